This design comes from an exercise in tuning for a short achievable clock period and few clock cycles per item on the open sky130 flow, not from production work. Only simulation tests tie the RTL to the original design; equivalence was not proved. Order is by start time. A run may have started before the one above it ended, and the first run may already hold edits. Some runs may be left out. An edit can pass the tests and still lose a function that they never use. No activity file was given, so power comes from the tool's default toggle rates.

### config.mk
export PLATFORM = sky130hd
export DESIGN_NAME = processor_arm
export DESIGN_NICKNAME = processor_arm
export VERILOG_FILES = /design/flow/design.v
export SDC_FILE = /design/flow/constraint.sdc
export NUM_CORES = 4
export LEC_CHECK = 0
export CAP_MARGIN = 20
export CORE_MARGIN = 2
export CORE_UTILIZATION = 40
export SLEW_MARGIN = 20
### constraint.sdc
create_clock -name core_clock -period 10.0 [get_ports {CLOCK_50}]
set_input_delay 2.0000 -clock core_clock [delete_from_list [all_inputs] [get_ports {CLOCK_50}]]
set_output_delay 2.0000 -clock core_clock [all_outputs]
set_load 0.01 [all_outputs]
### design.v
module mux2
    #(parameter N = 64) (
    input  logic [N-1:0] d0, d1,
    input  logic         s,
    output logic [N-1:0] y
);
    assign y = s ? d1 : d0;
endmodule
module adder 
    #(parameter N = 64) (
    input  logic [N-1:0] a, b,
    output logic [N-1:0] y
);
    assign y = a + b;
endmodule
module sl2
    #(parameter N = 64) (
    input  logic [N-1:0] a,
    output logic [N-1:0] y
);
    assign y = {a[N-3:0], 2'b00};
endmodule
module flopr
	#(parameter N = 64) (
	input  logic         clk, reset,
	input  logic [N-1:0] d,
	output logic [N-1:0] q
);
	always_ff @(posedge clk, posedge reset)
	begin
		if (reset) q <= '0;  
		else       q <= d;
	end
endmodule
module flopr_e
    #(parameter N = 64) (
    input  logic         clk, reset,
    input  logic [N-1:0] d,
    input  logic         enable,
    output logic [N-1:0] q
);
    always_ff @(posedge clk, posedge reset)
    begin
        if (reset)       q <= '0;
        else if (enable) q <= d;
    end
endmodule
module alu (
	input  logic [63:0] a, b,
	input  logic [3:0]  ALUControl,
	output logic [63:0] result,
	output logic        zero
);
	always_comb
	begin
		case(ALUControl)
			4'b0000     : result = a & b;
			4'b0001      : result = a | b;
			4'b0010    : result = a + b;
			4'b0110   : result = a - b;
			4'b0111: result = b;
			4'b1100     : result = ~(a | b);
			4'b1000    : result = b << (2'b00 * 16);
			4'b1001    : result = b << (2'b01 * 16);
			4'b1010    : result = b << (2'b10 * 16);
			4'b1011    : result = b << (2'b11 * 16);
			default      : result = 64'b0;
		endcase
		zero = result ? 1'b0 : 1'b1;
	end
endmodule
module signext (
	input  logic [31:0] a,
	output logic [63:0] y
);
	always_comb
	begin
		casez(a[31:21])  
			11'b111_1100_0010  : y = {{55{a[20]}}, a[20:12]};  
			11'b111_1100_0000  : y = {{55{a[20]}}, a[20:12]};  
			11'b101_1010_0???   : y = {{45{a[23]}}, a[23:5]};   
			11'b100_1000_100?  : y = {52'b0, a[21:10]};        
			11'b100_1001_000?  : y = {52'b0, a[21:10]};        
			11'b101_1001_000?  : y = {52'b0, a[21:10]};        
			11'b110_1000_100?  : y = {52'b0, a[21:10]};        
			11'b110_1001_01??  : y = {48'b0, a[20:5]};         
			default: y = 64'b0;                    
		endcase
	end
endmodule
module regfile (
    input  logic        clk, we3,
    input  logic [4:0]  ra1, ra2, wa3,
    input  logic [63:0] wd3,
    output logic [63:0] rd1, rd2
);
    logic [63:0] registers [0:30];
    logic [63:0] rf1, rf2;
    assign rf1 = (ra1 == 5'd31) ? 64'd0 : registers[ra1];
    assign rf2 = (ra2 == 5'd31) ? 64'd0 : registers[ra2];
    always_ff @(posedge clk)
    begin
        if (we3 & (wa3 != 5'd31)) registers[wa3] <= wd3;
    end
    mux2 #(64) R_DATA1(
        .d0(rf1),
        .d1(wd3),
        .s(we3 & (wa3 != 5'd31) & (ra1 == wa3)),
        .y(rd1)
    );
    mux2 #(64) R_DATA2(
        .d0(rf2),
        .d1(wd3),
        .s(we3 & (wa3 != 5'd31) & (ra2 == wa3)),
        .y(rd2)
    );
endmodule
module maindec (
    input  logic [10:0] Op,
    output logic        Reg2Loc,
    output logic        ALUSrc,
    output logic        MemtoReg,
    output logic        RegWrite,
    output logic        MemRead,
    output logic        MemWrite,
    output logic        Branch,
    output logic [1:0]  ALUOp
);
    always_comb
    begin
        casez(Op)
            11'b111_1100_0010: begin
                Reg2Loc  = 1'b0;
                ALUSrc   = 1'b1;
                MemtoReg = 1'b1;
                RegWrite = 1'b1;
                MemRead  = 1'b1;
                MemWrite = 1'b0;
                Branch   = 1'b0;
                ALUOp    = 2'b00;
            end
            11'b111_1100_0000: begin
                Reg2Loc  = 1'b1;
                ALUSrc   = 1'b1;
                MemtoReg = 1'b0;
                RegWrite = 1'b0;
                MemRead  = 1'b0;
                MemWrite = 1'b1;
                Branch   = 1'b0;
                ALUOp    = 2'b00;
            end
            11'b101_1010_0???: begin
                Reg2Loc  = 1'b1;
                ALUSrc   = 1'b0;
                MemtoReg = 1'b0;
                RegWrite = 1'b0;
                MemRead  = 1'b0;
                MemWrite = 1'b0;
                Branch   = 1'b1;
                ALUOp    = 2'b01;
            end
            11'b100_0101_1000: begin
                Reg2Loc  = 1'b0;
                ALUSrc   = 1'b0;
                MemtoReg = 1'b0;
                RegWrite = 1'b1;
                MemRead  = 1'b0;
                MemWrite = 1'b0;
                Branch   = 1'b0;
                ALUOp    = 2'b10;
            end
            11'b110_0101_1000: begin
                Reg2Loc  = 1'b0;
                ALUSrc   = 1'b0;
                MemtoReg = 1'b0;
                RegWrite = 1'b1;
                MemRead  = 1'b0;
                MemWrite = 1'b0;
                Branch   = 1'b0;
                ALUOp    = 2'b10;
            end
            11'b100_0101_0000: begin
                Reg2Loc  = 1'b0;
                ALUSrc   = 1'b0;
                MemtoReg = 1'b0;
                RegWrite = 1'b1;
                MemRead  = 1'b0;
                MemWrite = 1'b0;
                Branch   = 1'b0;
                ALUOp    = 2'b10;
            end
            11'b101_0101_0000: begin
                Reg2Loc  = 1'b0;
                ALUSrc   = 1'b0;
                MemtoReg = 1'b0;
                RegWrite = 1'b1;
                MemRead  = 1'b0;
                MemWrite = 1'b0;
                Branch   = 1'b0;
                ALUOp    = 2'b10;
            end
            11'b100_1000_100?: begin
                Reg2Loc  = 1'b0;
                ALUSrc   = 1'b1;
                MemtoReg = 1'b0;
                RegWrite = 1'b1;
                MemRead  = 1'b0;
                MemWrite = 1'b0;
                Branch   = 1'b0;
                ALUOp    = 2'b11;
            end
            11'b100_1001_000?: begin
                Reg2Loc  = 1'b0;
                ALUSrc   = 1'b1;
                MemtoReg = 1'b0;
                RegWrite = 1'b1;
                MemRead  = 1'b0;
                MemWrite = 1'b0;
                Branch   = 1'b0;
                ALUOp    = 2'b11;
            end
            11'b101_1001_000?: begin
                Reg2Loc  = 1'b0;
                ALUSrc   = 1'b1;
                MemtoReg = 1'b0;
                RegWrite = 1'b1;
                MemRead  = 1'b0;
                MemWrite = 1'b0;
                Branch   = 1'b0;
                ALUOp    = 2'b11;
            end
            11'b110_1000_100?: begin
                Reg2Loc  = 1'b0;
                ALUSrc   = 1'b1;
                MemtoReg = 1'b0;
                RegWrite = 1'b1;
                MemRead  = 1'b0;
                MemWrite = 1'b0;
                Branch   = 1'b0;
                ALUOp    = 2'b11;
            end
            11'b110_1001_01??: begin
                Reg2Loc  = 1'b0;
                ALUSrc   = 1'b1;
                MemtoReg = 1'b0;
                RegWrite = 1'b1;
                MemRead  = 1'b0;
                MemWrite = 1'b0;
                Branch   = 1'b0;
                ALUOp    = 2'b11;
            end
            default: begin            
                Reg2Loc  = 1'b0;
                ALUSrc   = 1'b0;
                MemtoReg = 1'b0;
                RegWrite = 1'b0;
                MemRead  = 1'b0;
                MemWrite = 1'b0;
                Branch   = 1'b0;
                ALUOp    = 2'b00;
            end
        endcase
    end
endmodule
module aludec (
    input  logic [10:0] funct,  
    input  logic [1:0]  aluop,  
    output logic [3:0]  alucontrol
);
    always_comb
        case(aluop)
            2'b00: alucontrol = 4'b0010;
            2'b01: alucontrol = 4'b0111;
            2'b10:
                case(funct)
                    11'b100_0101_1000   : alucontrol = 4'b0010;
                    11'b110_0101_1000   : alucontrol = 4'b0110;
                    11'b100_0101_0000   : alucontrol = 4'b0000;
                    11'b101_0101_0000   : alucontrol = 4'b0001;
                    default: alucontrol = 4'b0000;
                endcase
            2'b11:
                casez(funct)
                    11'b100_1000_100?:  alucontrol = 4'b0010;
                    11'b100_1001_000?:  alucontrol = 4'b0000;
                    11'b101_1001_000?:  alucontrol = 4'b0001;
                    11'b110_1000_100?:  alucontrol = 4'b0110;
                    11'b110_1001_01??:  case(funct[1:0])  
                                2'b00  : alucontrol = 4'b1000;
                                2'b01  : alucontrol = 4'b1001;
                                2'b10  : alucontrol = 4'b1010;
                                default: alucontrol = 4'b1011;
                            endcase
                    default: alucontrol = 4'b0000;
                endcase
            default: alucontrol = 4'b0000;
        endcase
endmodule
module controller(
    input  logic [10:0] instr,
    output logic [3:0]  AluControl,						
    output logic        reg2loc, regWrite, AluSrc, Branch, memtoReg, memRead, memWrite
);
    logic [1:0] AluOp_s;
    maindec decPpal(
        .Op(instr), 
        .Reg2Loc(reg2loc), 
        .ALUSrc(AluSrc), 
        .MemtoReg(memtoReg), 
        .RegWrite(regWrite), 
        .MemRead(memRead), 
        .MemWrite(memWrite), 
        .Branch(Branch), 
        .ALUOp(AluOp_s)
    );	
    aludec decAlu (
        .funct(instr), 
        .aluop(AluOp_s), 
        .alucontrol(AluControl)
    );
endmodule
module hazard_du (
    input  logic [4:0] Instr_Ra1, Instr_Ra2,
    input  logic [4:0] ID_EX_Rd, EX_MEM_Rd, MEM_WB_Rd,
    input  logic       MEM_WB_MemRead,
    input  logic       ID_EX_RegWrite,
    input  logic       EX_MEM_RegWrite,
    output logic       PCWrite,
    output logic       IF_ID_Write,
    output logic       stall
);
    always_comb
        if (ID_EX_RegWrite & (ID_EX_Rd !== 5'd31) & (ID_EX_Rd == Instr_Ra1 | ID_EX_Rd == Instr_Ra2)) begin
            IF_ID_Write = 1'b0;
            PCWrite     = 1'b0;
            stall       = 1'b1;
        end
        else if (EX_MEM_RegWrite & (EX_MEM_Rd !== 5'd31) & (EX_MEM_Rd == Instr_Ra1 | EX_MEM_Rd == Instr_Ra2)) begin
            IF_ID_Write = 1'b0;
            PCWrite     = 1'b0;
            stall       = 1'b1;
        end
        else begin
            IF_ID_Write = 1'b1;
            PCWrite     = 1'b1;
            stall       = 1'b0;
        end
endmodule
module fetch
    #(parameter N = 64) (
    input  logic         PCSrc_F,
    input  logic         clk, reset,
    input  logic [N-1:0] PCBranch_F,
    output logic [N-1:0] imem_addr_F,
    input  logic         enable
);
    logic [N-1:0] mux_out;
    logic [N-1:0] add_out;
    mux2 #(64) MUX(
        .d0(add_out),
        .d1(PCBranch_F),
        .s(PCSrc_F),
        .y(mux_out)
    );
    flopr_e #(64) PC(
        .clk(clk),
        .reset(reset),
        .d(mux_out),
        .q(imem_addr_F),
        .enable(enable)
    );
    adder #(64) Add(
        .a(imem_addr_F),
        .b(64'd4),
        .y(add_out)
    );
endmodule
module decode
    #(parameter N = 64) (
    input  logic         regWrite_D, reg2loc_D, clk,
    input  logic [N-1:0] writeData3_D,
    input  logic [31:0]  instr_D,
    output logic [N-1:0] signImm_D, readData1_D, readData2_D, 
    input  logic [4:0]   wa3_D,  
    output logic [4:0]   ra1_D, ra2_D
); 
    assign ra1_D = instr_D[9:5];
    mux2 #(5) ra2mux(
        .d0(instr_D[20:16]),
        .d1(instr_D[4:0]),
        .s(reg2loc_D),
        .y(ra2_D)
    );
    regfile registers(
        .clk(clk),
        .we3(regWrite_D),
        .ra1(ra1_D),
        .ra2(ra2_D),
        .wa3(wa3_D),            
        .wd3(writeData3_D),
        .rd1(readData1_D),
        .rd2(readData2_D)
    );
    signext ext(
        .a(instr_D),
        .y(signImm_D)
    );
endmodule
module execute
    #(parameter N = 64) (
    input  logic         AluSrc,
    input  logic [3:0]   AluControl,
    input  logic [N-1:0] PC_E,
    input  logic [N-1:0] signImm_E,
    input  logic [N-1:0] readData1_E,
    input  logic [N-1:0] readData2_E,
    output logic [N-1:0] PCBranch_E,
    output logic [N-1:0] aluResult_E,
    output logic [N-1:0] writeData_E,
    output logic         zero_E
);
    logic [N-1:0] mux_out;
    logic [N-1:0] shift_left_2_out;
    mux2 #(64) MUX(
        .d0(readData2_E),
        .d1(signImm_E),
        .s(AluSrc),
        .y(mux_out)
    );
    alu ALU(
        .a(readData1_E),
        .b(mux_out),
        .ALUControl(AluControl),
        .result(aluResult_E),
        .zero(zero_E)
    );
    sl2 #(64) Shift_left_2(
        .a(signImm_E),
        .y(shift_left_2_out)
    );
    adder #(64) Add(
        .a(PC_E),
        .b(shift_left_2_out),
        .y(PCBranch_E)
    );
    assign writeData_E = readData2_E;
endmodule
module memory(
    input  logic Branch_M, zero_M,					
    output logic PCSrc_M
);
    assign PCSrc_M = Branch_M & zero_M;
endmodule
module writeback
    #(parameter N = 64) (
    input  logic [N-1:0] aluResult_W, DM_readData_W,
    input  logic         memtoReg,
    output logic [N-1:0] writeData3_W
);
    mux2 #(64) MtoRmux(
        .d0(aluResult_W),
        .d1(DM_readData_W),
        .s(memtoReg),
        .y(writeData3_W)
    );
endmodule
module datapath 
    #(parameter N = 64) (
    input  logic         reset, clk,
    input  logic         reg2loc,									
    input  logic         AluSrc,
    input  logic [3:0]   AluControl,
    input  logic         Branch,
    input  logic         memRead,
    input  logic         memWrite,
    input  logic         regWrite,	
    input  logic         memtoReg,									
    input  logic [31:0]  IM_readData,
    input  logic [N-1:0] DM_readData,
    output logic [N-1:0] IM_addr, DM_addr, DM_writeData,
    output logic         DM_writeEnable, DM_readEnable,
    output logic         IF_ID_Write,  
    output logic         flush         
);					
    logic         PCSrc;
    logic [N-1:0] PCBranch_E, aluResult_E, writeData_E, writeData3; 
    logic [N-1:0] signImm_D, readData1_D, readData2_D;
    logic         zero_E;
    logic [95:0]  qIF_ID;
    logic [270:0] qID_EX;
    logic [202:0] qEX_MEM;
    logic [135:0] qMEM_WB;
    logic [4:0]   Reg_address1, Reg_address2;
    logic         PCWrite, stall;  
    logic [9:0]   Ctrl_signals;
    fetch #(64) FETCH(
        .PCSrc_F(PCSrc),
        .clk(clk),
        .reset(reset),
        .PCBranch_F(qEX_MEM[197:134]),
        .imem_addr_F(IM_addr),
        .enable(PCWrite | PCSrc)
    );
    flopr_e #(96) IF_ID(
        .clk(clk),
        .reset(reset), 
        .d(PCSrc ? 96'b0 : {IM_addr, IM_readData}),
        .q(qIF_ID),
        .enable(IF_ID_Write | PCSrc)
    );
    hazard_du HDU(
        .Instr_Ra1(Reg_address1),
        .Instr_Ra2(Reg_address2),
        .ID_EX_Rd(qID_EX[4:0]),
        .EX_MEM_Rd(qEX_MEM[4:0]),
        .MEM_WB_Rd(qMEM_WB[4:0]),
        .MEM_WB_MemRead(qMEM_WB[135]),
        .ID_EX_RegWrite(qID_EX[262]),
        .EX_MEM_RegWrite(qEX_MEM[199]),
        .PCWrite(PCWrite),
        .IF_ID_Write(IF_ID_Write),
        .stall(stall)
    );
    decode #(64) DECODE(
        .regWrite_D(qMEM_WB[134]),
        .reg2loc_D(reg2loc), 
        .clk(clk),
        .writeData3_D(writeData3),
        .instr_D(qIF_ID[31:0]), 
        .signImm_D(signImm_D), 
        .readData1_D(readData1_D),
        .readData2_D(readData2_D),
        .wa3_D(qMEM_WB[4:0]),
        .ra1_D(Reg_address1),
        .ra2_D(Reg_address2)
    );
    mux2 #(10) ID_CTRL_SIGNALS(
        .d0({AluSrc, AluControl, Branch, memRead, memWrite, regWrite, memtoReg}),
        .d1(10'b0),
        .s(stall | PCSrc),
        .y(Ctrl_signals)
    );
    flopr #(271) ID_EX(
        .clk(clk),
        .reset(reset), 
        .d({Ctrl_signals, qIF_ID[95:32], signImm_D, readData1_D, readData2_D, qIF_ID[4:0]}),
        .q(qID_EX)
    );
    execute #(64) EXECUTE(
        .AluSrc(qID_EX[270]),
        .AluControl(qID_EX[269:266]),
        .PC_E(qID_EX[260:197]), 
        .signImm_E(qID_EX[196:133]), 
        .readData1_E(qID_EX[132:69]), 
        .readData2_E(qID_EX[68:5]), 
        .PCBranch_E(PCBranch_E), 
        .aluResult_E(aluResult_E), 
        .writeData_E(writeData_E), 
        .zero_E(zero_E)
    );
    flopr #(203) EX_MEM(
        .clk(clk),
        .reset(reset), 
        .d({PCSrc ? 5'b0 : qID_EX[265:261], PCBranch_E, zero_E, aluResult_E, writeData_E, qID_EX[4:0]}),
        .q(qEX_MEM)
    );
    memory MEMORY(
        .Branch_M(qEX_MEM[202]), 
        .zero_M(qEX_MEM[133]), 
        .PCSrc_M(PCSrc)
    );
    assign flush = PCSrc;
    assign DM_writeData = qEX_MEM[68:5];
    assign DM_addr = qEX_MEM[132:69];
    assign DM_writeEnable = qEX_MEM[200];
    assign DM_readEnable = qEX_MEM[201];
    flopr #(136) MEM_WB(
        .clk(clk),
        .reset(reset), 
        .d({qEX_MEM[201], qEX_MEM[199:198], qEX_MEM[132:69], DM_readData, qEX_MEM[4:0]}),
        .q(qMEM_WB)
    );
    writeback #(64) WRITEBACK(
        .aluResult_W(qMEM_WB[132:69]), 
        .DM_readData_W(qMEM_WB[68:5]), 
        .memtoReg(qMEM_WB[133]), 
        .writeData3_W(writeData3)
    );		
endmodule
module processor_arm
    #(parameter N = 64) (
    input  logic         CLOCK_50, reset,
    output logic [N-1:0] IM_addr,
    input  logic [31:0]  IM_readData,
    output logic [N-1:0] DM_writeData, DM_addr,
    output logic         DM_writeEnable, DM_readEnable,
    input  logic [N-1:0] DM_readData
);
    logic [31:0]  q;		
    logic [3:0]   AluControl;
    logic         reg2loc, regWrite, AluSrc, Branch, memtoReg, memRead, memWrite;
    logic [10:0]  instr;
    logic         IF_ID_Write;    
    logic         flush;          
    controller c(
        .instr(instr), 
        .AluControl(AluControl), 
        .reg2loc(reg2loc), 
        .regWrite(regWrite), 
        .AluSrc(AluSrc), 
        .Branch(Branch),
        .memtoReg(memtoReg), 
        .memRead(memRead), 
        .memWrite(memWrite)
    );
    datapath #(64) dp(
        .reset(reset), 
        .clk(CLOCK_50), 
        .reg2loc(reg2loc), 
        .AluSrc(AluSrc), 
        .AluControl(AluControl), 
        .Branch(Branch), 
        .memRead(memRead),
        .memWrite(memWrite), 
        .regWrite(regWrite), 
        .memtoReg(memtoReg), 
        .IM_readData(q), 
        .DM_readData(DM_readData), 
        .IM_addr(IM_addr), 
        .DM_addr(DM_addr), 
        .DM_writeData(DM_writeData), 
        .DM_writeEnable(DM_writeEnable), 
        .DM_readEnable(DM_readEnable),
        .IF_ID_Write(IF_ID_Write),
        .flush(flush)
    );
    assign q = IM_readData;
    flopr_e #(11) IF_ID_TOP(
        .clk(CLOCK_50),
        .reset(reset), 
        .d(flush ? 11'b0 : q[31:21]), 
        .q(instr),
        .enable(IF_ID_Write | flush)
    );
endmodule
### run.sh
#!/bin/bash
# synth_recipe.tcl (not shown) runs the flow's synth.tcl, then flattens the netlist and writes it again
# the make line also repeats each setting of config.mk as NAME=value (left out here)
make -C /OpenROAD-flow-scripts/flow DESIGN_CONFIG=/design/flow/config.mk WORK_HOME=/design/flow/orfs CLKGATE_MAP_FILE= SYNTH_SCRIPT=/design/flow/synth_recipe.tcl finish
==> metrics.csv, run 1 <==
stage;metric;value;unit
power;pwr-share-comb;17.9;%
clock_network;cts_tree;yes;
synth;ys_ff_latch;2706;
clock_network;clockBufferDepth;4;
placed_design;gp_congestion;0.940;
floorplanning;core;327000;sq um
synth;syn_area_per_cell;12.1;sq um
critical_path;critPathArrivalTime;9.88;ns
routing;via_per_inst;6.28;
sta;rsz0062_at_grt;no;
routing;met2_length;208000;um
power;intPower;21.4;mW
placed_design;io_buffers;291;
critical_path;crit_path_frequent_cell;nor4_1;
placed_design;placed_area;138000;sq um
critical_path;cp_top_family;simple AND/OR/NAND/NOR gates;
clock_network;cts_setup_buffers;0;
routing;vias;96400;
sta;slew_headroom;15.6;%
clock_network;cts_max_level;5;
clock_network;clock-sinks;2706;
final_layout;final_cell_area;148000;sq um
routing;wl_met1;193000;um
synth;synth.distinct_cells;92;
final_layout;num-fill-cells;29200;
critical_path;cp_slowest_cell;nor4_1;
clock_network;clk_latency;0.90;ns
routing;firstDrtPassIters;9;
global_routing;grt_pass1_wl;673000;um
synth;synthArstFlopShare;26.7;%
sta;setup_viol;0;
global_routing;grt_max_degree;148;
sta;fin_crit_sh;91.0;%
sta;tightest_slew;1.24;ns
clock_network;ctsResizeCount;0;
final_layout;nets;11000;
critical_path;path_buf_inv;2;
final_layout;area_growth;12.4;%
critical_path;cp.required;10.78;ns
critical_path;path_class;flip-flop to flip-flop;
synth;synth.area.top_cells;edfxtp_1, dfrtp_1, mux4_2;
routing;ant_nets;0;
global_routing;grtUsageTotal;27.8;%
placed_design;hpwl;293000;um
placed_design;pre_cts_ws;0.919;ns
floorplanning;rows;210;
sta;period_minus_slack;9.10;ns
floorplanning;start_util;40.2;%
final_layout;final_util;45.1;%
global_routing;antenna_found_initial;30;
synth;syn_area;131000;sq um
critical_path;path_max_fanout;49;
power;pwr-share-clk;35.1;%
global_routing;first_global_vias;92200;
synth;synth_warnings;12;
sta;tns;0;ns
power;power_switching_share;29.6;%
routing;wire_per_inst;30.8;um
routing;highest_layer;met5;
worst_hold_path;hold_class;flip-flop to flip-flop;
routing;finalWirelength;473000;um
power;p_switching;9.00;mW
clock_network;numCtsBuffers;296;
critical_path;reg2reg_slack;0.90;ns
power;power_leakage;53.2;nW
routing;drt_iter0_markers;13000;
power;seq_power_share;46.9;%
synth;ys_seq_area_share;59.1;%
global_routing;grt.overflow.total;0;
power;fin_total_pwr;30.4;mW
synth;yosys_most_used_dff;edfxtp_1;
floorplanning;dieHeight;577;um
floorplanning;io_pins;292;
critical_path;crit_path_end_kind;flip-flop;
sta;hold_violations;0;
clock_network;root_buffer;clkbuf_16;
clock_network;path_clk_slew;0.06;ns
synth;synth-edff-count;1984;
critical_path;max_stage_delay;0.76;ns
sta;timing.final.max_slew_violations;0;
synth;yosys.area.top_type;edfxtp_1;
routing;met3WireLength;54200;um
synth;netlist.area_leader.share;45.4;%
power;power_density;206;nW/um^2
sta;maxClockFrequency;110;MHz
status;outcome;finished clean;
clock_network;ctsHoldBuffers;0;
critical_path;crit_chain;buf_4, mux2_4, or4_4, or4b_1, nor2_1, o21ai_0, nor3_1, a41oi_1, xor2_1, ha_1, nand4_1, nor4_1, or3b_2, a21oi_1, mux2i_1, nand2_1, nor4_1, or4b_2, nor4_1, buf_4, nand4b_1, nor4_2;
final_layout;drive_above_1_share;12.5;%
power;ir_drop;132;uV
final_layout;final_cells;15300;
floorplanning;die_w;577;um
sta;finClkSkew;0.0675;ns
floorplanning;die_area;333000;sq um
sta;fin_hold_ws;0.339;ns
placed_design;dp.cells;14800;
routing;route.detailed.drc;0;
run;drv_cap;0;
synth;synth_cells;10900;
sta;finalWorstSetupSlack;0.904;ns
critical_path;cp-start-kind;flip-flop;
metal layers:
metal / up-vias / track usage (%)
met5: - / 0
met4: 8 / 9.69
met3: 979 / 6.32
met2: 5945 / 41.7
met1: 49000 / 39.6
li1: 40400 / -
worst register-to-register path, delay by kind of cell (launching register included):
kind | cells | cell delay (ns)
flops | 1 | 0.69
xor+xnor | 1 | 0.22
mux | 2 | 0.63
compound gates | 3 | 0.73
simple gates | 13 | 5.26
fa+ha+maj | 1 | 0.57
buf+inv | 2 | 0.86
power by group through the flow:
| stage | logic (mW) | clock network [mW] | registers, mW |
|---|---|---|---|
| 2_1_floorplan | 3.10 | 0 | 14.1 |
| 4_1_cts | 5.33 | 10.8 | 14.3 |
| 5_1_grt | 5.80 | 11.3 | 14.3 |
| 6_report | 5.45 | 10.7 | 14.3 |
| 3_3_place_gp | 5.21 | 0 | 14.5 |
| 3_5_place_dp | 5.31 | 0 | 14.5 |
cells by family (layout without fill, tap and decap cells):
kind of cell | count (synthesis) | in the layout | synth area share, %
multiplexers | 898 | 898 | 12.4
XOR/XNOR | 243 | 243 | 1.63
AO/OA/AOI/OAI | 1640 | 1640 | 8.35
adder cells (fa/ha/maj) | 130 | 130 | 1.25
other | 0 | 12 | 0
flip-flops | 2706 | 2706 | 59.1
AND/OR/NAND/NOR | 4206 | 4206 | 14.0
buffers and inverters | 1034 | 1161 | 3.34
layout make-up:
cell class / count / area [sq um] / area share (%)
timing repair buffer: 523 / 5050 / 3.42
clock buffer: 394 / 8060 / 5.46
tap: 4346 / 5440 / 3.68
antenna: 12 / 30.0 / 0.0203
sequential: 2706 / 77700 / 52.6
clock inverter: 127 / 1180 / 0.796
inverter: 117 / 443 / 0.300
multi-input combinational: 7117 / 49800 / 33.7
Yosys cell counts (all sizes together), types with 11 or more instances:
cell type / number
inv: 117
dfrtp: 722
nand2b: 19
o32a: 17
o2111ai: 12
or3: 17
nand3: 1003
mux4: 576
nand4b: 11
clkbuf: 641
nor3: 65
a211o: 15
and2: 19
ha: 128
nand2: 2272
o31ai: 20
xnor2: 132
nor2b: 52
nor2: 468
a311oi: 326
nor4: 27
xor2: 111
o221ai: 16
edfxtp: 1984
a211oi: 22
a22oi: 37
o22ai: 164
nand4: 56
o21bai: 18
buf: 276
mux2i: 312
a21oi: 307
a31oi: 114
and3: 127
o21ai: 348
o211ai: 30
o21a: 24
a21o: 90
cells in the final DEF (no fill, tap or decap), types with 30 or more instances in the layout:
cell type,instances
nand2_1,2268
edfxtp_1,1984
nand3_1,1001
dfrtp_1,712
mux4_2,576
nor2_1,434
o21ai_0,342
a311oi_1,326
a21oi_1,306
clkbuf_16,303
clkdlybuf4s50_1,291
mux2i_1,280
buf_4,200
o22ai_1,163
xnor2_1,131
ha_1,128
and3_1,127
inv_1,114
a31oi_1,114
xor2_1,111
a21o_1,90
clkbuf_1,77
nor3_1,64
nand4_1,56
nor2b_1,52
clkinv_2,49
a22oi_1,37
nor2_4,33
buf_12,32
clkinv_1,30
registers in the layout, summed over array words and instances, names as in the netlist:
| name | flops |
|---|---|
| dp.MEM_WB.q | 135 |
| dp.EX_MEM.q | 202 |
| dp.ID_EX.q | 225 |
| dp.DECODE.registers.registers | 1984 |
| dp.IF_ID.q | 96 |
| dp.FETCH.PC.q | 64 |
final timing paths:
check	cells after the start	from	to
worst min register to register	0	dp.IF_ID.q[36]	dp.ID_EX.q[201]
min in group asynchronous	2	reset	dp.IF_ID.q[77]
worst min-delay path	0	dp.IF_ID.q[36]	dp.ID_EX.q[201]
worst max-delay path	22	dp.ID_EX.q[270]	dp.EX_MEM.q[133]
max in group asynchronous	4	reset	dp.EX_MEM.q[148]
worst max register to register	22	dp.ID_EX.q[270]	dp.EX_MEM.q[133]
Testbench counts, summed over its fixed seeds: cycles 86,871, instrs 48,617.
==> inputs of run 2 (changes only) <==
==> design.v (replaced) <==
module processor_arm
    #(parameter N = 64) (
    input  logic         CLOCK_50, reset,
    output logic [N-1:0] IM_addr,
    input  logic [31:0]  IM_readData,
    output logic [N-1:0] DM_writeData, DM_addr,
    output logic         DM_writeEnable, DM_readEnable,
    input  logic [N-1:0] DM_readData
);
    logic clk;
    assign clk = CLOCK_50;
    logic [9:0]  pc;             
    logic [31:0] ir_d;
    logic [9:0]  pc_d;
    logic        v_d;
    logic        pred_d;         
    logic [4:0]  r2_d;           
    logic [30:0] oh1, oh2;       
    logic [63:0] a_e, b_e, s_e;
    logic        sub_e, and_e, or_e, ekz_e;    
    logic [4:0]  rd_e;
    logic        we_e, ld_e, st_e;
    logic [63:0] res_m, sd_m;
    logic [4:0]  rd_m;
    logic        we_m, ld_m;
    logic [63:0] dma_q;
    logic        dre_q, dwe_q;
    logic [9:0]  ima_q;
    logic [63:0] regs [0:30];
    logic [30:0] zbit;
    logic [10:0] op;
    assign op = ir_d[31:21];
    logic is_ldur, is_stur, is_cbz, is_add, is_sub, is_and, is_orr;
    logic is_addi, is_subi, is_andi, is_orri, is_movz, is_r, is_i;
    logic [11:0] dec_d, dec_f;
    logic [10:0] fop;
    assign fop = IM_readData[31:21];
    assign dec_f = {(fop == 11'b111_1100_0010),
                    (fop == 11'b111_1100_0000),
                    (fop[10:3] == 8'b1011_0100),
                    (fop == 11'b100_0101_1000),
                    (fop == 11'b110_0101_1000),
                    (fop == 11'b100_0101_0000),
                    (fop == 11'b101_0101_0000),
                    (fop[10:1] == 10'b100_1000_100),
                    (fop[10:1] == 10'b110_1000_100),
                    (fop[10:1] == 10'b100_1001_000),
                    (fop[10:1] == 10'b101_1001_000),
                    (fop[10:2] == 9'b110_1001_01)};
    assign {is_ldur, is_stur, is_cbz, is_add, is_sub, is_and, is_orr,
            is_addi, is_subi, is_andi, is_orri, is_movz} = dec_d;
    assign is_r    = is_add | is_sub | is_and | is_orr;
    assign is_i    = is_addi | is_subi | is_andi | is_orri;
    logic [4:0] rn, r2, rt;
    assign rn = ir_d[9:5];
    assign rt = ir_d[4:0];
    assign r2 = r2_d;
    logic uses1, uses2, writes;
    assign uses1  = is_r | is_i | is_ldur | is_stur;
    assign uses2  = is_r | is_stur | is_cbz;
    assign writes = (is_r | is_i | is_movz | is_ldur) & (rt != 5'd31);
    logic [63:0] sum_e, suma_e, and_v, or_v, alu_e;
    logic        z_e, sub_d;
    ks_add64 ADD(.a(a_e), .b(b_e), .inv1(sub_e), .inv2(sub_e ^ sub_d), .s1(sum_e), .s2(suma_e));
    assign and_v = a_e & b_e;
    assign or_v  = a_e | b_e;
    assign alu_e = and_e ? and_v : or_e ? or_v : sum_e;
    logic zs_and, zs_or, zs_sub;
    zdet64 ZDET(.a(a_e), .b(b_e), .and_op(zs_and), .or_op(zs_or), .sub_op(zs_sub), .z(z_e));
    logic [63:0] rf1, rf2, mval;
    logic [1983:0] regs_flat;
    always_comb
        for (int i = 0; i < 31; i++)
            regs_flat[i*64 +: 64] = regs[i];
    rfread RF1(.oh(oh1), .regs(regs_flat), .y(rf1));
    rfread RF2(.oh(oh2), .regs(regs_flat), .y(rf2));
    logic e1, e2, m1, m2;
    assign e1 = we_e & (rd_e == rn);
    assign e2 = we_e & (rd_e == r2);
    assign m1 = we_m & (rd_m == rn);
    assign m2 = we_m & (rd_m == r2);
    assign mval = ld_m ? DM_readData : res_m;
    logic        e1m, e2r, sum_sel;
    logic [63:0] a_oth, b_oth, s_oth, a_next, b_next, s_next;
    assign sum_sel = ~and_e & ~or_e;
    assign e1m   = e1 & ~is_movz;
    assign e2r   = e2 & is_r;
    assign a_oth = (is_movz ? 64'd0 : m1 ? mval : rf1) ^ {64{sub_d}};
    assign s_oth = m2 ? mval : rf2;
    assign b_oth = is_r ? s_oth : bimm;
    fwd4 FA(.x_sum(suma_e), .x_and(and_v ^ {64{sub_d}}), .x_or(or_v ^ {64{sub_d}}), .x_oth(a_oth),
            .s_sum(e1m & sum_sel), .s_and(e1m & and_e), .s_or(e1m & or_e), .s_oth(~e1m), .y(a_next));
    fwd4 FB(.x_sum(sum_e), .x_and(and_v), .x_or(or_v), .x_oth(b_oth),
            .s_sum(e2r & sum_sel), .s_and(e2r & and_e), .s_or(e2r & or_e), .s_oth(~e2r), .y(b_next));
    fwd4 FS(.x_sum(sum_e), .x_and(and_v), .x_or(or_v), .x_oth(s_oth),
            .s_sum(e2 & sum_sel), .s_and(e2 & and_e), .s_or(e2 & or_e), .s_oth(~e2), .y(s_next));
    logic stall;
    assign stall = v_d & ( (uses1 & e1 & ld_e) | (uses2 & e2 & ld_e) |
                           (is_cbz & ~e2 & m2 & ld_m) );
    logic zc, taken, redirect_d;
    assign zc    = |(oh2 & zbit) | (r2 == 5'd31);
    logic cbz_ok;
    assign cbz_ok     = v_d & is_cbz & ~stall;
    logic rd_ne, rd_e1, rd_e0;
    assign rd_ne      = cbz_ok & ~e2 & (zc ^ pred_d);
    assign rd_e1      = cbz_ok & e2 & ~pred_d;    
    assign rd_e0      = cbz_ok & e2 & pred_d;     
    assign redirect_d = rd_ne | (z_e ? rd_e1 : rd_e0);
    logic [9:0] target, fix_pc;
    assign target = pc_d + ir_d[14:5];
    logic [9:0] pc_d1, pc1;
    always_comb
        for (int i = 0; i < 10; i++) begin
            pc_d1[i] = pc_d[i] ^ (&(pc_d | ~((10'd1 << i) - 10'd1)));
            pc1[i]   = pc[i]   ^ (&(pc   | ~((10'd1 << i) - 10'd1)));
        end
    assign fix_pc = pred_d ? pc_d1 : target;
    logic [31:0] fi;
    logic [4:0]  frt;
    logic        f_cbz, fd, fe, fm, dkz, dknz, fz, pred_f;
    assign fi    = IM_readData;
    assign frt   = fi[4:0];
    assign f_cbz = (fi[31:24] == 8'b1011_0100);
    assign fd    = v_d & writes & (rt == frt);
    assign fe    = we_e & (rd_e == frt);
    assign fm    = we_m & (rd_m == frt);
    assign dkz   = (is_sub & (rn == ir_d[20:16])) |
                   (is_andi & (ir_d[21:10] == 12'd0)) |
                   (is_and & ((rn == 5'd31) | (ir_d[20:16] == 5'd31))) |
                   (is_movz & (ir_d[20:5] == 16'd0));
    assign dknz  = (is_movz & (ir_d[20:5] != 16'd0)) |
                   (is_orri & (ir_d[21:10] != 12'd0));
    logic [31:0] zvo;
    assign zvo = {1'b1, zbit};
    fpred FP(.frt(frt), .zvo(zvo), .d_en(v_d & writes), .d_rd(rt), .dkz(dkz),
             .e_en(we_e), .e_rd(rd_e), .ze(ekz_e), .fz(fz));
    assign pred_f = f_cbz & fz;
    logic [9:0] target_f;
    assign target_f = pc + fi[14:5];
    logic [4:0]  f_r2;
    logic [30:0] f_oh1, f_oh2;
    assign f_r2 = fi[28] ? fi[4:0] : fi[20:16];
    always_comb
        for (int i = 0; i < 31; i++) begin
            f_oh1[i] = (fi[9:5] == i);
            f_oh2[i] = (f_r2 == i);
        end
    logic [63:0] bimm;
    always_comb begin
        if (is_ldur | is_stur)  bimm = {{55{ir_d[20]}}, ir_d[20:12]};
        else if (is_movz)       bimm = {48'd0, ir_d[20:5]} << {ir_d[22:21], 4'd0};
        else                    bimm = {52'd0, ir_d[21:10]};
    end
    logic        go;
    assign sub_d = is_sub | is_subi;
    assign go    = v_d & ~stall;
    logic [9:0] pc_base, pc_next, ima_next;
    logic [9:0] pa, pa_r, pcb_r, fix_r, x1, x0, x1r, x0r;
    logic       red1, red0;
    assign pc_base = stall ? pc : pc1;
    assign pa      = (f_cbz & ~stall) ? target_f : pc_base;
    assign pa_r    = reset ? 10'd0 : pa;
    assign pcb_r   = reset ? 10'd0 : pc_base;
    assign fix_r   = reset ? 10'd0 : fix_pc;
    assign red1    = rd_ne | rd_e1;
    assign red0    = rd_ne | rd_e0;
    pcsel2 P1(.red(red1), .fz(fz), .fix(fix_pc), .pa(pa), .pb(pc_base), .y(x1));
    pcsel2 P0(.red(red0), .fz(fz), .fix(fix_pc), .pa(pa), .pb(pc_base), .y(x0));
    pcsel2 R1(.red(red1), .fz(fz), .fix(fix_r), .pa(pa_r), .pb(pcb_r), .y(x1r));
    pcsel2 R0(.red(red0), .fz(fz), .fix(fix_r), .pa(pa_r), .pb(pcb_r), .y(x0r));
    zsel ZS1(.z(z_e), .x1(x1), .x0(x0), .y(pc_next));
    zsel ZS2(.z(z_e), .x1(x1r), .x0(x0r), .y(ima_next));
    always_ff @(posedge clk, posedge reset) begin
        if (reset) begin
            pc  <= 10'd0;
            v_d <= 1'b0;
        end else begin
            pc <= pc_next;
            if (~stall)      v_d <= ~redirect_d;
        end
    end
    always_ff @(posedge clk) begin
        if (~stall) begin
            ir_d   <= IM_readData;
            pc_d   <= pc;
            pred_d <= pred_f;
            dec_d  <= dec_f;
            r2_d   <= f_r2;
            oh1    <= f_oh1;
            oh2    <= f_oh2;
        end
    end
    always_ff @(posedge clk, posedge reset) begin
        if (reset) begin
            we_e <= 1'b0;
            zs_and <= 1'b0;
            zs_or  <= 1'b0;
            zs_sub <= 1'b0;
            ld_e <= 1'b0;
            st_e <= 1'b0;
            we_m <= 1'b0;
            res_m <= 64'd0;      
            dre_q <= 1'b0;
            dwe_q <= 1'b0;
        end else begin
            we_e <= go & writes;
            zs_and <= is_and | is_andi;
            zs_or  <= is_orr | is_orri;
            zs_sub <= sub_d;
            ld_e <= go & is_ldur;
            st_e <= go & is_stur;
            we_m <= we_e;
            res_m <= alu_e;
            dre_q <= ld_e;
            dwe_q <= st_e;
        end
    end
    always_ff @(posedge clk) begin
        a_e   <= a_next;
        b_e   <= b_next;
        sub_e <= sub_d;
        ekz_e <= dkz;
        and_e <= is_and | is_andi;
        or_e  <= is_orr | is_orri;
        s_e   <= s_next;
        rd_e  <= rt;
        ld_m  <= ld_e;
        dma_q <= alu_e;
        ima_q <= ima_next;
        sd_m  <= s_e;
        rd_m  <= rd_e;
    end
    always_ff @(posedge clk) begin
        if (we_m) regs[rd_m] <= mval;
        if (we_m & ld_m) zbit[rd_m] <= ~|DM_readData;
        if (we_e & ~ld_e) zbit[rd_e] <= z_e;
    end
    assign IM_addr        = {52'd0, ima_q, 2'b00};
    assign DM_addr        = dma_q;
    assign DM_writeData   = sd_m;
    assign DM_writeEnable = dwe_q;
    assign DM_readEnable  = dre_q;
endmodule
module ks_add64 (
    input  logic [63:0] a, b,
    input  logic        inv1, inv2,
    output logic [63:0] s1, s2
);
    logic [63:0]    p0, g0, c;
    logic [447:0]   G, P;
    assign p0 = a ^ b;
    assign g0 = a & b;
    assign G[63:0] = g0;
    assign P[63:0] = p0;
    genvar l, i;
    generate
        for (l = 1; l < 7; l = l + 1) begin : lvl
            for (i = 0; i < 64; i = i + 1) begin : bt
                if (i >= (1 << (l - 1))) begin : op
                    assign G[l*64+i] = G[(l-1)*64+i] | (P[(l-1)*64+i] & G[(l-1)*64+i-(1 << (l-1))]);
                    assign P[l*64+i] = P[(l-1)*64+i] & P[(l-1)*64+i-(1 << (l-1))];
                end else begin : pass
                    assign G[l*64+i] = G[(l-1)*64+i];
                    assign P[l*64+i] = P[(l-1)*64+i];
                end
            end
        end
    endgenerate
    assign c  = {G[6*64+62:6*64], 1'b0};
    assign s1 = (p0 ^ {64{inv1}}) ^ c;
    assign s2 = (p0 ^ {64{inv2}}) ^ c;
endmodule
module zdet64 (
    input  logic [63:0] a, b,
    input  logic        and_op, or_op, sub_op,
    output logic        z
);
    logic [63:0] p, o, t;
    assign p = a ^ b;
    assign o = a | b;
    always_comb
        for (int i = 0; i < 64; i++)
            t[i] = and_op ? (a[i] & b[i]) : or_op ? o[i] :
                   sub_op ? ~p[i] : (p[i] ^ ((i == 0) ? 1'b0 : o[i-1]));
    assign z = ~|t;
endmodule
module fwd4 (
    input  logic [63:0] x_sum, x_and, x_or, x_oth,
    input  logic        s_sum, s_and, s_or, s_oth,
    output logic [63:0] y
);
    assign y = ({64{s_sum}} & x_sum) | ({64{s_and}} & x_and) |
               ({64{s_or}} & x_or) | ({64{s_oth}} & x_oth);
endmodule
module rfread (
    input  logic [30:0]   oh,
    input  logic [1983:0] regs,
    output logic [63:0]   y
);
    always_comb begin
        y = 64'd0;
        for (int i = 0; i < 31; i++)
            y = y | ({64{oh[i]}} & regs[i*64 +: 64]);
    end
endmodule
module fpred (
    input  logic [4:0]  frt,
    input  logic [31:0] zvo,
    input  logic        d_en, dkz, e_en, ze,
    input  logic [4:0]  d_rd, e_rd,
    output logic        fz
);
    assign fz = (d_en & (d_rd == frt)) ? dkz :
                (e_en & (e_rd == frt)) ? ze : zvo[frt];
endmodule
module zsel (
    input  logic       z,
    input  logic [9:0] x1, x0,
    output logic [9:0] y
);
    assign y = z ? x1 : x0;
endmodule
module pcsel2 (
    input  logic       red, fz,
    input  logic [9:0] fix, pa, pb,
    output logic [9:0] y
);
    assign y = red ? fix : fz ? pa : pb;
endmodule
==> flow/run.sh (new file) <==
#!/bin/bash
# Standard layout (standard.sh, standard synthesis unchanged), with the
# timing repair asked to aim well below the clock period, and the port buffers
# made plain buffers (the default picks a delay cell, which the footprint-
# matching repair then cannot swap for a faster buffer).
set -euo pipefail
bash standard.sh SETUP_SLACK_MARGIN=7 "BUFFER_PORTS_ARGS=-buffer_cell sky130_fd_sc_hd__buf_6" finish > flow_make.log 2>&1
==> standard.sh (new file) <==
#!/bin/bash
# synth_recipe.tcl (not shown) runs the flow's synth.tcl, then flattens the netlist and writes it again
# the make line also repeats each setting of config.mk as NAME=value (left out here)
make -C /OpenROAD-flow-scripts/flow DESIGN_CONFIG=/design/flow/config.mk WORK_HOME=/design/flow/orfs CLKGATE_MAP_FILE= SYNTH_SCRIPT=/design/flow/synth_recipe.tcl "${@:-finish}"
--- a/config.mk
+++ b/config.mk
@@ -11 +11,3 @@
 export SLEW_MARGIN = 20
+export SYNTH_HIERARCHICAL = 1
+export SYNTH_MINIMUM_KEEP_SIZE = 0
removed: run.sh
==> run 2 against run 1 <==
  * Now fails the layout checks on slew limit
  * Synthesized cell count decreased by 8.5%
  * Register-to-register slack improved by 5.5 ns
  * Clock skew increased by 0.0029 ns
  * Highest routed layer unchanged
==> metrics.csv, run 2 <==
stage;metric;value;unit;change
placed_design;pre_cts_ws;5.05;ns;+4.13 ns
global_routing;grt.overflow.total;0;;unchanged
global_routing;grt_pass1_wl;784000;um;+16%
sta;timing.final.max_slew_violations;29;;+29
synth;yosys_most_used_dff;edfxtp_1;;
clock_network;ctsHoldBuffers;0;;unchanged
status;outcome;finished with violations;;
synth;ys_seq_area_share;58.4;%;-0.70 points
clock_network;numCtsBuffers;284;;-4.1%
global_routing;grtUsageTotal;35.3;%;+7.5 points
routing;firstDrtPassIters;15;;+6
final_layout;final_cell_mix;edfxtp_1, a22oi_1, nand2_1;;
critical_path;worstRegToRegCells;9;;-59%
power;power_leakage;53.2;nW;about the same
floorplanning;core;309000;sq um;-5.5%
synth;ys_ff_latch;2557;;-5.5%
synth;syn_area;124000;sq um;-5.4%
global_routing;grt_max_degree;65;;-56%
synth;synth.distinct_cells;119;;+29%
synth;synth_common_cells;edfxtp_1, a22oi_1, nand2_1, clkbuf_1, nor2_1;;
sta;rsz0062_at_grt;yes;;
final_layout;nets;10700;;-2.6%
final_layout;layout_commonest_cell;edfxtp_1;;
final_layout;area_growth;23.7;%;
synth;synthArstFlopShare;3.29;%;-23 points
critical_path;path_buf_inv;6;;+4
floorplanning;die_area;315000;sq um;-5.3%
sta;setup_viol;0;;unchanged
clock_network;clockBufferDepth;4;;unchanged
placed_design;io_buffers;237;;-19%
clock_network;cts_max_level;5;;unchanged
critical_path;crit_chain;buf_12, xor2_2, nor4_2, buf_4, nand4bb_1, mux2i_2, a31oi_4, buf_6, buf_6, buf_12, buf_16, mux2i_2, o21ai_1, mux2_4;;
floorplanning;dieHeight;561;um;-2.7%
synth;synth.area.top_cells;edfxtp_1, a22oi_1, dfxtp_1;;
worst_hold_path;hold_start;s_e[15];;
clock_network;clk_latency;0.92;ns;+0.02 ns
synth;syn_area_per_cell;12.5;sq um;+3.5%
run;drv_cap;0;;unchanged
sta;period_minus_slack;3.59;ns;-5.50 ns
clock_network;clock-sinks;2557;;-5.5%
critical_path;crit_cells;14;;-36%
routing;vias;106000;;+10%
global_routing;antenna_found_initial;49;;+63%
critical_path;max_stage_delay;0.34;ns;-0.42 ns
critical_path;path_class;input pin to flip-flop;;
critical_path;critPathArrivalTime;4.38;ns;-5.50 ns
synth;yosysMostFrequentCell;edfxtp_1;;
critical_path;cp_top_family;buffers and inverters;;
global_routing;first_global_vias;98300;;+6.6%
critical_path;r2r_start;oh1[7];;
clock_network;cts_tree;yes;;
clock_network;path_clk_slew;0.06;ns;about the same
routing;route.detailed.drc;0;;unchanged
sta;finalWorstSetupSlack;6.41;ns;+5.50 ns
sta;finClkSkew;0.0704;ns;+0.00286 ns
sta;hold_violations;0;;unchanged
final_layout;drive_above_1_share;29.2;%;+17 points
sta;tns;0;ns;unchanged
critical_path;cp.required;10.79;ns;about the same
worst_hold_path;hold_class;flip-flop to flip-flop;;
placed_design;hpwl;334000;um;+14%
status;violations;slew limit;;
synth;synth_warnings;9;;-3
critical_path;reg2reg_slack;6.41;ns;+5.50 ns
floorplanning;die_w;561;um;-2.7%
final_layout;num-fill-cells;26200;;-10%
clock_network;root_buffer;clkbuf_16;;
worst_hold_path;min_to;sd_m[15];;
critical_path;cp-start-kind;input pin;;
critical_path;crit_path_end_kind;flip-flop;;
worst_hold_path;hold_path_depth;0;;unchanged
power;power_density;186;nW/um^2;-9.6%
synth;synth-edff-count;2097;;+5.7%
synth;netlist.area_leader.share;50.7;%;+5.3 points
floorplanning;rows;204;;-2.9%
placed_design;gp_congestion;1.01;;+7.5%
synth;synth_cells;9930;;-8.5%
sta;tightest_slew;1.65;ns;+0.413 ns
critical_path;cp_slowest_cell;nor4_2;;
critical_path;r2r_end;a_e[19];;
routing;finalWirelength;605000;um;+28%
final_layout;regMostFlops;regs;;
routing;ant_nets;0;;unchanged
routing;via_per_inst;7.19;;+14%
routing;drt_iter0_markers;19700;;+51%
critical_path;path_max_fanout;5;;-90%
sta;slew_headroom;-10.2;%;-26 points
final_layout;largest_reg_flops;1984;;unchanged
sta;maxClockFrequency;278;MHz;+150%
power;ir_drop;126;uV;-4.2%
synth;yosys.area.top_type;edfxtp_1;;
sta;fin_crit_sh;35.9;%;-55 points
routing;wire_per_inst;41.1;um;+33%
floorplanning;start_util;40.2;%;+0.056 points
floorplanning;io_pins;292;;unchanged
[run 2: how the worst max path moves through the flow]
| stage | startpoint | end | slack, ns |
|---|---|---|---|
| global placement | rd_e[0] | s_e[19] | 4.94 |
| floorplan | IM_readData[5] | pc[8] | 6.01 |
| finish | IM_readData[2] | pc[3] | 6.41 |
| detailed placement | rd_e[0] | s_e[19] | 5.05 |
| global route | IM_readData[5] | pc[8] | 6.32 |
| CTS | IM_readData[5] | pc[8] | 6.50 |
[run 2: power by group]
| part | total (mW) | leakage (nW) | switching (mW) | internal [mW] |
|---|---|---|---|---|
| clock | 10.5 | 4.40 | 4.59 | 5.96 |
| sequential | 12.7 | 23.5 | 0.363 | 12.4 |
| combinational | 5.33 | 25.3 | 3.32 | 2.01 |
| total | 28.6 | 53.2 | 8.27 | 20.3 |
[run 2: timing repair]
action | CTS | global route
setup buffers | 186 | 176
cloned | 34 | 47
gates resized for setup | 1292 | 754
endpoints found under the setup margin | 1664 | 1278
pin swaps | 308 | 513
[run 2: cells by family (layout without fill, tap and decap cells)]
logic type,after synthesis,in the layout,share of synthesized area (%)
other,2,87,0.00604
muxes,249,249,2.35
and+or+nand+nor,2202,2214,9.23
adders and majority gates,226,226,2.29
xor gates and xnor gates,470,470,3.57
DFF,2557,2557,58.4
buffers and inverters,1012,1608,4.19
AOI/OAI and AO/OA,3212,3212,20.0
[run 2: routing by layer]
metal	GRT usage, %	vias up	wire length (um)
met3	13.8	2685	98300
met5	0	-	716
li1	-	40600	-
met4	23.1	43	51900
met1	43.2	52500	204000
met2	51.7	10200	250000
[run 2: cell type report]
class                      count  area (sq um)  share of cell area [%]
tap                         4120          5150                    3.35
timing repair buffer         911         11900                    7.76
sequential                  2557         73000                    47.5
clock buffer                 341          7500                    4.88
clock inverter               160          1570                    1.02
timing repair inverter         1          5.00                 0.00326
antenna                       32          80.1                  0.0521
multi-input combinational   6426         53700                    34.9
inverter                     195           746                   0.485
[run 2: metrics by stage]
stage          util, %  hold WS, ns  area [sq um]  power (mW)  std cells
2_1_floorplan        -        0.310        126000        15.1       9983
3_3_place_gp      42.4        0.313        131000        17.1      13800
3_5_place_dp      42.4        0.315        131000        17.2      13800
4_1_cts           47.8        0.320        148000        28.0      14500
5_1_grt           49.7        0.324        154000        29.1      14700
6_report          49.7        0.305        154000        28.6      14700
[run 2: Yosys stat by module (local to each module, per instance)]
module / area [sq um] / flip-flops and latches / cells / times used
fwd4: 1620 / 0 / 220 / 3
fpred: 478 / 0 / 46 / 1
pcsel2: 213 / 0 / 33 / 4
rfread: 10900 / 0 / 1497 / 2
zdet64: 4050 / 0 / 574 / 1
zsel: 161 / 0 / 11 / 2
ks_add64: 5930 / 0 / 818 / 1
processor_arm: 86000 / 2557 / 4684 / 1
Testbench counts for the RTL of run 2, summed over its fixed seeds: cycles 51,340, instrs 48,617.
==> inputs of run 3 (changes only) <==
--- a/design.v
+++ b/design.v
@@ -136,2 +136,5 @@
              .e_en(we_e), .e_rd(rd_e), .ze(ekz_e), .fz(fz));
+    logic fzn;
+    fpredn FPN(.frt(frt), .zvo(zvo), .d_en(v_d & writes), .d_rd(rt), .dkz(dkz),
+               .e_en(we_e), .e_rd(rd_e), .ze(ekz_e), .fzn(fzn));
     assign pred_f = f_cbz & fz;
@@ -168,4 +171,4 @@
     pcsel2 P0(.red(red0), .fz(fz), .fix(fix_pc), .pa(pa), .pb(pc_base), .y(x0));
-    pcsel2 R1(.red(red1), .fz(fz), .fix(fix_r), .pa(pa_r), .pb(pcb_r), .y(x1r));
-    pcsel2 R0(.red(red0), .fz(fz), .fix(fix_r), .pa(pa_r), .pb(pcb_r), .y(x0r));
+    pcsel2n R1(.red(red1), .fzn(fzn), .fix(fix_r), .pa(pa_r), .pb(pcb_r), .y(x1r));
+    pcsel2n R0(.red(red0), .fzn(fzn), .fix(fix_r), .pa(pa_r), .pb(pcb_r), .y(x0r));
     zsel ZS1(.z(z_e), .x1(x1), .x0(x0), .y(pc_next));
@@ -329 +332,18 @@
 endmodule
+module fpredn (
+    input  logic [4:0]  frt,
+    input  logic [31:0] zvo,
+    input  logic        d_en, dkz, e_en, ze,
+    input  logic [4:0]  d_rd, e_rd,
+    output logic        fzn
+);
+    assign fzn = (d_en & (d_rd == frt)) ? ~dkz :
+                 (e_en & (e_rd == frt)) ? ~ze : ~zvo[frt];
+endmodule
+module pcsel2n (
+    input  logic       red, fzn,
+    input  logic [9:0] fix, pa, pb,
+    output logic [9:0] y
+);
+    assign y = red ? fix : fzn ? pb : pa;
+endmodule
--- a/config.mk
+++ b/config.mk
@@ -9,3 +9,4 @@
 export CORE_MARGIN = 2
-export CORE_UTILIZATION = 40
+export CORE_UTILIZATION = 35
+export PLACE_DENSITY = 0.45
 export SLEW_MARGIN = 20
==> run 3 against run 2 <==
  * Now clean on timing, DRC and antenna
  * Final area up 1.6%
  * Setup slack got worse by 0.026 ns
  * Core utilization fell by 5.5 points
  * Synthesized cell count is 1.0% higher
  * Count of clock-buffer cells in the layout up 31
  * Sequential power about the same
  * Combinational power up 3%
  * Total power grew 2.3%
  * Synthesized area grew 0.10%
  * Non-clock buffer count rose by 43
  * Die area rose by 14%
==> metrics.csv, run 3 <==
stage;metric;value;unit;change
sta;fin_hold_ws;0.313;ns;+0.00760 ns
clock_network;cts_tree;yes;;
synth;yosys.area.top_type;edfxtp_1;;
sta;slew_headroom;27.7;%;+38 points
critical_path;cp.required;10.86;ns;+0.07 ns
synth;synth.area.top_cells;edfxtp_1, a22oi_1, dfxtp_1;;
synth;synth.distinct_cells;112;;-5.9%
global_routing;grt.overflow.total;0;;unchanged
sta;setup_viol;0;;unchanged
floorplanning;rows;218;;+6.9%
clock_network;clock-sinks;2557;;unchanged
floorplanning;dieHeight;600;um;+6.9%
placed_design;hpwl;363000;um;+8.6%
sta;fin_crit_sh;36.2;%;+0.26 points
clock_network;ctsHoldBuffers;0;;unchanged
routing;ant_nets;0;;unchanged
critical_path;cp-start-kind;input pin;;
sta;finalWorstSetupSlack;6.38;ns;-0.0263 ns
power;intPower;20.7;mW;+1.8%
clock_network;numCtsBuffers;298;;+4.9%
global_routing;grt_max_degree;102;;+57%
floorplanning;io_pins;292;;unchanged
power;pwr-share-clk;37.7;%;+0.8 points
sta;period_minus_slack;3.62;ns;+0.0263 ns
power;p_switching;8.57;mW;+3.6%
synth;ys_seq_area_share;58.4;%;-0.059 points
critical_path;path_class;input pin to flip-flop;;
sta;tightest_slew;1.07;ns;-0.579 ns
power;power_leakage;54.0;nW;+1.6%
power;fin_total_pwr;29.3;mW;+2.3%
synth;syn_area_per_cell;12.4;sq um;-0.90%
final_layout;final_util;44.2;%;-5.5 points
placed_design;gp_congestion;0.962;;-4.8%
synth;yosysMostFrequentCell;edfxtp_1;;
critical_path;max_stage_delay;0.61;ns;+0.27 ns
routing;firstDrtPassIters;7;;-8
final_layout;nets;10900;;+1.6%
status;outcome;finished clean;;
global_routing;grtUsageTotal;33.6;%;-1.8 points
run;drv_cap;0;;unchanged
critical_path;cp_slowest_cell;nor4_4;;
worst_hold_path;hold_class;flip-flop to flip-flop;;
power;ir_drop;151;uV;+20%
placed_design;pre_cts_ws;4.98;ns;-0.0672 ns
synth;synth-edff-count;2097;;unchanged
sta;finClkSkew;0.0466;ns;-0.0238 ns
final_layout;final_cell_mix;edfxtp_1, a22oi_1, nand2_1;;
synth;synthArstFlopShare;3.29;%;unchanged
critical_path;reg2reg_slack;6.67;ns;+0.26 ns
floorplanning;start_util;35.2;%;-5.0 points
placed_design;io_buffers;237;;unchanged
floorplanning;die_area;360000;sq um;+14%
synth;ys_ff_latch;2557;;unchanged
sta;hold_violations;0;;unchanged
clock_network;root_buffer;clkbuf_16;;
global_routing;grt_pass1_wl;830000;um;+5.9%
final_layout;drive_above_1_share;29.4;%;+0.22 points
power;power_density;188;nW/um^2;+0.75%
final_layout;area_growth;25.5;%;
routing;finalWirelength;648000;um;+7.1%
global_routing;antenna_found_initial;39;;-20%
synth;syn_area;124000;sq um;+0.10%
final_layout;largest_reg_flops;1984;;unchanged
routing;vias;103000;;-2.5%
synth;synth_warnings;9;;unchanged
power;pwr-share-comb;18.7;%;about the same
global_routing;first_global_vias;97100;;-1.2%
synth;yosys_most_used_dff;edfxtp_1;;
final_layout;layout_commonest_cell;edfxtp_1;;
power;seq_power_share;43.6;%;-0.9 points
clock_network;clockBufferDepth;4;;unchanged
critical_path;critPathArrivalTime;4.48;ns;+0.10 ns
synth;synth_common_cells;edfxtp_1, a22oi_1, nor2_1, clkbuf_1, nand2_1;;
floorplanning;core;353000;sq um;+14%
synth;synth_cells;10000;;+1.0%
critical_path;crit_path_end_kind;flip-flop;;
sta;maxClockFrequency;276;MHz;-0.72%
clock_network;path_clk_slew;0.06;ns;about the same
routing;via_per_inst;6.65;;-7.6%
final_layout;regMostFlops;regs;;
routing;drt_iter0_markers;16200;;-18%
clock_network;cts_max_level;5;;unchanged
floorplanning;die_w;600;um;+6.9%
sta;timing.final.max_slew_violations;0;;-100%
critical_path;path_max_fanout;8;;+3
synth;netlist.area_leader.share;50.6;%;-0.051 points
sta;rsz0062_at_grt;yes;;
critical_path;crit_chain;buf_6, nor4_4, nand4_1, nor4_4, buf_6, and3_4, inv_2, o21a_1, o22ai_1;;
routing;wire_per_inst;41.7;um;+1.6%
sta;tns;0;ns;unchanged
clock_network;clk_latency;0.94;ns;+0.02 ns
routing;route.detailed.drc;0;;unchanged
power;power_switching_share;29.3;%;+0.35 points
[run 3: cell types whose count changed after synthesis, moves of 35 or more]
cell,delta
nand2_1,-103
mux2_2,-144
mux2i_1,+77
a21oi_1,-35
a211oi_1,+56
nor2_1,+114
a21o_1,+43
inv_1,+69
[run 3: worst paths after layout]
| check | depth (start not counted) | endpoint | start |
|---|---|---|---|
| max | 9 | zbit[1] | DM_readData[21] |
| min | 0 | sd_m[9] | s_e[9] |
| max reg2reg | 14 | pc[0] | a_e[38] |
| min reg2reg | 0 | sd_m[9] | s_e[9] |
| max in group asynchronous | 4 | res_m[36] | reset |
| min in group asynchronous | 2 | pc[4] | reset |
[run 3: layout make-up]
type | count | area [sq um]
antenna | 33 | 82.6
timing repair buffer | 954 | 12100
sequential | 2557 | 73100
clock buffer | 372 | 8090
fill | 31900 | 197000
clock inverter | 168 | 1540
multi-input combinational | 6444 | 54000
tap | 4730 | 5920
inverter | 264 | 1110
timing repair inverter | 24 | 170
[run 3: logic make-up (layout without fill, tap and decap cells)]
group / Yosys count / count (layout) / share of synthesized area, %
AO/OA/AOI/OAI: 3275 / 3276 / 20.4
XOR/XNOR: 488 / 488 / 3.67
adder cells (fa/ha/maj): 226 / 226 / 2.28
buffers and inverters: 1088 / 1782 / 4.39
flip-flops: 2557 / 2557 / 58.4
multiplexers: 182 / 182 / 1.71
other: 2 / 89 / 0.00604
AND/OR/NAND/NOR: 2212 / 2216 / 9.19
[run 3: power by group through the flow]
stage | Clock, mW | Combinational [mW] | Sequential, mW
finish | 11.0 | 5.48 | 12.8
global route | 11.5 | 5.72 | 12.8
CTS | 11.1 | 4.90 | 12.8
detailed placement | 0 | 4.36 | 12.9
global placement | 0 | 4.32 | 12.9
floorplan | 0 | 2.33 | 12.8
[run 3: through the flow]
step                cell area [sq um]  std cells
global placement               132000      14500
floorplan                      125000      10100
detailed placement             132000      14500
global route                   156000      15500
CTS                            150000      15300
finish                         156000      15500
[run 3: per-layer routing]
metal  routed length [um]  share of wire, %  GRT usage (%)
met1               241000                37           41.7
met2               287000                44           52.0
met3                77100                12           10.1
met4                42600               6.6           18.6
met5                  270             0.042          0.388
[run 3: per-module statistics from Yosys (local to each module, per instance)]
| module | cells inside | flip-flops and latches | cell area [sq um] | times used |
|---|---|---|---|---|
| fpred | 46 | 0 | 478 | 1 |
| fpredn | 46 | 0 | 449 | 1 |
| fwd4 | 220 | 0 | 1620 | 3 |
| ks_add64 | 818 | 0 | 5930 | 1 |
| pcsel2 | 33 | 0 | 213 | 2 |
| pcsel2n | 33 | 0 | 213 | 2 |
| processor_arm | 4738 | 2557 | 85700 | 1 |
| rfread | 1497 | 0 | 10900 | 2 |
| zdet64 | 574 | 0 | 4050 | 1 |
| zsel | 11 | 0 | 161 | 2 |
[run 3: what timing repair did]
action | 4_1_cts | 5_1_grt
setup endpoints to repair | 2969 | 1618
pin swaps | 288 | 677
gates cloned | 41 | 51
setup buffers | 222 | 139
endpoints found under the hold margin | 0 | 0
gates resized for setup | 1325 | 874
[run 3: critical path, delay by kind of cell]
family | cells | cell delay, ns
and+or+nand+nor | 4 | 1.84
buffers and inverters | 3 | 0.37
AOI/OAI and AO/OA | 2 | 0.25
Testbench counts for the RTL of run 3, summed over its fixed seeds: cycles 51,340, instrs 48,617.
==> inputs of run 4 (changes only) <==
--- a/design.v
+++ b/design.v
@@ -30,2 +30,4 @@
     logic [30:0] zbit;
+    logic        wl_v, wl_z;
+    logic [4:0]  wl_r;
     logic [10:0] op;
@@ -100,3 +102,5 @@
     logic zc, taken, redirect_d;
-    assign zc    = |(oh2 & zbit) | (r2 == 5'd31);
+    logic w2;
+    assign w2    = wl_v & (wl_r == r2);
+    assign zc    = w2 ? wl_z : |(oh2 & zbit) | (r2 == 5'd31);
     logic cbz_ok;
@@ -176,2 +180,6 @@
     always_ff @(posedge clk, posedge reset) begin
+        if (reset) wl_v <= 1'b0;
+        else       wl_v <= we_m & ld_m & ~(we_e & ~ld_e & (rd_e == rd_m));
+    end
+    always_ff @(posedge clk, posedge reset) begin
         if (reset) begin
@@ -237,3 +245,5 @@
         if (we_m) regs[rd_m] <= mval;
-        if (we_m & ld_m) zbit[rd_m] <= ~|DM_readData;
+        wl_r <= rd_m;
+        wl_z <= ~|DM_readData;
+        if (wl_v) zbit[wl_r] <= wl_z;
         if (we_e & ~ld_e) zbit[rd_e] <= z_e;
--- a/config.mk
+++ b/config.mk
@@ -7,3 +7,3 @@
 export LEC_CHECK = 0
-export CAP_MARGIN = 20
+export CAP_MARGIN = 30
 export CORE_MARGIN = 2
@@ -11,3 +11,3 @@
 export PLACE_DENSITY = 0.45
-export SLEW_MARGIN = 20
+export SLEW_MARGIN = 50
 export SYNTH_HIERARCHICAL = 1
==> run 4 against run 3 <==
  * Still clean
  * Die area about the same
  * Critical path depth decreased by 8
  * Count of clock-buffer cells in the layout increased by 17
  * Via count decreased by 0.45%
  * Critical endpoint is now DM_writeData[61]
  * Largest cell class unchanged
==> metrics.csv, run 4 <==
stage;metric;value;unit;change
power;p_switching;8.50;mW;-0.79%
sta;hold_violations;0;;unchanged
routing;wire_per_inst;40.8;um;-2.1%
sta;tns;0;ns;unchanged
synth;yosysMostFrequentCell;edfxtp_1;;
synth;synth_cells;10000;;+0.19%
critical_path;path_buf_inv;1;;-2
synth;synth_warnings;9;;unchanged
synth;synth_common_cells;edfxtp_1, a22oi_1, nand2_1, clkbuf_1, nor2_1;;
floorplanning;dieHeight;600;um;about the same
power;seq_power_share;43.6;%;about the same
global_routing;first_global_vias;97600;;+0.43%
critical_path;r2r_end;pc[4];;
synth;synth.distinct_cells;108;;-3.6%
final_layout;regMostFlops;regs;;
floorplanning;start_util;35.2;%;about the same
sta;finClkSkew;0.0813;ns;+0.0347 ns
clock_network;numCtsBuffers;305;;+2.3%
synth;syn_area_per_cell;12.4;sq um;-0.26%
final_layout;num-fill-cells;32000;;+0.17%
critical_path;r2r_start;dec_d[0];;
power;pwr-share-comb;17.9;%;-0.8 points
sta;finalWorstSetupSlack;6.50;ns;+0.124 ns
worst_hold_path;hold_path_depth;0;;unchanged
run;drv_cap;0;;unchanged
sta;tightest_slew;1.20;ns;+0.129 ns
global_routing;antenna_found_initial;35;;-10%
floorplanning;die_area;360000;sq um;about the same
synth;yosys.area.top_type;edfxtp_1;;
global_routing;grtUsageTotal;33.6;%;+0.044 points
power;pwr-share-clk;38.5;%;+0.8 points
clock_network;ctsHoldBuffers;0;;unchanged
critical_path;critPathArrivalTime;1.50;ns;-2.98 ns
critical_path;crit_path_end_kind;primary output;;
status;outcome;finished clean;;
routing;firstDrtPassIters;9;;+2
sta;slew_headroom;19.8;%;-7.9 points
power;power_leakage;53.2;nW;-1.6%
sta;fin_crit_sh;35.0;%;-1.2 points
clock_network;cts_max_level;5;;unchanged
final_layout;area_growth;25.3;%;
routing;ant_nets;0;;unchanged
power;power_density;187;nW/um^2;about the same
sta;period_minus_slack;3.50;ns;-0.124 ns
final_layout;final_cells;15500;;-0.11%
sta;timing.final.max_slew_violations;0;;unchanged
critical_path;cp-start-kind;flip-flop;;
placed_design;io_buffers;237;;unchanged
clock_network;root_buffer;clkbuf_16;;
floorplanning;die_w;600;um;about the same
sta;maxClockFrequency;286;MHz;+3.5%
global_routing;grt.overflow.total;0;;unchanged
clock_network;clock-sinks;2564;;+0.27%
routing;route.detailed.drc;0;;unchanged
worst_hold_path;min_to;sd_m[2];;
final_layout;final_cell_area;156000;sq um;-0.25%
final_layout;drive_above_1_share;29.4;%;about the same
floorplanning;rows;218;;unchanged
critical_path;path_max_fanout;1;;-7
routing;via_per_inst;6.63;;-0.34%
sta;rsz0062_at_grt;yes;;
routing;finalWirelength;634000;um;-2.2%
routing;drt_iter0_markers;16200;;+0.13%
global_routing;grt_max_degree;78;;-24%
critical_path;cp.required;8.00;ns;-2.86 ns
placed_design;hpwl;359000;um;-1.1%
critical_path;crit_chain;buf_6;;
synth;ys_seq_area_share;58.5;%;+0.16 points
placed_design;gp_congestion;0.968;;+0.57%
critical_path;cp_slowest_cell;dfxtp_4;;
critical_path;max_stage_delay;0.42;ns;-0.19 ns
routing;vias;103000;;-0.45%
placed_design;placed_area;133000;sq um;+0.69%
synth;synth-edff-count;2097;;unchanged
power;intPower;20.7;mW;-0.15%
critical_path;cp_top_family;flip-flops;;
floorplanning;core;353000;sq um;about the same
synth;synth.area.top_cells;edfxtp_1, a22oi_1, dfxtp_1;;
critical_path;path_class;flip-flop to primary output;;
clock_network;cts_tree;yes;;
clock_network;clk_latency;0.96;ns;+0.02 ns
power;ir_drop;144;uV;-4.9%
sta;setup_viol;0;;unchanged
critical_path;worstRegToRegCells;13;;-1
final_layout;layout_commonest_cell;edfxtp_1;;
global_routing;grt_pass1_wl;834000;um;+0.45%
power;power_switching_share;29.1;%;-0.13 points
synth;synthArstFlopShare;3.32;%;+0.030 points
placed_design;dp.cells;14600;;+0.25%
final_layout;nets;10800;;-0.17%
worst_hold_path;hold_class;flip-flop to flip-flop;;
synth;syn_area;124000;sq um;about the same
clock_network;path_clk_slew;0.06;ns;about the same
final_layout;largest_reg_flops;1984;;unchanged
final_layout;final_cell_mix;edfxtp_1, a22oi_1, nand2_1;;
worst_hold_path;hold_start;s_e[2];;
floorplanning;io_pins;292;;unchanged
final_layout;final_util;44.1;%;-0.075 points
critical_path;reg2reg_slack;6.57;ns;-0.10 ns
placed_design;pre_cts_ws;5.37;ns;+0.388 ns
clock_network;clockBufferDepth;4;;unchanged
synth;netlist.area_leader.share;50.7;%;about the same
synth;ys_ff_latch;2564;;+0.27%
synth;yosys_most_used_dff;edfxtp_1;;
==> run 4: worst max-delay path by stage <==
stage,start,endpoint,depth (start not counted)
final,sd_m[61],DM_writeData[61],1
after global routing,IM_readData[6],ima_q[9],13
after CTS,sd_m[61],DM_writeData[61],1
after detailed placement,IM_readData[1],pc[9],11
after global placement,IM_readData[1],pc[8],9
after floorplan,rd_m[0],regs[13][0],3
==> run 4: metal layers <==
layer  GRT usage (%)  vias up  part of all wire [%]
met3            10.5     1673                    13
li1                -    40900                     -
met4            18.0       16                   6.4
met2            51.0     7604                    44
met1            42.7    52700                    37
met5               0        -                 0.055
==> run 4: worst register-to-register path, cell delays in order (launching register included) <==
cell	delay, ns
edfxtp_1	0.33
clkbuf_8	0.44
clkinvlp_4	0.24
buf_4	0.19
o32ai_1	0.26
nand4_1	0.13
nand3_1	0.30
mux2i_1	0.20
a31oi_4	0.31
buf_8	0.19
buf_6	0.13
mux2i_1	0.20
o21ai_1	0.10
mux2_4	0.29
==> run 4: area by class of cell <==
class                      count  area, sq um  area share, %
antenna                       23         57.6         0.0370
clock buffer                 389         8230           5.28
clock inverter               168         1620           1.04
inverter                     258         1030          0.659
multi-input combinational   6461        53400           34.3
sequential                  2564        73200           47.0
tap                         4730         5920           3.80
timing repair buffer         935        12300           7.90
timing repair inverter         1         8.76        0.00562
==> run 4: timing repair <==
| item | in CTS | in global routing |
|---|---|---|
| setup buffers | 214 | 113 |
| pin swaps | 423 | 736 |
| endpoints found under the setup margin | 1156 | 600 |
| cloned | 44 | 17 |
| resized for setup | 1291 | 713 |
==> run 4: power by group through the flow <==
stage	sequential [mW]	clock (mW)	combinational, mW
3_5_place_dp	12.9	0	4.24
3_3_place_gp	12.9	0	4.14
5_1_grt	12.8	11.8	5.44
4_1_cts	12.7	11.3	4.75
2_1_floorplan	12.8	0	2.17
6_report	12.7	11.2	5.22
==> run 4: Yosys stat by module, one instance, submodules excluded <==
module / flip-flops and latches / copies in the design / cell area [sq um]
ks_add64: 0 / 1 / 5930
rfread: 0 / 2 / 10900
pcsel2n: 0 / 2 / 213
fwd4: 0 / 3 / 1620
zdet64: 0 / 1 / 4050
fpred: 0 / 1 / 478
fpredn: 0 / 1 / 449
pcsel2: 0 / 2 / 213
processor_arm: 2564 / 1 / 85600
zsel: 0 / 2 / 161
==> run 4: logic make-up after synthesis <==
| kind of cell | count (synthesis) | share of synthesized area (%) |
|---|---|---|
| AO/OA/AOI/OAI | 3272 | 20.2 |
| XOR/XNOR | 502 | 3.77 |
| adder cells (fa/ha/maj) | 225 | 2.28 |
| buffers and inverters | 1081 | 4.38 |
| flip-flops | 2564 | 58.5 |
| multiplexers | 165 | 1.56 |
| other | 2 | 0.00604 |
| AND/OR/NAND/NOR | 2238 | 9.28 |
==> run 4: per-stage QoR <==
step | hold WS (ns) | total power, mW
2_1_floorplan | 0.310 | 15.0
3_3_place_gp | 0.311 | 17.0
3_5_place_dp | 0.312 | 17.1
4_1_cts | 0.318 | 28.8
6_report | 0.317 | 29.2
5_1_grt | 0.329 | 30.0
Testbench counts for the RTL of run 4, summed over its fixed seeds: cycles 51,357, instrs 48,617.
==> inputs of run 5 (changes only) <==
--- a/design.v
+++ b/design.v
@@ -145,3 +145,3 @@
     logic [9:0] target_f;
-    assign target_f = pc + fi[14:5];
+    ks_add10 TADD(.a(pc), .b(fi[14:5]), .s(target_f));
     logic [4:0]  f_r2;
@@ -168,3 +168,3 @@
     assign pa      = (f_cbz & ~stall) ? target_f : pc_base;
-    assign pa_r    = reset ? 10'd0 : pa;
+    assign pa_r    = (f_cbz & ~stall & ~reset) ? target_f : reset ? 10'd0 : pc_base;
     assign pcb_r   = reset ? 10'd0 : pc_base;
@@ -359 +359,27 @@
 endmodule
+module ks_add10 (
+    input  logic [9:0] a, b,
+    output logic [9:0] s
+);
+    logic [9:0]  p0, c;
+    logic [49:0] G, P;
+    assign p0 = a ^ b;
+    assign G[9:0] = a & b;
+    assign P[9:0] = p0;
+    genvar l, i;
+    generate
+        for (l = 1; l < 5; l = l + 1) begin : lvl
+            for (i = 0; i < 10; i = i + 1) begin : bt
+                if (i >= (1 << (l - 1))) begin : op
+                    assign G[l*10+i] = G[(l-1)*10+i] | (P[(l-1)*10+i] & G[(l-1)*10+i-(1 << (l-1))]);
+                    assign P[l*10+i] = P[(l-1)*10+i] & P[(l-1)*10+i-(1 << (l-1))];
+                end else begin : pass
+                    assign G[l*10+i] = G[(l-1)*10+i];
+                    assign P[l*10+i] = P[(l-1)*10+i];
+                end
+            end
+        end
+    endgenerate
+    assign c = {G[4*10+8:4*10], 1'b0};
+    assign s = p0 ^ c;
+endmodule
==> run 5 against run 4 <==
  * Non-clock buffer count grew 139
  * Sequential share of layout area shrank 1.1 points
  * Critical path depth is the same
  * Wire length grew 2.5%
  * Maximum frequency grew 1.0%
  * Register-to-register slack gained 0.10 ns
  * Critical path type unchanged
  * Largest power group unchanged
  * Highest routed layer unchanged
==> metrics.csv, run 5 <==
stage;metric;value;unit;change
critical_path;max_stage_delay;0.40;ns;-0.02 ns
critical_path;cp-start-kind;flip-flop;;
global_routing;first_global_vias;98200;;+0.68%
final_layout;final_cell_mix;edfxtp_1, a22oi_1, nand2_1;;
power;pwr-share-comb;18.5;%;+0.6 points
synth;ys_seq_area_share;58.3;%;-0.22 points
synth;synth_cells;10000;;-0.090%
critical_path;path_buf_inv;1;;unchanged
synth;ys_ff_latch;2564;;unchanged
routing;vias;104000;;+0.92%
sta;tightest_slew;0.909;ns;-0.295 ns
global_routing;grt_pass1_wl;842000;um;+0.93%
synth;yosysMostFrequentCell;edfxtp_1;;
sta;slew_headroom;38.2;%;+18 points
clock_network;clockBufferDepth;4;;unchanged
power;seq_power_share;43.6;%;about the same
critical_path;crit_path_end_kind;primary output;;
placed_design;hpwl;361000;um;+0.62%
global_routing;grtUsageTotal;33.4;%;-0.19 points
critical_path;cp.required;8.00;ns;about the same
routing;wire_per_inst;41.5;um;+1.6%
clock_network;cts_tree;yes;;
power;power_density;183;nW/um^2;-2.1%
critical_path;cp_slowest_cell;dfrtp_1;;
final_layout;drive_above_1_share;31.9;%;+2.5 points
final_layout;largest_reg_flops;1984;;unchanged
sta;finClkSkew;0.0431;ns;-0.0383 ns
global_routing;grt.overflow.total;0;;unchanged
synth;synth.distinct_cells;114;;+5.6%
placed_design;placed_area;133000;sq um;+0.37%
clock_network;numCtsBuffers;300;;-1.6%
floorplanning;core;355000;sq um;+0.69%
clock_network;clock-sinks;2564;;unchanged
final_layout;regMostFlops;regs;;
critical_path;crit_chain;buf_6;;
synth;yosys_most_used_dff;edfxtp_1;;
power;p_switching;8.59;mW;+1.1%
sta;hold_violations;0;;unchanged
synth;synthArstFlopShare;3.32;%;unchanged
routing;finalWirelength;650000;um;+2.5%
synth;netlist.area_leader.share;50.5;%;-0.19 points
clock_network;root_buffer;clkbuf_16;;
sta;tns;0;ns;unchanged
floorplanning;dieHeight;601;um;+0.18%
worst_hold_path;hold_class;flip-flop to flip-flop;;
critical_path;path_class;flip-flop to primary output;;
synth;syn_area;125000;sq um;+0.37%
routing;route.detailed.drc;0;;unchanged
sta;timing.final.max_slew_violations;0;;unchanged
routing;firstDrtPassIters;7;;-2
placed_design;io_buffers;237;;unchanged
final_layout;area_growth;27.8;%;
sta;fin_hold_ws;0.324;ns;+0.00743 ns
floorplanning;die_area;361000;sq um;+0.37%
synth;syn_area_per_cell;12.4;sq um;+0.46%
routing;via_per_inst;6.63;;about the same
sta;finalWorstSetupSlack;6.54;ns;+0.0347 ns
critical_path;path_max_fanout;1;;unchanged
sta;setup_viol;0;;unchanged
sta;fin_crit_sh;34.6;%;-0.35 points
clock_network;path_clk_slew;0.06;ns;about the same
critical_path;reg2reg_slack;6.67;ns;+0.10 ns
critical_path;critPathArrivalTime;1.46;ns;-0.04 ns
global_routing;grt_max_degree;73;;-6.4%
floorplanning;start_util;35.1;%;-0.11 points
synth;yosys.area.top_type;edfxtp_1;;
floorplanning;die_w;601;um;+0.18%
sta;period_minus_slack;3.46;ns;-0.0347 ns
synth;synth_warnings;9;;unchanged
final_layout;final_cell_area;159000;sq um;+2.4%
clock_network;cts_max_level;5;;unchanged
routing;drt_iter0_markers;16000;;-1.1%
floorplanning;io_pins;292;;unchanged
power;pwr-share-clk;37.9;%;-0.6 points
power;fin_total_pwr;29.2;mW;+0.22%
run;drv_cap;0;;unchanged
synth;synth.area.top_cells;edfxtp_1, a22oi_1, dfxtp_1;;
placed_design;gp_congestion;0.946;;-2.3%
placed_design;pre_cts_ws;5.32;ns;-0.0494 ns
floorplanning;rows;219;;+0.46%
synth;synth_common_cells;edfxtp_1, a22oi_1, nor2_1, nand2_1, clkbuf_1;;
synth;synth-edff-count;2097;;unchanged
global_routing;antenna_found_initial;26;;-26%
power;intPower;20.7;mW;-0.13%
power;power_leakage;55.1;nW;+3.6%
power;power_switching_share;29.4;%;+0.25 points
critical_path;cp_top_family;flip-flops;;
sta;rsz0062_at_grt;yes;;
final_layout;layout_commonest_cell;edfxtp_1;;
status;outcome;finished clean;;
sta;maxClockFrequency;289;MHz;+1.0%
routing;ant_nets;0;;unchanged
clock_network;clk_latency;0.95;ns;about the same
final_layout;nets;11000;;+1.2%
power;ir_drop;146;uV;+1.4%
-- run 5: changes by cell type in the layout (fill, tap and decap cells not counted), moves of 37 or more --
cell,delta
nand2_4,-37
a21oi_2,+44
a22oi_1,-37
o21ai_4,-40
buf_4,+72
nand2_1,-70
o21ai_1,-39
nor2_4,+53
-- run 5: metrics by stage --
step | utilization [%] | cells
after floorplan | - | 10100
after CTS | 42.9 | 15400
after global routing | 44.9 | 15700
after global placement | 37.1 | 14500
after detailed placement | 37.6 | 14600
final | 44.9 | 15700
-- run 5: cell families (layout without fill, tap and decap cells) --
logic type	count (synthesis)	after routing	share of synthesized area (%)
AOI/OAI and AO/OA	3288	3288	20.5
DFF	2564	2564	58.3
and+or+nand+nor	2187	2194	9.10
buffers and inverters	1089	1877	4.37
xor gates and xnor gates	493	493	3.70
adders and majority gates	225	225	2.27
muxes	192	192	1.80
other	2	79	0.00602
-- run 5: final timing paths --
check,from,end,depth (start not counted)
setup / recovery,dre_q,DM_readEnable,1
hold / removal,s_e[55],sd_m[55],0
setup reg to reg,b_e[12],pc[3],12
hold reg to reg,s_e[55],sd_m[55],0
max in group asynchronous,reset,we_m,3
min in group asynchronous,reset,pc[7],2
-- run 5: per-layer routing --
metal | vias up | routed length (um) | track usage, %
met5 | - | 251 | 0
met4 | 14 | 52500 | 21.5
met3 | 1774 | 74100 | 8.75
met2 | 7383 | 284000 | 50.8
met1 | 53400 | 239000 | 42.2
li1 | 41300 | - | -
-- run 5: final cells by class --
class	count	area [sq um]
antenna	23	57.6
tap	4751	5940
clock buffer	373	8130
timing repair inverter	2	17.5
multi-input combinational	6448	55000
fill	32100	196000
timing repair buffer	1074	14600
clock inverter	164	1500
inverter	264	1030
sequential	2564	73200
-- run 5: repair_timing --
item,in CTS,in global routing
pin swaps,414,735
hold buffers,0,0
setup endpoints to repair,1242,701
gates resized for setup,1274,914
gates cloned,73,42
setup buffers,249,173
-- run 5: Yosys stat by module, one instance, submodules excluded --
module | times used | flip-flops and latches
ks_add64 | 1 | 0
ks_add10 | 1 | 0
fpredn | 1 | 0
rfread | 2 | 0
processor_arm | 1 | 2564
fwd4 | 3 | 0
pcsel2 | 2 | 0
fpred | 1 | 0
pcsel2n | 2 | 0
zdet64 | 1 | 0
zsel | 2 | 0
-- run 5: power groups by stage --
stage          clock, mW  combinational [mW]  sequential [mW]
2_1_floorplan          0                2.24             12.8
3_3_place_gp           0                4.14             12.9
3_5_place_dp           0                4.26             12.9
4_1_cts             11.2                4.80             12.7
5_1_grt             11.6                5.59             12.8
6_report            11.1                5.40             12.8
Testbench counts for the RTL of run 5, summed over its fixed seeds: cycles 51,357, instrs 48,617.
==> inputs of run 6 (changes only) <==
--- a/design.v
+++ b/design.v
@@ -140,5 +140,2 @@
              .e_en(we_e), .e_rd(rd_e), .ze(ekz_e), .fz(fz));
-    logic fzn;
-    fpredn FPN(.frt(frt), .zvo(zvo), .d_en(v_d & writes), .d_rd(rt), .dkz(dkz),
-               .e_en(we_e), .e_rd(rd_e), .ze(ekz_e), .fzn(fzn));
     assign pred_f = f_cbz & fz;
@@ -164,17 +161,9 @@
     logic [9:0] pc_base, pc_next, ima_next;
-    logic [9:0] pa, pa_r, pcb_r, fix_r, x1, x0, x1r, x0r;
-    logic       red1, red0;
+    logic sf, st, sb, sfr, str_, sbr;
     assign pc_base = stall ? pc : pc1;
-    assign pa      = (f_cbz & ~stall) ? target_f : pc_base;
-    assign pa_r    = (f_cbz & ~stall & ~reset) ? target_f : reset ? 10'd0 : pc_base;
-    assign pcb_r   = reset ? 10'd0 : pc_base;
-    assign fix_r   = reset ? 10'd0 : fix_pc;
-    assign red1    = rd_ne | rd_e1;
-    assign red0    = rd_ne | rd_e0;
-    pcsel2 P1(.red(red1), .fz(fz), .fix(fix_pc), .pa(pa), .pb(pc_base), .y(x1));
-    pcsel2 P0(.red(red0), .fz(fz), .fix(fix_pc), .pa(pa), .pb(pc_base), .y(x0));
-    pcsel2n R1(.red(red1), .fzn(fzn), .fix(fix_r), .pa(pa_r), .pb(pcb_r), .y(x1r));
-    pcsel2n R0(.red(red0), .fzn(fzn), .fix(fix_r), .pa(pa_r), .pb(pcb_r), .y(x0r));
-    zsel ZS1(.z(z_e), .x1(x1), .x0(x0), .y(pc_next));
-    zsel ZS2(.z(z_e), .x1(x1r), .x0(x0r), .y(ima_next));
+    pcsel3 PS(.z(z_e), .rd_ne(rd_ne), .rd_e1(rd_e1), .rd_e0(rd_e0), .fz(fz),
+              .t(f_cbz & ~stall), .reset(reset),
+              .sf(sf), .st(st), .sb(sb), .sfr(sfr), .str_(str_), .sbr(sbr));
+    ao3 A1(.s0(sf), .x0(fix_pc), .s1(st), .x1(target_f), .s2(sb), .x2(pc_base), .y(pc_next));
+    ao3 A2(.s0(sfr), .x0(fix_pc), .s1(str_), .x1(target_f), .s2(sbr), .x2(pc_base), .y(ima_next));
     always_ff @(posedge clk, posedge reset) begin
@@ -328,33 +317,2 @@
 endmodule
-module zsel (
-    input  logic       z,
-    input  logic [9:0] x1, x0,
-    output logic [9:0] y
-);
-    assign y = z ? x1 : x0;
-endmodule
-module pcsel2 (
-    input  logic       red, fz,
-    input  logic [9:0] fix, pa, pb,
-    output logic [9:0] y
-);
-    assign y = red ? fix : fz ? pa : pb;
-endmodule
-module fpredn (
-    input  logic [4:0]  frt,
-    input  logic [31:0] zvo,
-    input  logic        d_en, dkz, e_en, ze,
-    input  logic [4:0]  d_rd, e_rd,
-    output logic        fzn
-);
-    assign fzn = (d_en & (d_rd == frt)) ? ~dkz :
-                 (e_en & (e_rd == frt)) ? ~ze : ~zvo[frt];
-endmodule
-module pcsel2n (
-    input  logic       red, fzn,
-    input  logic [9:0] fix, pa, pb,
-    output logic [9:0] y
-);
-    assign y = red ? fix : fzn ? pb : pa;
-endmodule
 module ks_add10 (
@@ -385 +343,22 @@
 endmodule
+module pcsel3 (
+    input  logic z, rd_ne, rd_e1, rd_e0, fz, t, reset,
+    output logic sf, st, sb, sfr, str_, sbr
+);
+    logic red, tk;
+    assign red  = rd_ne | (z ? rd_e1 : rd_e0);
+    assign tk   = fz & t;
+    assign sf   = red;
+    assign st   = ~red & tk;
+    assign sb   = ~red & ~tk;
+    assign sfr  = red & ~reset;
+    assign str_ = ~red & tk & ~reset;
+    assign sbr  = ~red & ~tk & ~reset;
+endmodule
+module ao3 (
+    input  logic       s0, s1, s2,
+    input  logic [9:0] x0, x1, x2,
+    output logic [9:0] y
+);
+    assign y = ({10{s0}} & x0) | ({10{s1}} & x1) | ({10{s2}} & x2);
+endmodule
==> run 6 against run 5 <==
  * Final area down 3.8%
  * Sequential share of layout area up 1.8 points
  * Maximum frequency down 4.2%
  * Clock skew up 0.025 ns
  * Final cell count down 3.7%
  * Combinational power down 8.5%
  * Synthesized area down 1.6%
  * Still clean on timing, DRC and antenna
==> metrics.csv, run 6 <==
stage;metric;value;unit;change
final_layout;nets;10600;;-3.7%
critical_path;critPathArrivalTime;4.45;ns;+2.99 ns
synth;ys_ff_latch;2564;;unchanged
synth;synth_warnings;9;;unchanged
critical_path;path_max_fanout;6;;+5
routing;ant_nets;0;;unchanged
floorplanning;dieHeight;596;um;-0.78%
critical_path;cp.required;10.83;ns;+2.83 ns
synth;netlist.area_leader.share;51.3;%;+0.80 points
final_layout;drive_above_1_share;30.1;%;-1.8 points
critical_path;reg2reg_slack;6.38;ns;-0.29 ns
routing;vias;100000;;-3.6%
clock_network;clock-sinks;2564;;unchanged
synth;synth_cells;9755;;-2.8%
power;power_leakage;52.9;nW;-3.9%
global_routing;antenna_found_initial;21;;-19%
global_routing;grtUsageTotal;33.3;%;-0.14 points
critical_path;cp_slowest_cell;nor4_4;;
routing;finalWirelength;619000;um;-4.7%
sta;slew_headroom;38.7;%;+0.50 points
final_layout;final_cell_mix;edfxtp_1, a22oi_1, buf_6;;
critical_path;r2r_end;ima_q[6];;
floorplanning;die_w;596;um;-0.78%
floorplanning;io_pins;292;;unchanged
synth;syn_area_per_cell;12.6;sq um;+1.3%
sta;tightest_slew;0.901;ns;-0.00733 ns
power;pwr-share-comb;17.3;%;-1.2 points
clock_network;clockBufferDepth;4;;unchanged
critical_path;r2r_start;b_e[26];;
synth;synth.distinct_cells;113;;-0.88%
clock_network;path_clk_slew;0.06;ns;about the same
placed_design;io_buffers;237;;unchanged
global_routing;grt.overflow.total;0;;unchanged
sta;maxClockFrequency;277;MHz;-4.2%
synth;yosys_most_used_dff;edfxtp_1;;
floorplanning;rows;217;;-0.91%
floorplanning;start_util;35.2;%;+0.044 points
synth;syn_area;123000;sq um;-1.6%
power;pwr-share-clk;38.2;%;+0.3 points
routing;firstDrtPassIters;8;;+1
sta;period_minus_slack;3.62;ns;+0.153 ns
critical_path;crit_path_end_kind;flip-flop;;
sta;hold_violations;0;;unchanged
sta;timing.final.max_slew_violations;0;;unchanged
synth;synth-edff-count;2097;;unchanged
sta;tns;0;ns;unchanged
placed_design;hpwl;371000;um;+2.6%
power;power_switching_share;28.7;%;-0.71 points
routing;wire_per_inst;41.1;um;-1.1%
synth;yosysMostFrequentCell;edfxtp_1;;
critical_path;crit_chain;inv_1, ha_4, nor4bb_4, a31oi_1, o21ai_2, a31oi_4, nor4_4, and4_4, mux2_4, nor4_4, buf_4, a222oi_1, inv_1;;
worst_hold_path;hold_path_depth;0;;unchanged
sta;rsz0062_at_grt;yes;;
power;seq_power_share;44.5;%;+0.9 points
synth;ys_seq_area_share;59.2;%;+0.92 points
worst_hold_path;min_to;sd_m[51];;
power;intPower;20.4;mW;-1.5%
sta;setup_viol;0;;unchanged
global_routing;grt_pass1_wl;820000;um;-2.6%
synth;synth_common_cells;edfxtp_1, a22oi_1, nor2_1, clkbuf_1, dfxtp_1;;
global_routing;grt_max_degree;72;;-1.4%
power;p_switching;8.18;mW;-4.8%
final_layout;largest_reg_flops;1984;;unchanged
clock_network;clk_latency;0.96;ns;about the same
power;ir_drop;126;uV;-14%
sta;fin_crit_sh;36.2;%;+1.5 points
global_routing;first_global_vias;94900;;-3.4%
power;power_density;186;nW/um^2;+1.5%
critical_path;max_stage_delay;0.61;ns;+0.21 ns
routing;drt_iter0_markers;14900;;-7.1%
clock_network;ctsHoldBuffers;0;;unchanged
final_layout;regMostFlops;regs;;
floorplanning;die_area;356000;sq um;-1.5%
synth;synth.area.top_cells;edfxtp_1, a22oi_1, dfxtp_1;;
clock_network;root_buffer;clkbuf_16;;
placed_design;gp_congestion;0.991;;+4.7%
worst_hold_path;hold_class;flip-flop to flip-flop;;
run;drv_cap;0;;unchanged
routing;via_per_inst;6.64;;+0.15%
routing;route.detailed.drc;0;;unchanged
clock_network;cts_tree;yes;;
critical_path;path_class;flip-flop to flip-flop;;
critical_path;cp-start-kind;flip-flop;;
synth;synthArstFlopShare;3.32;%;unchanged
critical_path;worstRegToRegCells;13;;+1
worst_hold_path;hold_start;s_e[51];;
clock_network;cts_max_level;5;;unchanged
final_layout;area_growth;24.8;%;
floorplanning;core;349000;sq um;-1.7%
power;fin_total_pwr;28.5;mW;-2.4%
sta;finClkSkew;0.0680;ns;+0.0249 ns
final_layout;layout_commonest_cell;edfxtp_1;;
clock_network;numCtsBuffers;297;;-1.0%
status;outcome;finished clean;;
synth;yosys.area.top_type;edfxtp_1;;
run 6: cell count changes after synthesis, moves of 13 or more:
| cell | delta |
|---|---|
| a21o_1 | +15 |
| a21oi_1 | -28 |
| a222oi_1 | +20 |
| and2_1 | -13 |
| inv_1 | +21 |
| mux2_2 | -26 |
| mux2_4 | -19 |
| mux2i_1 | -25 |
| nand2_1 | -63 |
| nor2_1 | -19 |
| o21ai_0 | -34 |
| o21ai_1 | -36 |
run 6: cell type report:
class / instances / area (sq um)
diodes: 7 / 17.5
clock buffers: 361 / 7950
clock inverters: 170 / 1530
fillers: 31500 / 196000
inverters: 281 / 1080
multi-input cells: 6159 / 52500
flip-flops and latches: 2564 / 73200
well taps: 4599 / 5750
repair buffers: 941 / 11300
repair inverters: 1 / 7.51
run 6: worst max-delay path by stage:
stage,from,to,depth (start not counted)
3_3_place_gp,zs_sub,ima_q[2],10
3_5_place_dp,zs_sub,ima_q[9],10
2_1_floorplan,rd_m[2],regs[1][0],3
4_1_cts,dma_q[44],DM_addr[44],1
5_1_grt,b_e[5],ima_q[3],13
6_report,b_e[26],ima_q[6],13
run 6: metal layers:
metal	part of all wire [%]	track usage, %
met1	38	41.8
met2	45	52.4
met3	11	8.58
met4	6.6	18.1
met5	0.0086	0
run 6: what timing repair did:
item	4_1_cts	5_1_grt
cloned	28	10
gates resized for setup	1168	727
pin swaps	318	646
endpoints found under the setup margin	784	587
endpoints found under the hold margin	0	0
setup buffers	215	104
run 6: kinds of logic after synthesis:
kind of cell / after synthesis / share of synthesized area [%]
mux: 118 / 1.05
compound gates: 3203 / 20.5
simple gates: 2068 / 8.82
buf+inv: 1087 / 4.41
flops: 2564 / 59.2
xor+xnor: 488 / 3.72
fa+ha+maj: 225 / 2.30
other cells: 2 / 0.00611
run 6: power groups by stage:
stage                     registers (mW)  clock network [mW]  logic [mW]
after floorplan                     12.8                   0        2.04
after global placement              12.9                   0        3.96
after detailed placement            12.9                   0        4.04
after CTS                           12.7                11.0        4.49
after global routing                12.7                11.4        5.15
final                               12.7                10.9        4.94
run 6: per-stage QoR:
stage	hold slack (ns)	worst slack, ns	area, sq um	utilization (%)	cells
floorplan	0.310	5.87	123000	-	9808
global placement	0.315	4.77	130000	37.3	14100
detailed placement	0.312	5.26	132000	37.7	14200
CTS	0.309	6.52	148000	42.5	15000
global route	0.316	6.27	153000	43.9	15100
finish	0.295	6.38	153000	43.9	15100
run 6: modules after synthesis, one instance, submodules excluded, excerpt:
module | area [sq um] | flops+latches
ks_add64 | 5930 | 0
ao3 | 165 | 0
pcsel3 | 80.1 | 0
fwd4 | 1620 | 0
processor_arm | 84900 | 2564
ks_add10 | 438 | 0
run 6: critical path, delay by kind of cell (launching register included):
kind | cells | cell delay (ns)
AO/OA/AOI/OAI | 4 | 0.49
adder cells (fa/ha/maj) | 1 | 0.28
buffers and inverters | 3 | 0.36
flip-flops | 1 | 0.38
multiplexers | 1 | 0.37
AND/OR/NAND/NOR | 4 | 1.59
Testbench counts for the RTL of run 6, summed over its fixed seeds: cycles 51,357, instrs 48,617.

-- port drivers added, routing unchanged --
The flow's constraints put no driver on any port. The routed layouts listed below were extracted and timed again, unchanged, in two steps.
Step 1 (the two cells are an assumption about what drives the block):
set clk [get_ports {CLOCK_50}]
set_driving_cell -lib_cell sky130_fd_sc_hd__clkbuf_16 $clk
set_driving_cell -lib_cell sky130_fd_sc_hd__buf_2 [delete_from_list [all_inputs] $clk]
Step 2 moves the port delays by t, midway between the first and last clock arrival at a register: inputs arrive t later, outputs are due t later. That takes back most of the time a late clock gives input paths.
a / b / c = ideal ports / drivers / drivers and shift; a / b = the first two.
| run | t (ns) | setup slack, ns | slew at the worst register clock pin (ns) |
|---|---|---|---|
| run 1 | 0.975 | 0.904 / 0.904 / 0.904 | 0.07 / 0.07 |
| run 2 | 0.996 | 6.406 / 6.383 / 5.387 | 0.07 / 0.07 |
| run 3 | 1.022 | 6.380 / 6.447 / 5.424 | 0.07 / 0.07 |
| run 4 | 1.042 | 6.503 / 6.395 / 5.541 | 0.07 / 0.07 |
| run 5 | 1.025 | 6.538 / 6.432 / 5.513 | 0.07 / 0.07 |
| run 6 | 1.025 | 6.385 / 6.385 / 5.606 | 0.07 / 0.07 |
For run 5, which loses most, drivers alone change the setup slack by -0.106 ns; drivers and shift together by -1.025 ns.
